This is an optimization exercise on Yosys and OpenROAD, whose aim is small area and a short achievable clock period, not a production implementation. Where RTL was checked, it was by simulation tests only, not by an equivalence proof against the original. Runs are listed by start time; runs that overlapped did not see each other's results, and the first one shown may already differ from the original design. The series may have gaps, and a smaller design here may also do less where the tests do not look. Function not checked in run 2: the RTL went through the layout flow alone.

$ cat design/flow/design.v
`timescale 1ns / 1ps
module multiplier_comb_reg (
    input  logic        CLK_i,
    input  logic [31:0] DIN1_i,
    input  logic [31:0] DIN2_i,
    output logic [63:0] DOUT_o
);
    logic [31:0] din1_q;
    logic [31:0] din2_q;
    logic [63:0] prod;
    always_ff @(posedge CLK_i) begin
        din1_q <= DIN1_i;
        din2_q <= DIN2_i;
        DOUT_o <= prod;
    end
    multiplier_comb u_mult (
        .DIN1_i ( din1_q ),
        .DIN2_i ( din2_q ),
        .DOUT_o ( prod   )
    );
endmodule

`timescale 1ns / 1ps
module multiplier_comb (
    input  logic [31:0] DIN1_i,
    input  logic [31:0] DIN2_i,
    output logic [63:0] DOUT_o
);
    logic [0:31][32:0] rca_in1;
    logic [0:31][32:0] rca_in2;
    logic [0:31][32:0] rca_out;
    logic [0:31]       c_in;
    logic [0:31]       c_out;
    logic [63:0] data_out;
    genvar i;
    generate
        for (i = 0; i < 32; i++) begin : adders
            adder_RCA_33b adder (
                .C_i     ( c_in[i]    ),
                .A_33b_i ( rca_in1[i] ),
                .B_33b_i ( rca_in2[i] ),
                .S_33b_o ( rca_out[i] ),
                .C_o     ( c_out[i]   )           
            );
        end
    endgenerate
    generate
        for (i = 0; i < 31; i++) begin
            assign c_in[i] = 1'b0;
            assign rca_in1[i] = (DIN2_i[i]) ? {DIN1_i[31], DIN1_i} : 33'b0;
            assign rca_in2[i + 1] = {rca_out[i][32], rca_out[i][32:1]};
            assign data_out[i] = rca_out[i][0];
        end
    endgenerate
    assign rca_in2[0] = 33'b0;
    assign rca_in1[31] = (DIN2_i[31]) ? ~{DIN1_i[31], DIN1_i} : 33'b0;       
    assign c_in[31] = DIN2_i[31];                                            
    assign data_out[63:31] = rca_out[31];
    assign DOUT_o = data_out;
endmodule
module adder_RCA_33b(
        input  logic        C_i,
        input  logic [32:0] A_33b_i,
        input  logic [32:0] B_33b_i,
        output logic [32:0] S_33b_o,
        output logic        C_o
    );
    logic [32:0] carry_out;
    logic [32:0] carry_in;
    assign C_o = carry_out[32];
    assign carry_in = {carry_out[31:0], C_i};
    genvar k;
    generate
        for (k = 0; k <= 32; k++) begin : adders
            carry_adder fa (
                carry_in[k], 
                A_33b_i[k], 
                B_33b_i[k], 
                S_33b_o[k], 
                carry_out[k]
            );
        end
    endgenerate
endmodule
module carry_adder(
        input  logic C_i,
        input  logic A_i,
        input  logic B_i,
        output logic S_o,
        output logic C_o
    );
    logic and1;
    logic and2;
    logic xor1;
    logic xor2;
    assign and1 = A_i & B_i;
    assign xor1 = A_i ^ B_i;
    assign and2 = C_i & xor1;
    assign S_o  = C_i ^ xor1;
    assign C_o  = and1 | and2;
endmodule
$ cat design/flow/run.sh
#!/bin/bash
# synth_recipe.tcl (not shown) runs the flow's synth.tcl, then flattens the netlist and writes it again
# the make line also repeats each setting of config.mk as NAME=value (left out here)
make -C /OpenROAD-flow-scripts/flow DESIGN_CONFIG=/design/flow/config.mk WORK_HOME=/design/flow/orfs CLKGATE_MAP_FILE= SYNTH_SCRIPT=/design/flow/synth_recipe.tcl finish
$ cat design/flow/config.mk
export PLATFORM = sky130hd
export DESIGN_NAME = multiplier_comb_reg
export DESIGN_NICKNAME = multiplier_comb_reg
export VERILOG_FILES = /design/flow/design.v
export SDC_FILE = /design/flow/constraint.sdc
export NUM_CORES = 4
export LEC_CHECK = 0
export CAP_MARGIN = 20
export CORE_MARGIN = 2
export CORE_UTILIZATION = 40
export SLEW_MARGIN = 20
$ cat design/flow/constraint.sdc
create_clock -name core_clock -period 44.0 [get_ports {CLK_i}]
set_input_delay 8.8000 -clock core_clock [delete_from_list [all_inputs] [get_ports {CLK_i}]]
set_output_delay 8.8000 -clock core_clock [all_outputs]
set_load 0.01 [all_outputs]
==> results.cfg, run 1 <==
[run_status]
outcome = timing/DRC/antenna clean

[clock_tree]
tritoncts = built
post-cts-setup-buffer-count = 0
cts_htree_levels = 4
clkTransAtPathRegs_ns = 0.07
holdBufCountCts = 0
cts_max_path_buffers = 2
clk_root_buffer_cell = sky130_fd_sc_hd__clkbuf_16
cts-buffers-inserted = 17
cts.sink_count = 128
worstSkewPairLatency_ns = 0.50

[synth]
netlist_top_cells_area = sky130_fd_sc_hd__fa_1 (65%), sky130_fd_sc_hd__and2_1 (19%), sky130_fd_sc_hd__dfxtp_1 (8.6%)
ys_seq_elements = 128
yosysUniqueCellTypes = 13
ys_seq_area_share_pct = 8.61
warnings_from_yosys = 1
postSynthCellCount = 2436
edff_count_synth = 0
synthesis.area_um2 = 29800
synthMostInstantiatedCell = sky130_fd_sc_hd__fa_1
syn_avg_cell_area_um2 = 12.2
synth_top_flop_cell = sky130_fd_sc_hd__dfxtp_1
share_of_synthesized_flip_flops_with_an_asynchronous_set_or_reset_pct = 0
synth.net_count = 3494
commonest_cells_post_synth = sky130_fd_sc_hd__fa_1 (963), sky130_fd_sc_hd__and2_1 (910), sky130_fd_sc_hd__dfxtp_1 (128), sky130_fd_sc_hd__clkbuf_2 (114), sky130_fd_sc_hd__inv_1 (96)
synth_top_cell_by_area = sky130_fd_sc_hd__fa_1
synth_largest_type_area_fraction_pct = 64.7

[setup_path]
r2r_setup_slack_ns = 1.25
critical_path.n_buffers_inverters = 2
critPathLaunch = din1_q[1]
setup.worst_path.end_class = flop
critical_path_depth = 95
most_frequent_cell_on_the_critical_path = sky130_fd_sc_hd__fa_1
worst_reg_to_reg_path_cell_count = 95
arrival_ns = 43.10
crit_path_max_fanout = 2
crit_path_max_incr_delay_ns = 0.60
critical-path-slowest-cell = sky130_fd_sc_hd__fa_2
cpLargestDelayFamily = adder cells
crit_type = flop to flop
worst_r2r_startpoint = din1_q[1]
worst_setup_path_start_kind = flop
cp.required_ns = 44.36
r2r-end = DOUT_o[62]
cp-endpoint = DOUT_o[62]

[layout]
core_util_final_pct = 44.7
layout-drive-gt1-share_pct = 18.8
multi_input_comb_area_um2 = 26900
design.final.nets = 3466
layout.filler_cells = 6762
area.sequential_um2 = 2570
syn_to_final_growth_pct = 11.1

[global_route]
number_of_global_route_vias_before_repair = 19176
grt_max_degree = 35
grt_antenna_before_repair = 0
globalRouteTotalUtil_pct = 14.6
first_pass_grt_wire_length_um = 94600
grt.overflow.total = 0

[floorplan]
top_level_ports = 129
die_w_um = 277
fp-row-count = 100
die-height_um = 277
core_area_um2 = 74100
initial_utilization_pct = 40.2
die_area_um2 = 76600

[timing]
max_slew.worst_pin.slew_ns = 0.962
max-slew-margin-rel_pct = 35.8
timing_hold_violations_final = 0
finalSetupViolations = 0
final_min_period_over_clock_period_pct = 97.1
timing_max_transition_violations_final = 0
post-route-worst-setup-slack_ns = 1.25
final_critical_period_ns = 42.75
maximum_operating_frequency_ghz = 0.0234
maximum_clock_skew_at_final_layout_ns = 0.0249

[place]
dp_worst_setup_slack_ns = 0.0151
io_buffer_count = 128
globalplace.congestion = 0.729
detailed_place_hpwl_um = 41200

[detailed_routing]
post-route-drc-count = 0
drtPass1Iterations = 4
drtAntennaViolNets = 0
wl_per_cell_um = 13.9
route.detailed.vias_per_inst = 4.64
detail_route.iter0.violations = 341
total_via_count_after_detailed_routing = 15742
detail_route.wirelength_um = 47300

[job]
maxCapViolations = 0

[min_path]
hold_path_depth = 2
timing.hold.worst.class = flop to flop
worst min path at each step:
stage                     slack (ns)        end  startpoint
final                           0.67  DOUT_o[1]   din1_q[0]
after global routing            0.70  DOUT_o[1]   din1_q[0]
after CTS                       0.67  DOUT_o[1]   din1_q[0]
after detailed placement        0.65  DOUT_o[1]   din1_q[0]
after global placement          0.61  DOUT_o[1]   din1_q[0]
after floorplan                 0.50  DOUT_o[0]   din2_q[0]
area by class of cell:
| cell class | count | area share, % |
|---|---|---|
| repair buffers | 146 | 4.32 |
| well taps | 969 | 3.67 |
| flip-flops and latches | 128 | 7.76 |
| diodes | 1 | 0.00757 |
| inverters | 96 | 1.09 |
| clock buffers | 18 | 1.30 |
| multi-input cells | 2019 | 81.2 |
| clock inverters | 14 | 0.609 |
sequential cells by signal, indices dropped and copies added (netlist names):
name,cells
din2_q,32
din1_q,32
DOUT_o,64
per-stage QoR:
step | setup TNS, ns | cells | hold slack [ns] | cell area [um^2]
3_5_place_dp | 0 | 3358 | 0.652 | 31400
4_1_cts | 0 | 3390 | 0.669 | 32100
3_3_place_gp | 0 | 3358 | 0.609 | 31400
5_1_grt | -0.0709 | 3390 | 0.696 | 33100
2_1_floorplan | 0 | 2436 | 0.497 | 29800
6_report | 0 | 3391 | 0.666 | 33100
routing by layer:
metal  track usage [%]  share of wire, %
met5                 0                 0
met3              1.95               1.7
met4              3.55               1.6
met2              25.5                56
met1              19.4                41
kinds of logic (layout without fill, tap and decap cells):
family | after synthesis | in the layout | synth area share (%)
other | 0 | 1 | 0
adder cells (fa/ha/maj) | 993 | 993 | 66.0
AND/OR/NAND/NOR | 1026 | 1026 | 20.9
buffers and inverters | 289 | 274 | 4.52
flip-flops | 128 | 128 | 8.61
cell usage in the layout (no fill, tap or decap), drive strengths merged:
cell type,Yosys,layout
dfxtp,128,128
buf,79,18
clkinvlp,0,1
or2b,4,4
inv,96,102
and2,910,910
bufinv,0,4
nand2,83,83
clkbuf,114,18
fa,963,963
nor2b,1,1
diode,0,1
nand2b,28,28
ha,30,30
clkinv,0,3
clkdlybuf4s50,0,128
timing repair:
item,4_1_cts,5_1_grt
pin swaps,0,1
endpoints found under the setup margin,1,5
gates resized for setup,1,408
tightest hold or removal path: stages, from the launching register on:
cell and delay (ns):
sky130_fd_sc_hd__dfxtp_1 0.33, sky130_fd_sc_hd__and2_1 0.13, sky130_fd_sc_hd__ha_1 0.16
Power of run 1 is not shown: default switching activity piles up to over one toggle a cycle in this logic, so the estimate is an artifact.
==> run 2: too many edits to list; what changed since run 1 <==
design/flow/design.v: 101 -> 3041 lines; modules unchanged: 1
  multiplier_comb: edited, 37 -> 2920 lines, shown in part
  mc_bseln: new, 6 lines
  mc_bsel: new, 6 lines
  mc_xnor2: new, 6 lines
  mc_xor2: new, 6 lines
  mc_xor3: new, 6 lines
  mc_inv: new, 6 lines
  mc_fa: new, 7 lines
  mc_ha: new, 7 lines
  mc_nand2: new, 6 lines
  mc_nand2b: new, 6 lines
  mc_nor2b: new, 6 lines
  mc_nand3: new, 6 lines
  mc_or2: new, 6 lines
  mc_nor2: new, 6 lines
  mc_o21ai: new, 6 lines
  mc_a21oi: new, 6 lines
  removed: adder_RCA_33b, carry_adder
==> module multiplier_comb, changes in run 2, first 47 of 2950 lines <==
@@ -3,35 +3,2918 @@
     input  logic [31:0] DIN2_i,
     output logic [63:0] DOUT_o
 );
-    logic [0:31][32:0] rca_in1;
-    logic [0:31][32:0] rca_in2;
-    logic [0:31][32:0] rca_out;
-    logic [0:31]       c_in;
-    logic [0:31]       c_out;
-    logic [63:0] data_out;
-    genvar i;
-    generate
-        for (i = 0; i < 32; i++) begin : adders
-            adder_RCA_33b adder (
-                .C_i     ( c_in[i]    ),
-                .A_33b_i ( rca_in1[i] ),
-                .B_33b_i ( rca_in2[i] ),
-                .S_33b_o ( rca_out[i] ),
-                .C_o     ( c_out[i]   )           
-            );
-        end
-    endgenerate
-    generate
-        for (i = 0; i < 31; i++) begin
-            assign c_in[i] = 1'b0;
-            assign rca_in1[i] = (DIN2_i[i]) ? {DIN1_i[31], DIN1_i} : 33'b0;
-            assign rca_in2[i + 1] = {rca_out[i][32], rca_out[i][32:1]};
-            assign data_out[i] = rca_out[i][0];
-        end
-    endgenerate
-    assign rca_in2[0] = 33'b0;
-    assign rca_in1[31] = (DIN2_i[31]) ? ~{DIN1_i[31], DIN1_i} : 33'b0;       
-    assign c_in[31] = DIN2_i[31];                                            
-    assign data_out[63:31] = rca_out[31];
-    assign DOUT_o = data_out;
+    wire neg0, negn0, on0, tn0, cor0;
+    assign neg0 = DIN2_i[1];
+    assign cor0 = DIN2_i[1];
+    mc_inv u_1 (.a(DIN2_i[1]), .y(negn0));
+    mc_inv u_2 (.a(DIN2_i[0]), .y(on0));
+    mc_nand2b u_3 (.an(DIN2_i[0]), .b(DIN2_i[1]), .y(tn0));
+    wire [31:0] u0;
+    mc_xnor2 u_4 (.a(DIN1_i[0]), .b(neg0), .y(u0[0]));
+    mc_xnor2 u_5 (.a(DIN1_i[1]), .b(neg0), .y(u0[1]));
+    mc_xnor2 u_6 (.a(DIN1_i[2]), .b(neg0), .y(u0[2]));
+    mc_xnor2 u_7 (.a(DIN1_i[3]), .b(neg0), .y(u0[3]));
+    mc_xnor2 u_8 (.a(DIN1_i[4]), .b(neg0), .y(u0[4]));
==> module mc_bseln as of run 2 <==
module mc_bseln (
    input  logic u0, on, u1, tn,
    output logic ppn
);
    assign ppn = (u0 | on) & (u1 | tn);
endmodule
==> module mc_bsel as of run 2 <==
module mc_bsel (
    input  logic u0, on, u1, tn,
    output logic pp
);
    assign pp = ~((u0 | on) & (u1 | tn));
endmodule
==> module mc_xnor2 as of run 2 <==
module mc_xnor2 (
    input  logic a, b,
    output logic y
);
    assign y = ~(a ^ b);
endmodule
==> module mc_xor2 as of run 2 <==
module mc_xor2 (
    input  logic a, b,
    output logic y
);
    assign y = a ^ b;
endmodule
==> module mc_xor3 as of run 2 <==
module mc_xor3 (
    input  logic a, b, c,
    output logic y
);
    assign y = a ^ b ^ c;
endmodule
==> module mc_inv as of run 2 <==
module mc_inv (
    input  logic a,
    output logic y
);
    assign y = ~a;
endmodule
==> module mc_fa as of run 2 <==
module mc_fa (
    input  logic a, b, ci,
    output logic s, co
);
    assign s  = a ^ b ^ ci;
    assign co = (a & b) | (a & ci) | (b & ci);
endmodule
==> module mc_ha as of run 2 <==
module mc_ha (
    input  logic a, b,
    output logic s, co
);
    assign s  = a ^ b;
    assign co = a & b;
endmodule
==> module mc_nand2 as of run 2 <==
module mc_nand2 (
    input  logic a, b,
    output logic y
);
    assign y = ~(a & b);
endmodule
==> module mc_nand2b as of run 2 <==
module mc_nand2b (
    input  logic an, b,
    output logic y
);
    assign y = ~(~an & b);
endmodule
==> module mc_nor2b as of run 2 <==
module mc_nor2b (
    input  logic a, bn,
    output logic y
);
    assign y = ~(a | ~bn);
endmodule
==> module mc_nand3 as of run 2 <==
module mc_nand3 (
    input  logic a, b, c,
    output logic y
);
    assign y = ~(a & b & c);
endmodule
==> module mc_or2 as of run 2 <==
module mc_or2 (
    input  logic a, b,
    output logic y
);
    assign y = a | b;
endmodule
==> module mc_nor2 as of run 2 <==
module mc_nor2 (
    input  logic a, b,
    output logic y
);
    assign y = ~(a | b);
endmodule
==> module mc_o21ai as of run 2 <==
module mc_o21ai (
    input  logic a1, a2, b1,
    output logic y
);
    assign y = ~((a1 | a2) & b1);
endmodule
==> module mc_a21oi as of run 2 <==
module mc_a21oi (
    input  logic a1, a2, b1,
    output logic y
);
    assign y = ~((a1 & a2) | b1);
endmodule
removed: design/flow/run.sh
==> design/flow/flow/run.sh (new file) <==
#!/bin/bash
# Own layout flow: the standard ORFS flow (standard.sh, unchanged synthesis,
# floorplan, power grid, placement, CTS and routing), except that the port
# buffers that buffer_ports inserts are plain sky130_fd_sc_hd__buf_1 cells
# rather than the clock-delay cells it picks by default.
set -euo pipefail
bash standard.sh "BUFFER_PORTS_ARGS=-buffer_cell sky130_fd_sc_hd__buf_1" finish > standard_flow.log 2>&1
==> design/flow/standard.sh (new file) <==
#!/bin/bash
# synth_recipe.tcl (not shown) runs the flow's synth.tcl, then flattens the netlist and writes it again
# the make line also repeats each setting of config.mk as NAME=value (left out here)
make -C /OpenROAD-flow-scripts/flow DESIGN_CONFIG=/design/flow/config.mk WORK_HOME=/design/flow/orfs CLKGATE_MAP_FILE= SYNTH_SCRIPT=/design/flow/synth_recipe.tcl "${@:-finish}"
--- a/design/flow/config.mk
+++ b/design/flow/config.mk
@@ -9,3 +9,4 @@
 export CORE_MARGIN = 2
 export CORE_UTILIZATION = 40
 export SLEW_MARGIN = 20
+export SYNTH_HIERARCHICAL = 1
==> run 2 against run 1 <==
Sequential share of layout area grew 2.4 points. Highest routed layer unchanged. Clock skew down 0.0043 ns. Critical path depth decreased by 94. Synthesized cell count down 13%. Critical path type is now flop to output port. Cell area fell by 23%. Synthesized area decreased by 23%.
==> results.cfg, run 2 <==
[floorplan]
die_area_um2 = 59500
fp-row-count = 87
core_area_um2 = 56600
top_level_ports = 129
die-height_um = 244
initial_utilization_pct = 40.6
die_w_um = 244

[layout]
core_util_final_pct = 44.7
multi_input_comb_area_um2 = 20000
layout.cells.most_common_list = sky130_fd_sc_hd__o22ai_1 (513), sky130_fd_sc_hd__fa_1 (422), sky130_fd_sc_hd__xor2_1 (302)
layout-drive-gt1-share_pct = 9.06
layout.filler_cells = 5373
area.sequential_um2 = 2560
layout_commonest_cell = sky130_fd_sc_hd__o22ai_1
fin_area_um2 = 25300
syn_to_final_growth_pct = 10.0
n_antenna_cell = 0
largest_reg_flops = 64
registers.top_by_ff_count = DOUT_o
largest_registers = DOUT_o (64), din1_q (32), din2_q (32)
design.final.nets = 2889

[place]
placed_area_um2 = 24700
io_buffer_count = 128
globalplace.congestion = 0.935
detailed_place_hpwl_um = 55600

[synth]
synthesis.area_um2 = 23000
synthMostInstantiatedCell = sky130_fd_sc_hd__o22ai_1
warnings_from_yosys = 7
synth_top_cell_by_area = sky130_fd_sc_hd__fa_1
synth_largest_type_area_fraction_pct = 36.7
ys_seq_area_share_pct = 11.1
synth_top_flop_cell = sky130_fd_sc_hd__dfxtp_1
ys_seq_elements = 128
syn_avg_cell_area_um2 = 10.8
edff_count_synth = 0
share_of_synthesized_flip_flops_with_an_asynchronous_set_or_reset_pct = 0
yosysUniqueCellTypes = 16
commonest_cells_post_synth = sky130_fd_sc_hd__o22ai_1 (513), sky130_fd_sc_hd__fa_1 (422), sky130_fd_sc_hd__xnor2_1 (315), sky130_fd_sc_hd__xor2_1 (302), sky130_fd_sc_hd__dfxtp_1 (128)
postSynthCellCount = 2127
synth.net_count = 2721
netlist_top_cells_area = sky130_fd_sc_hd__fa_1 (37%), sky130_fd_sc_hd__o22ai_1 (14%), sky130_fd_sc_hd__xnor2_1 (12%)

[global_route]
grt_max_degree = 35
grt.overflow.total = 0
number_of_global_route_vias_before_repair = 20310
grt_antenna_before_repair = 0
globalRouteTotalUtil_pct = 25.0
first_pass_grt_wire_length_um = 114000

[clock_tree]
post-cts-setup-buffer-count = 0
cts_htree_levels = 4
cts-buffers-inserted = 17
worstSkewPairLatency_ns = 0.51
tritoncts = built
clk_root_buffer_cell = sky130_fd_sc_hd__clkbuf_16
holdBufCountCts = 0
cts_max_path_buffers = 2
cts-resized-gates = 0
cts.sink_count = 128
clkTransAtPathRegs_ns = 0.08

[timing]
finalSetupViolations = 0
final_min_period_over_clock_period_pct = 22.2
timing.setup.tns_ns = 0
maximum_operating_frequency_ghz = 0.102
timing_max_transition_violations_final = 0
timing_hold_violations_final = 0
max-slew-margin-rel_pct = 25.6
max_slew.worst_pin.slew_ns = 1.11
final_critical_period_ns = 9.78
maximum_clock_skew_at_final_layout_ns = 0.0206
rsz_0062_raised_after_global_routing = false

[detailed_routing]
drtPass1Iterations = 7
detail_route.wirelength_um = 72900
wl_per_cell_um = 23.8
total_via_count_after_detailed_routing = 18610
post-route-drc-count = 0
route.detailed.vias_per_inst = 6.07
drtAntennaViolNets = 0
detail_route.iter0.violations = 2173

[setup_path]
critical_path.n_buffers_inverters = 1
cpLargestDelayFamily = flip-flops
worst_setup_path_start_kind = flop
critical_path_depth = 1
crit_type = flop to output port
arrival_ns = 0.98
cp-endpoint = DOUT_o[26]
critPathLaunch = DOUT_o[26]
setup.worst_path.end_class = output port
r2r_setup_slack_ns = 35.28
worst_r2r_startpoint = din2_q[9]
r2r-end = DOUT_o[61]
worstPathCellList = buf_1
crit_path_max_fanout = 1
worst_reg_to_reg_path_cell_count = 38
critical-path-slowest-cell = sky130_fd_sc_hd__dfxtp_1
crit_path_max_incr_delay_ns = 0.31
cp.required_ns = 35.20

[min_path]
timing.hold.worst.class = flop to flop

[job]
maxCapViolations = 0

[run_status]
outcome = timing/DRC/antenna clean
run 2: stage by stage:
stage,setup slack (ns),instances,hold slack (ns)
6_report,34.22,3064,0.855
5_1_grt,34.16,3064,0.902
4_1_cts,34.17,3064,0.867
3_5_place_dp,34.74,3032,0.852
3_3_place_gp,34.76,3032,0.851
2_1_floorplan,34.87,2127,1.01
run 2: kinds of logic (layout without fill, tap and decap cells):
| group | count (synthesis) | after routing | synth area share, % |
|---|---|---|---|
| AOI/OAI and AO/OA | 619 | 619 | 17.7 |
| xor gates and xnor gates | 617 | 617 | 23.5 |
| adders and majority gates | 529 | 529 | 42.5 |
| buffers and inverters | 98 | 279 | 2.64 |
| DFF | 128 | 128 | 11.1 |
| and+or+nand+nor | 136 | 136 | 2.46 |
run 2: final cells by class:
class	instances	share of cell area, %
Multi-Input combinational cell	1901	78.9
Sequential cell	128	10.1
Timing Repair Buffer	213	4.42
Tap cell	756	3.74
Clock buffer	17	1.68
Clock inverter	15	0.647
Inverter	34	0.504
run 2: metal layers:
layer	wire length, um	global-route usage, %	vias up
li1	-	-	7988
met4	3630	12.9	0
met2	34900	41.3	1140
met5	0	0	-
met1	27700	30.1	9225
met3	6730	6.31	257
run 2: how the worst min path moves through the flow:
stage | startpoint | to | slack (ns) | cells after the start
after floorplan | din2_q[2] | DOUT_o[2] | 1.01 | 5
after global placement | din2_q[1] | DOUT_o[0] | 0.85 | 2
after detailed placement | din2_q[1] | DOUT_o[0] | 0.85 | 2
after CTS | din2_q[1] | DOUT_o[0] | 0.87 | 2
after global routing | din2_q[1] | DOUT_o[0] | 0.90 | 2
final | din2_q[1] | DOUT_o[0] | 0.85 | 2
run 2: per-module statistics from Yosys, one instance, submodules excluded, excerpt:
module / cells inside / flops+latches
mc_nand2: 1 / 0
mc_nand3: 1 / 0
mc_bsel: 1 / 0
mc_fa: 1 / 0
mc_ha: 1 / 0
mc_nand2b: 1 / 0
multiplier_comb: 64 / 0
mc_xnor2: 1 / 0
Power of run 2 is left out for the same reason.
==> run 3, diff against run 2 <==
--- a/design/flow/design.v
+++ b/design/flow/design.v
@@ -2233,12 +2233,10 @@
     mc_xnor2 u_2605 (.a(pp15[31]), .b(c2601), .y(s2603));
     mc_or2 u_2606 (.a(pp15[31]), .b(c2601), .y(c2604));
     wire [63:0] sm;
-    wire s2607, c2608;
-    mc_ha u_2609 (.a(cor0), .b(pp0[0]), .s(s2607), .co(c2608));
-    assign sm[0] = s2607;
-    wire s2610, c2611;
-    mc_ha u_2612 (.a(pp0[1]), .b(c2608), .s(s2610), .co(c2611));
-    assign sm[1] = s2610;
+    wire c2608;
+    mc_ha u_2609 (.a(cor0), .b(pp0[0]), .s(sm[0]), .co(c2608));
+    wire c2611;
+    mc_ha u_2612 (.a(pp0[1]), .b(c2608), .s(sm[1]), .co(c2611));
     wire p2613, g2614;
     mc_ha u_2615 (.a(pp1[0]), .b(s1150), .s(p2613), .co(g2614));
     wire p2616, g2617;
@@ -2247,28 +2245,20 @@
     mc_ha u_2621 (.a(s1156), .b(s1159), .s(p2619), .co(g2620));
     wire p2622, g2623;
     mc_ha u_2624 (.a(c1160), .b(s1165), .s(p2622), .co(g2623));
-    wire n2625;
-    mc_xor2 u_2626 (.a(p2613), .b(c2611), .y(n2625));
-    assign sm[2] = n2625;
+    mc_xor2 u_2626 (.a(p2613), .b(c2611), .y(sm[2]));
     wire n2627;
     mc_a21oi u_2628 (.a1(p2613), .a2(c2611), .b1(g2614), .y(n2627));
-    wire n2629;
-    mc_xnor2 u_2630 (.a(p2616), .b(n2627), .y(n2629));
-    assign sm[3] = n2629;
+    mc_xnor2 u_2630 (.a(p2616), .b(n2627), .y(sm[3]));
     wire n2631;
     mc_a21oi u_2632 (.a1(p2616), .a2(g2614), .b1(g2617), .y(n2631));
     wire n2633;
     mc_nand3 u_2634 (.a(p2616), .b(p2613), .c(c2611), .y(n2633));
     wire n2635;
     mc_nand2 u_2636 (.a(n2631), .b(n2633), .y(n2635));
-    wire n2637;
-    mc_xor2 u_2638 (.a(p2619), .b(n2635), .y(n2637));
-    assign sm[4] = n2637;
+    mc_xor2 u_2638 (.a(p2619), .b(n2635), .y(sm[4]));
     wire n2639;
     mc_a21oi u_2640 (.a1(p2619), .a2(n2635), .b1(g2620), .y(n2639));
-    wire n2641;
-    mc_xnor2 u_2642 (.a(p2622), .b(n2639), .y(n2641));
-    assign sm[5] = n2641;
+    mc_xnor2 u_2642 (.a(p2622), .b(n2639), .y(sm[5]));
     wire n2643;
     mc_a21oi u_2644 (.a1(p2622), .a2(g2620), .b1(g2623), .y(n2643));
     wire n2645;
@@ -2293,28 +2283,20 @@
     mc_ha u_2667 (.a(c1184), .b(s1195), .s(p2665), .co(g2666));
     wire p2668, g2669;
     mc_ha u_2670 (.a(s1204), .b(s1207), .s(p2668), .co(g2669));
-    wire n2671;
-    mc_xor2 u_2672 (.a(p2659), .b(n2657), .y(n2671));
-    assign sm[6] = n2671;
+    mc_xor2 u_2672 (.a(p2659), .b(n2657), .y(sm[6]));
     wire n2673;
     mc_a21oi u_2674 (.a1(p2659), .a2(n2657), .b1(g2660), .y(n2673));
-    wire n2675;
-    mc_xnor2 u_2676 (.a(p2662), .b(n2673), .y(n2675));
-    assign sm[7] = n2675;
+    mc_xnor2 u_2676 (.a(p2662), .b(n2673), .y(sm[7]));
     wire n2677;
     mc_a21oi u_2678 (.a1(p2662), .a2(g2660), .b1(g2663), .y(n2677));
     wire n2679;
     mc_nand3 u_2680 (.a(p2662), .b(p2659), .c(n2657), .y(n2679));
     wire n2681;
     mc_nand2 u_2682 (.a(n2677), .b(n2679), .y(n2681));
-    wire n2683;
-    mc_xor2 u_2684 (.a(p2665), .b(n2681), .y(n2683));
-    assign sm[8] = n2683;
+    mc_xor2 u_2684 (.a(p2665), .b(n2681), .y(sm[8]));
     wire n2685;
     mc_a21oi u_2686 (.a1(p2665), .a2(n2681), .b1(g2666), .y(n2685));
-    wire n2687;
-    mc_xnor2 u_2688 (.a(p2668), .b(n2685), .y(n2687));
-    assign sm[9] = n2687;
+    mc_xnor2 u_2688 (.a(p2668), .b(n2685), .y(sm[9]));
     wire n2689;
     mc_a21oi u_2690 (.a1(p2668), .a2(g2666), .b1(g2669), .y(n2689));
     wire n2691;
@@ -2339,28 +2321,20 @@
     mc_ha u_2713 (.a(c1238), .b(s1255), .s(p2711), .co(g2712));
     wire p2714, g2715;
     mc_ha u_2716 (.a(s1270), .b(s1273), .s(p2714), .co(g2715));
-    wire n2717;
-    mc_xor2 u_2718 (.a(p2705), .b(n2703), .y(n2717));
-    assign sm[10] = n2717;
+    mc_xor2 u_2718 (.a(p2705), .b(n2703), .y(sm[10]));
     wire n2719;
     mc_a21oi u_2720 (.a1(p2705), .a2(n2703), .b1(g2706), .y(n2719));
-    wire n2721;
-    mc_xnor2 u_2722 (.a(p2708), .b(n2719), .y(n2721));
-    assign sm[11] = n2721;
+    mc_xnor2 u_2722 (.a(p2708), .b(n2719), .y(sm[11]));
     wire n2723;
     mc_a21oi u_2724 (.a1(p2708), .a2(g2706), .b1(g2709), .y(n2723));
     wire n2725;
     mc_nand3 u_2726 (.a(p2708), .b(p2705), .c(n2703), .y(n2725));
     wire n2727;
     mc_nand2 u_2728 (.a(n2723), .b(n2725), .y(n2727));
-    wire n2729;
-    mc_xor2 u_2730 (.a(p2711), .b(n2727), .y(n2729));
-    assign sm[12] = n2729;
+    mc_xor2 u_2730 (.a(p2711), .b(n2727), .y(sm[12]));
     wire n2731;
     mc_a21oi u_2732 (.a1(p2711), .a2(n2727), .b1(g2712), .y(n2731));
-    wire n2733;
-    mc_xnor2 u_2734 (.a(p2714), .b(n2731), .y(n2733));
-    assign sm[13] = n2733;
+    mc_xnor2 u_2734 (.a(p2714), .b(n2731), .y(sm[13]));
     wire n2735;
     mc_a21oi u_2736 (.a1(p2714), .a2(g2712), .b1(g2715), .y(n2735));
     wire n2737;
@@ -2385,28 +2359,20 @@
     mc_ha u_2759 (.a(c1316), .b(s1339), .s(p2757), .co(g2758));
     wire p2760, g2761;
     mc_ha u_2762 (.a(c1340), .b(s1363), .s(p2760), .co(g2761));
-    wire n2763;
-    mc_xor2 u_2764 (.a(p2751), .b(n2749), .y(n2763));
-    assign sm[14] = n2763;
+    mc_xor2 u_2764 (.a(p2751), .b(n2749), .y(sm[14]));
     wire n2765;
     mc_a21oi u_2766 (.a1(p2751), .a2(n2749), .b1(g2752), .y(n2765));
-    wire n2767;
-    mc_xnor2 u_2768 (.a(p2754), .b(n2765), .y(n2767));
-    assign sm[15] = n2767;
+    mc_xnor2 u_2768 (.a(p2754), .b(n2765), .y(sm[15]));
     wire n2769;
     mc_a21oi u_2770 (.a1(p2754), .a2(g2752), .b1(g2755), .y(n2769));
     wire n2771;
     mc_nand3 u_2772 (.a(p2754), .b(p2751), .c(n2749), .y(n2771));
     wire n2773;
     mc_nand2 u_2774 (.a(n2769), .b(n2771), .y(n2773));
-    wire n2775;
-    mc_xor2 u_2776 (.a(p2757), .b(n2773), .y(n2775));
-    assign sm[16] = n2775;
+    mc_xor2 u_2776 (.a(p2757), .b(n2773), .y(sm[16]));
     wire n2777;
     mc_a21oi u_2778 (.a1(p2757), .a2(n2773), .b1(g2758), .y(n2777));
-    wire n2779;
-    mc_xnor2 u_2780 (.a(p2760), .b(n2777), .y(n2779));
-    assign sm[17] = n2779;
+    mc_xnor2 u_2780 (.a(p2760), .b(n2777), .y(sm[17]));
     wire n2781;
     mc_a21oi u_2782 (.a1(p2760), .a2(g2758), .b1(g2761), .y(n2781));
     wire n2783;
@@ -2431,28 +2397,20 @@
     mc_ha u_2805 (.a(c1418), .b(s1447), .s(p2803), .co(g2804));
     wire p2806, g2807;
     mc_ha u_2808 (.a(c1448), .b(s1477), .s(p2806), .co(g2807));
-    wire n2809;
-    mc_xor2 u_2810 (.a(p2797), .b(n2795), .y(n2809));
-    assign sm[18] = n2809;
+    mc_xor2 u_2810 (.a(p2797), .b(n2795), .y(sm[18]));
     wire n2811;
     mc_a21oi u_2812 (.a1(p2797), .a2(n2795), .b1(g2798), .y(n2811));
-    wire n2813;
-    mc_xnor2 u_2814 (.a(p2800), .b(n2811), .y(n2813));
-    assign sm[19] = n2813;
+    mc_xnor2 u_2814 (.a(p2800), .b(n2811), .y(sm[19]));
     wire n2815;
     mc_a21oi u_2816 (.a1(p2800), .a2(g2798), .b1(g2801), .y(n2815));
     wire n2817;
     mc_nand3 u_2818 (.a(p2800), .b(p2797), .c(n2795), .y(n2817));
     wire n2819;
     mc_nand2 u_2820 (.a(n2815), .b(n2817), .y(n2819));
-    wire n2821;
-    mc_xor2 u_2822 (.a(p2803), .b(n2819), .y(n2821));
-    assign sm[20] = n2821;
+    mc_xor2 u_2822 (.a(p2803), .b(n2819), .y(sm[20]));
     wire n2823;
     mc_a21oi u_2824 (.a1(p2803), .a2(n2819), .b1(g2804), .y(n2823));
-    wire n2825;
-    mc_xnor2 u_2826 (.a(p2806), .b(n2823), .y(n2825));
-    assign sm[21] = n2825;
+    mc_xnor2 u_2826 (.a(p2806), .b(n2823), .y(sm[21]));
     wire n2827;
     mc_a21oi u_2828 (.a1(p2806), .a2(g2804), .b1(g2807), .y(n2827));
     wire n2829;
@@ -2477,28 +2435,20 @@
     mc_ha u_2851 (.a(c1544), .b(s1579), .s(p2849), .co(g2850));
     wire p2852, g2853;
     mc_ha u_2854 (.a(c1580), .b(s1615), .s(p2852), .co(g2853));
-    wire n2855;
-    mc_xor2 u_2856 (.a(p2843), .b(n2841), .y(n2855));
-    assign sm[22] = n2855;
+    mc_xor2 u_2856 (.a(p2843), .b(n2841), .y(sm[22]));
     wire n2857;
     mc_a21oi u_2858 (.a1(p2843), .a2(n2841), .b1(g2844), .y(n2857));
-    wire n2859;
-    mc_xnor2 u_2860 (.a(p2846), .b(n2857), .y(n2859));
-    assign sm[23] = n2859;
+    mc_xnor2 u_2860 (.a(p2846), .b(n2857), .y(sm[23]));
     wire n2861;
     mc_a21oi u_2862 (.a1(p2846), .a2(g2844), .b1(g2847), .y(n2861));
     wire n2863;
     mc_nand3 u_2864 (.a(p2846), .b(p2843), .c(n2841), .y(n2863));
     wire n2865;
     mc_nand2 u_2866 (.a(n2861), .b(n2863), .y(n2865));
-    wire n2867;
-    mc_xor2 u_2868 (.a(p2849), .b(n2865), .y(n2867));
-    assign sm[24] = n2867;
+    mc_xor2 u_2868 (.a(p2849), .b(n2865), .y(sm[24]));
     wire n2869;
     mc_a21oi u_2870 (.a1(p2849), .a2(n2865), .b1(g2850), .y(n2869));
-    wire n2871;
-    mc_xnor2 u_2872 (.a(p2852), .b(n2869), .y(n2871));
-    assign sm[25] = n2871;
+    mc_xnor2 u_2872 (.a(p2852), .b(n2869), .y(sm[25]));
     wire n2873;
     mc_a21oi u_2874 (.a1(p2852), .a2(g2850), .b1(g2853), .y(n2873));
     wire n2875;
@@ -2523,28 +2473,20 @@
     mc_ha u_2897 (.a(s1732), .b(s1735), .s(p2895), .co(g2896));
     wire p2898, g2899;
     mc_ha u_2900 (.a(c1736), .b(s1777), .s(p2898), .co(g2899));
-    wire n2901;
-    mc_xor2 u_2902 (.a(p2889), .b(n2887), .y(n2901));
-    assign sm[26] = n2901;
+    mc_xor2 u_2902 (.a(p2889), .b(n2887), .y(sm[26]));
     wire n2903;
     mc_a21oi u_2904 (.a1(p2889), .a2(n2887), .b1(g2890), .y(n2903));
-    wire n2905;
-    mc_xnor2 u_2906 (.a(p2892), .b(n2903), .y(n2905));
-    assign sm[27] = n2905;
+    mc_xnor2 u_2906 (.a(p2892), .b(n2903), .y(sm[27]));
     wire n2907;
     mc_a21oi u_2908 (.a1(p2892), .a2(g2890), .b1(g2893), .y(n2907));
     wire n2909;
     mc_nand3 u_2910 (.a(p2892), .b(p2889), .c(n2887), .y(n2909));
     wire n2911;
     mc_nand2 u_2912 (.a(n2907), .b(n2909), .y(n2911));
-    wire n2913;
-    mc_xor2 u_2914 (.a(p2895), .b(n2911), .y(n2913));
-    assign sm[28] = n2913;
+    mc_xor2 u_2914 (.a(p2895), .b(n2911), .y(sm[28]));
     wire n2915;
     mc_a21oi u_2916 (.a1(p2895), .a2(n2911), .b1(g2896), .y(n2915));
-    wire n2917;
-    mc_xnor2 u_2918 (.a(p2898), .b(n2915), .y(n2917));
-    assign sm[29] = n2917;
+    mc_xnor2 u_2918 (.a(p2898), .b(n2915), .y(sm[29]));
     wire n2919;
     mc_a21oi u_2920 (.a1(p2898), .a2(g2896), .b1(g2899), .y(n2919));
     wire n2921;
@@ -2569,28 +2511,20 @@
     mc_ha u_2943 (.a(c1868), .b(s1912), .s(p2941), .co(g2942));
     wire p2944, g2945;
     mc_ha u_2946 (.a(c1913), .b(s1957), .s(p2944), .co(g2945));
-    wire n2947;
-    mc_xor2 u_2948 (.a(p2935), .b(n2933), .y(n2947));
-    assign sm[30] = n2947;
+    mc_xor2 u_2948 (.a(p2935), .b(n2933), .y(sm[30]));
     wire n2949;
     mc_a21oi u_2950 (.a1(p2935), .a2(n2933), .b1(g2936), .y(n2949));
-    wire n2951;
-    mc_xnor2 u_2952 (.a(p2938), .b(n2949), .y(n2951));
-    assign sm[31] = n2951;
+    mc_xnor2 u_2952 (.a(p2938), .b(n2949), .y(sm[31]));
     wire n2953;
     mc_a21oi u_2954 (.a1(p2938), .a2(g2936), .b1(g2939), .y(n2953));
     wire n2955;
     mc_nand3 u_2956 (.a(p2938), .b(p2935), .c(n2933), .y(n2955));
     wire n2957;
     mc_nand2 u_2958 (.a(n2953), .b(n2955), .y(n2957));
-    wire n2959;
-    mc_xor2 u_2960 (.a(p2941), .b(n2957), .y(n2959));
-    assign sm[32] = n2959;
+    mc_xor2 u_2960 (.a(p2941), .b(n2957), .y(sm[32]));
     wire n2961;
     mc_a21oi u_2962 (.a1(p2941), .a2(n2957), .b1(g2942), .y(n2961));
-    wire n2963;
-    mc_xnor2 u_2964 (.a(p2944), .b(n2961), .y(n2963));
-    assign sm[33] = n2963;
+    mc_xnor2 u_2964 (.a(p2944), .b(n2961), .y(sm[33]));
     wire n2965;
     mc_a21oi u_2966 (.a1(p2944), .a2(g2942), .b1(g2945), .y(n2965));
     wire n2967;
@@ -2615,28 +2549,20 @@
     mc_ha u_2989 (.a(s2084), .b(c2046), .s(p2987), .co(g2988));
     wire p2990, g2991;
     mc_ha u_2992 (.a(s2124), .b(c2085), .s(p2990), .co(g2991));
-    wire n2993;
-    mc_xor2 u_2994 (.a(p2981), .b(n2979), .y(n2993));
-    assign sm[34] = n2993;
+    mc_xor2 u_2994 (.a(p2981), .b(n2979), .y(sm[34]));
     wire n2995;
     mc_a21oi u_2996 (.a1(p2981), .a2(n2979), .b1(g2982), .y(n2995));
-    wire n2997;
-    mc_xnor2 u_2998 (.a(p2984), .b(n2995), .y(n2997));
-    assign sm[35] = n2997;
+    mc_xnor2 u_2998 (.a(p2984), .b(n2995), .y(sm[35]));
     wire n2999;
     mc_a21oi u_3000 (.a1(p2984), .a2(g2982), .b1(g2985), .y(n2999));
     wire n3001;
     mc_nand3 u_3002 (.a(p2984), .b(p2981), .c(n2979), .y(n3001));
     wire n3003;
     mc_nand2 u_3004 (.a(n2999), .b(n3001), .y(n3003));
-    wire n3005;
-    mc_xor2 u_3006 (.a(p2987), .b(n3003), .y(n3005));
-    assign sm[36] = n3005;
+    mc_xor2 u_3006 (.a(p2987), .b(n3003), .y(sm[36]));
     wire n3007;
     mc_a21oi u_3008 (.a1(p2987), .a2(n3003), .b1(g2988), .y(n3007));
-    wire n3009;
-    mc_xnor2 u_3010 (.a(p2990), .b(n3007), .y(n3009));
-    assign sm[37] = n3009;
+    mc_xnor2 u_3010 (.a(p2990), .b(n3007), .y(sm[37]));
     wire n3011;
     mc_a21oi u_3012 (.a1(p2990), .a2(g2988), .b1(g2991), .y(n3011));
     wire n3013;
@@ -2661,28 +2587,20 @@
     mc_ha u_3035 (.a(c2198), .b(s2230), .s(p3033), .co(g3034));
     wire p3036, g3037;
     mc_ha u_3038 (.a(s2264), .b(c2231), .s(p3036), .co(g3037));
-    wire n3039;
-    mc_xor2 u_3040 (.a(p3027), .b(n3025), .y(n3039));
-    assign sm[38] = n3039;
+    mc_xor2 u_3040 (.a(p3027), .b(n3025), .y(sm[38]));
     wire n3041;
     mc_a21oi u_3042 (.a1(p3027), .a2(n3025), .b1(g3028), .y(n3041));
-    wire n3043;
-    mc_xnor2 u_3044 (.a(p3030), .b(n3041), .y(n3043));
-    assign sm[39] = n3043;
+    mc_xnor2 u_3044 (.a(p3030), .b(n3041), .y(sm[39]));
     wire n3045;
     mc_a21oi u_3046 (.a1(p3030), .a2(g3028), .b1(g3031), .y(n3045));
     wire n3047;
     mc_nand3 u_3048 (.a(p3030), .b(p3027), .c(n3025), .y(n3047));
     wire n3049;
     mc_nand2 u_3050 (.a(n3045), .b(n3047), .y(n3049));
-    wire n3051;
-    mc_xor2 u_3052 (.a(p3033), .b(n3049), .y(n3051));
-    assign sm[40] = n3051;
+    mc_xor2 u_3052 (.a(p3033), .b(n3049), .y(sm[40]));
     wire n3053;
     mc_a21oi u_3054 (.a1(p3033), .a2(n3049), .b1(g3034), .y(n3053));
-    wire n3055;
-    mc_xnor2 u_3056 (.a(p3036), .b(n3053), .y(n3055));
-    assign sm[41] = n3055;
+    mc_xnor2 u_3056 (.a(p3036), .b(n3053), .y(sm[41]));
     wire n3057;
     mc_a21oi u_3058 (.a1(p3036), .a2(g3034), .b1(g3037), .y(n3057));
     wire n3059;
@@ -2707,28 +2625,20 @@
     mc_ha u_3081 (.a(c2326), .b(s2352), .s(p3079), .co(g3080));
     wire p3082, g3083;
     mc_ha u_3084 (.a(s2380), .b(c2353), .s(p3082), .co(g3083));
-    wire n3085;
-    mc_xor2 u_3086 (.a(p3073), .b(n3071), .y(n3085));
-    assign sm[42] = n3085;
+    mc_xor2 u_3086 (.a(p3073), .b(n3071), .y(sm[42]));
     wire n3087;
     mc_a21oi u_3088 (.a1(p3073), .a2(n3071), .b1(g3074), .y(n3087));
-    wire n3089;
-    mc_xnor2 u_3090 (.a(p3076), .b(n3087), .y(n3089));
-    assign sm[43] = n3089;
+    mc_xnor2 u_3090 (.a(p3076), .b(n3087), .y(sm[43]));
     wire n3091;
     mc_a21oi u_3092 (.a1(p3076), .a2(g3074), .b1(g3077), .y(n3091));
     wire n3093;
     mc_nand3 u_3094 (.a(p3076), .b(p3073), .c(n3071), .y(n3093));
     wire n3095;
     mc_nand2 u_3096 (.a(n3091), .b(n3093), .y(n3095));
-    wire n3097;
-    mc_xor2 u_3098 (.a(p3079), .b(n3095), .y(n3097));
-    assign sm[44] = n3097;
+    mc_xor2 u_3098 (.a(p3079), .b(n3095), .y(sm[44]));
     wire n3099;
     mc_a21oi u_3100 (.a1(p3079), .a2(n3095), .b1(g3080), .y(n3099));
-    wire n3101;
-    mc_xnor2 u_3102 (.a(p3082), .b(n3099), .y(n3101));
-    assign sm[45] = n3101;
+    mc_xnor2 u_3102 (.a(p3082), .b(n3099), .y(sm[45]));
     wire n3103;
     mc_a21oi u_3104 (.a1(p3082), .a2(g3080), .b1(g3083), .y(n3103));
     wire n3105;
@@ -2753,28 +2663,20 @@
     mc_ha u_3127 (.a(c2430), .b(s2450), .s(p3125), .co(g3126));
     wire p3128, g3129;
     mc_ha u_3130 (.a(s2472), .b(c2451), .s(p3128), .co(g3129));
-    wire n3131;
-    mc_xor2 u_3132 (.a(p3119), .b(n3117), .y(n3131));
-    assign sm[46] = n3131;
+    mc_xor2 u_3132 (.a(p3119), .b(n3117), .y(sm[46]));
     wire n3133;
     mc_a21oi u_3134 (.a1(p3119), .a2(n3117), .b1(g3120), .y(n3133));
-    wire n3135;
-    mc_xnor2 u_3136 (.a(p3122), .b(n3133), .y(n3135));
-    assign sm[47] = n3135;
+    mc_xnor2 u_3136 (.a(p3122), .b(n3133), .y(sm[47]));
     wire n3137;
     mc_a21oi u_3138 (.a1(p3122), .a2(g3120), .b1(g3123), .y(n3137));
     wire n3139;
     mc_nand3 u_3140 (.a(p3122), .b(p3119), .c(n3117), .y(n3139));
     wire n3141;
     mc_nand2 u_3142 (.a(n3137), .b(n3139), .y(n3141));
-    wire n3143;
-    mc_xor2 u_3144 (.a(p3125), .b(n3141), .y(n3143));
-    assign sm[48] = n3143;
+    mc_xor2 u_3144 (.a(p3125), .b(n3141), .y(sm[48]));
     wire n3145;
     mc_a21oi u_3146 (.a1(p3125), .a2(n3141), .b1(g3126), .y(n3145));
-    wire n3147;
-    mc_xnor2 u_3148 (.a(p3128), .b(n3145), .y(n3147));
-    assign sm[49] = n3147;
+    mc_xnor2 u_3148 (.a(p3128), .b(n3145), .y(sm[49]));
     wire n3149;
     mc_a21oi u_3150 (.a1(p3128), .a2(g3126), .b1(g3129), .y(n3149));
     wire n3151;
@@ -2799,28 +2701,20 @@
     mc_ha u_3173 (.a(c2510), .b(s2524), .s(p3171), .co(g3172));
     wire p3174, g3175;
     mc_ha u_3176 (.a(s2540), .b(c2525), .s(p3174), .co(g3175));
-    wire n3177;
-    mc_xor2 u_3178 (.a(p3165), .b(n3163), .y(n3177));
-    assign sm[50] = n3177;
+    mc_xor2 u_3178 (.a(p3165), .b(n3163), .y(sm[50]));
     wire n3179;
     mc_a21oi u_3180 (.a1(p3165), .a2(n3163), .b1(g3166), .y(n3179));
-    wire n3181;
-    mc_xnor2 u_3182 (.a(p3168), .b(n3179), .y(n3181));
-    assign sm[51] = n3181;
+    mc_xnor2 u_3182 (.a(p3168), .b(n3179), .y(sm[51]));
     wire n3183;
     mc_a21oi u_3184 (.a1(p3168), .a2(g3166), .b1(g3169), .y(n3183));
     wire n3185;
     mc_nand3 u_3186 (.a(p3168), .b(p3165), .c(n3163), .y(n3185));
     wire n3187;
     mc_nand2 u_3188 (.a(n3183), .b(n3185), .y(n3187));
-    wire n3189;
-    mc_xor2 u_3190 (.a(p3171), .b(n3187), .y(n3189));
-    assign sm[52] = n3189;
+    mc_xor2 u_3190 (.a(p3171), .b(n3187), .y(sm[52]));
     wire n3191;
     mc_a21oi u_3192 (.a1(p3171), .a2(n3187), .b1(g3172), .y(n3191));
-    wire n3193;
-    mc_xnor2 u_3194 (.a(p3174), .b(n3191), .y(n3193));
-    assign sm[53] = n3193;
+    mc_xnor2 u_3194 (.a(p3174), .b(n3191), .y(sm[53]));
     wire n3195;
     mc_a21oi u_3196 (.a1(p3174), .a2(g3172), .b1(g3175), .y(n3195));
     wire n3197;
@@ -2845,28 +2739,20 @@
     mc_ha u_3219 (.a(c2566), .b(s2574), .s(p3217), .co(g3218));
     wire p3220, g3221;
     mc_ha u_3222 (.a(s2584), .b(c2575), .s(p3220), .co(g3221));
-    wire n3223;
-    mc_xor2 u_3224 (.a(p3211), .b(n3209), .y(n3223));
-    assign sm[54] = n3223;
+    mc_xor2 u_3224 (.a(p3211), .b(n3209), .y(sm[54]));
     wire n3225;
     mc_a21oi u_3226 (.a1(p3211), .a2(n3209), .b1(g3212), .y(n3225));
-    wire n3227;
-    mc_xnor2 u_3228 (.a(p3214), .b(n3225), .y(n3227));
-    assign sm[55] = n3227;
+    mc_xnor2 u_3228 (.a(p3214), .b(n3225), .y(sm[55]));
     wire n3229;
     mc_a21oi u_3230 (.a1(p3214), .a2(g3212), .b1(g3215), .y(n3229));
     wire n3231;
     mc_nand3 u_3232 (.a(p3214), .b(p3211), .c(n3209), .y(n3231));
     wire n3233;
     mc_nand2 u_3234 (.a(n3229), .b(n3231), .y(n3233));
-    wire n3235;
-    mc_xor2 u_3236 (.a(p3217), .b(n3233), .y(n3235));
-    assign sm[56] = n3235;
+    mc_xor2 u_3236 (.a(p3217), .b(n3233), .y(sm[56]));
     wire n3237;
     mc_a21oi u_3238 (.a1(p3217), .a2(n3233), .b1(g3218), .y(n3237));
-    wire n3239;
-    mc_xnor2 u_3240 (.a(p3220), .b(n3237), .y(n3239));
-    assign sm[57] = n3239;
+    mc_xnor2 u_3240 (.a(p3220), .b(n3237), .y(sm[57]));
     wire n3241;
     mc_a21oi u_3242 (.a1(p3220), .a2(g3218), .b1(g3221), .y(n3241));
     wire n3243;
@@ -2889,28 +2775,20 @@
     mc_ha u_3262 (.a(s2597), .b(c2591), .s(p3260), .co(g3261));
     wire p3263, g3264;
     mc_ha u_3265 (.a(s2600), .b(c2598), .s(p3263), .co(g3264));
-    wire n3266;
-    mc_xor2 u_3267 (.a(p3257), .b(n3255), .y(n3266));
-    assign sm[58] = n3266;
+    mc_xor2 u_3267 (.a(p3257), .b(n3255), .y(sm[58]));
     wire n3268;
     mc_a21oi u_3269 (.a1(p3257), .a2(n3255), .b1(g3258), .y(n3268));
-    wire n3270;
-    mc_xnor2 u_3271 (.a(p3260), .b(n3268), .y(n3270));
-    assign sm[59] = n3270;
+    mc_xnor2 u_3271 (.a(p3260), .b(n3268), .y(sm[59]));
     wire n3272;
     mc_a21oi u_3273 (.a1(p3260), .a2(g3258), .b1(g3261), .y(n3272));
     wire n3274;
     mc_nand3 u_3275 (.a(p3260), .b(p3257), .c(n3255), .y(n3274));
     wire n3276;
     mc_nand2 u_3277 (.a(n3272), .b(n3274), .y(n3276));
-    wire n3278;
-    mc_xor2 u_3279 (.a(p3263), .b(n3276), .y(n3278));
-    assign sm[60] = n3278;
+    mc_xor2 u_3279 (.a(p3263), .b(n3276), .y(sm[60]));
     wire n3280;
     mc_a21oi u_3281 (.a1(p3263), .a2(n3276), .b1(g3264), .y(n3280));
-    wire n3282;
-    mc_xnor2 u_3283 (.a(s2603), .b(n3280), .y(n3282));
-    assign sm[61] = n3282;
+    mc_xnor2 u_3283 (.a(s2603), .b(n3280), .y(sm[61]));
     wire n3284;
     mc_nand2 u_3285 (.a(s2603), .b(g3264), .y(n3284));
     wire n3286;
@@ -2929,16 +2807,12 @@
     mc_nand2 u_3299 (.a(n3290), .b(n3296), .y(n3298));
     wire p3300, g3301;
     mc_ha u_3302 (.a(sn15), .b(c2604), .s(p3300), .co(g3301));
-    wire n3303;
-    mc_xor2 u_3304 (.a(p3300), .b(n3298), .y(n3303));
-    assign sm[62] = n3303;
+    mc_xor2 u_3304 (.a(p3300), .b(n3298), .y(sm[62]));
     wire n3305;
     mc_a21oi u_3306 (.a1(p3300), .a2(n3298), .b1(g3301), .y(n3305));
     wire n3307;
     mc_inv u_3308 (.a(n3305), .y(n3307));
-    wire n3309;
-    mc_inv u_3310 (.a(n3307), .y(n3309));
-    assign sm[63] = n3309;
+    mc_inv u_3310 (.a(n3307), .y(sm[63]));
     assign DOUT_o = sm;
 endmodule
 module mc_bseln (
==> design/flow/flow/run.sh (replaced) <==
#!/bin/bash
# Own layout flow: the standard ORFS flow (standard.sh: the standard
# synthesis, floorplan, power grid, placement, CTS and routing) with two changes:
#  1. after synthesis, combinational cells that ABC's speed script up-sized
#     (the design has no timing pressure at the design's period) go back to
#     their smallest drive strength; repair_design re-sizes any that need it.
#     Flip-flops are left exactly as synthesis made them.
#  2. the port buffers that buffer_ports inserts are plain buf_1 cells rather
#     than the clock-delay cells it picks by default.
set -euo pipefail
R=orfs/results/sky130hd/multiplier_comb_reg/base
bash standard.sh synth > synth.log 2>&1
cp $R/1_2_yosys.v synth_netlist_orig.v
sed -E -i \
  -e 's/\bsky130_fd_sc_hd__(a21oi|a21boi|a22oi|a211oi|o211ai|o21ai|nor2b|nand2b|nor2|nand2|nor3|nand3|inv|xor2|xnor2|o22ai|a21o|o21a|or2|and2)_(2|4|8)\b/sky130_fd_sc_hd__\1_1/g' \
  $R/1_2_yosys.v
diff synth_netlist_orig.v $R/1_2_yosys.v > downsize.diff || true
touch $R/1_2_yosys.v
bash standard.sh "BUFFER_PORTS_ARGS=-buffer_cell sky130_fd_sc_hd__buf_1" finish > layout.log 2>&1
--- a/design/flow/config.mk
+++ b/design/flow/config.mk
@@ -8,5 +8,7 @@
 export CAP_MARGIN = 20
 export CORE_MARGIN = 2
 export CORE_UTILIZATION = 40
+export CTS_BUF_LIST = sky130_fd_sc_hd__clkbuf_8
+export CTS_CLUSTER_SIZE = 16
 export SLEW_MARGIN = 20
 export SYNTH_HIERARCHICAL = 1
==> run 3 against run 2 <==
Still clean on timing, DRC and antenna. Sequential share of layout area increased by 0.19 points. Hold slack improved by 0.016 ns. Non-clock buffer count is 1 higher. Final cell count down 0.23%. Clock-buffer cell count stayed put. Cell area shrank 1.9%. Clock skew increased by 0.0038 ns. Critical path type unchanged. Critical endpoint is now DOUT_o[7]. Largest cell class unchanged.
==> results.cfg, run 3 <==
[layout]
core_util_final_pct = 45.1
layout.filler_cells = 5305
layout-drive-gt1-share_pct = 5.76
n_antenna_cell = 0
largest_reg_flops = 64
area.sequential_um2 = 2560
registers.top_by_ff_count = DOUT_o
layout.cells.most_common_list = sky130_fd_sc_hd__o22ai_1 (513), sky130_fd_sc_hd__fa_1 (422), sky130_fd_sc_hd__xor2_1 (302)
syn_to_final_growth_pct = 11.6
layout_commonest_cell = sky130_fd_sc_hd__o22ai_1
largest_registers = DOUT_o (64), din1_q (32), din2_q (32)
multi_input_comb_area_um2 = 19700
design.final.nets = 2890

[setup_path]
arrival_ns = 1.07
crit_type = flop to output port
critical-path-slowest-cell = sky130_fd_sc_hd__dfxtp_1
worstPathCellList = buf_1
crit_path_max_incr_delay_ns = 0.33
cpLargestDelayFamily = flip-flops
critical_path.n_buffers_inverters = 1
worst_setup_path_start_kind = flop
setup.worst_path.end_class = output port
cp.required_ns = 35.20
crit_path_max_fanout = 1

[clock_tree]
cts.sink_count = 128
tritoncts = built
cts_htree_levels = 4
clk_root_buffer_cell = sky130_fd_sc_hd__clkbuf_8
cts_max_path_buffers = 2
post-cts-setup-buffer-count = 0
holdBufCountCts = 0
worstSkewPairLatency_ns = 0.58
cts-buffers-inserted = 17
clkTransAtPathRegs_ns = 0.09
cts-resized-gates = 0

[floorplan]
initial_utilization_pct = 40.4
die_area_um2 = 57500
die-height_um = 240
die_w_um = 240
top_level_ports = 129
fp-row-count = 86
core_area_um2 = 55100

[detailed_routing]
route.detailed.vias_per_inst = 6.11
post-route-drc-count = 0
drtAntennaViolNets = 0
total_via_count_after_detailed_routing = 18686
detail_route.iter0.violations = 2014
drtPass1Iterations = 7
wl_per_cell_um = 23.8
detail_route.wirelength_um = 72600

[min_path]
timing.hold.worst.class = flop to flop

[global_route]
number_of_global_route_vias_before_repair = 20136
grt.overflow.total = 0
first_pass_grt_wire_length_um = 113000
globalRouteTotalUtil_pct = 26.0
grt_antenna_before_repair = 0
grt_max_degree = 35

[timing]
rsz_0062_raised_after_global_routing = false
finalSetupViolations = 0
timing.setup.tns_ns = 0
max_slew.worst_pin.slew_ns = 1.07
final_min_period_over_clock_period_pct = 22.4
maximum_operating_frequency_ghz = 0.101
max-slew-margin-rel_pct = 28.5
timing_max_transition_violations_final = 0
maximum_clock_skew_at_final_layout_ns = 0.0244
timing_hold_violations_final = 0
final_critical_period_ns = 9.87

[synth]
synthesis.area_um2 = 22200
syn_avg_cell_area_um2 = 10.8
warnings_from_yosys = 7
postSynthCellCount = 2063
synth.net_count = 2657

[place]
io_buffer_count = 128
detailed_place_hpwl_um = 55000
globalplace.congestion = 0.947

[run_status]
outcome = timing/DRC/antenna clean

[job]
maxCapViolations = 0
-- run 3: final cells by class --
class | count | share of cell area [%]
Sequential cell | 128 | 10.3
Timing Repair Buffer | 214 | 4.53
Multi-Input combinational cell | 1901 | 79.3
Tap cell | 748 | 3.77
Clock inverter | 15 | 0.670
Clock buffer | 17 | 0.942
Inverter | 34 | 0.514
-- run 3: final timing paths --
check	start	endpoint	slack [ns]	cells past startpoint
max	DOUT_o[7]	DOUT_o[7]	34.13	1
min	din2_q[1]	DOUT_o[0]	0.87	2
max reg2reg	din2_q[5]	DOUT_o[61]	35.55	36
min reg2reg	din2_q[1]	DOUT_o[0]	0.87	2
-- run 3: metrics by stage --
step	hold slack [ns]	instance area (um^2)	worst slack [ns]	std cells
after floorplan	0.888	22200	34.87	2063
after global placement	0.877	24400	34.76	3025
after detailed placement	0.849	24400	34.74	3025
after CTS	0.874	24800	34.06	3057
after global routing	0.920	24800	34.06	3057
final	0.871	24800	34.13	3057
-- run 3: layer usage --
layer	share of wire [%]	wire length (um)	GRT usage [%]
met4	4.3	3140	12.0
met2	49	35300	43.5
met1	38	27500	32.2
met5	0	0	0
met3	9.3	6760	5.52
Power of run 3 is left out for the same reason.
==> run 4, diff against run 3 <==
--- a/design/flow/config.mk
+++ b/design/flow/config.mk
@@ -8,7 +8,8 @@
 export CAP_MARGIN = 20
 export CORE_MARGIN = 2
 export CORE_UTILIZATION = 40
-export CTS_BUF_LIST = sky130_fd_sc_hd__clkbuf_8
-export CTS_CLUSTER_SIZE = 16
+export CTS_BUF_LIST = sky130_fd_sc_hd__clkbuf_4 sky130_fd_sc_hd__clkbuf_8
+export CTS_CLUSTER_DIAMETER = 200
+export CTS_CLUSTER_SIZE = 32
 export SLEW_MARGIN = 20
 export SYNTH_HIERARCHICAL = 1
==> run 4 against run 3 <==
Highest routed layer unchanged. Via count stayed put. Fmax unchanged. Still clean. Worst setup slack did not move. Clock-buffer cell count is the same.
==> results.cfg, run 4 <==
[run_status]
outcome = timing/DRC/antenna clean

[layout]
syn_to_final_growth_pct = 11.6
layout-drive-gt1-share_pct = 5.76
layout.cells.most_common_list = sky130_fd_sc_hd__o22ai_1 (513), sky130_fd_sc_hd__fa_1 (422), sky130_fd_sc_hd__xor2_1 (302)
registers.top_by_ff_count = DOUT_o
layout_commonest_cell = sky130_fd_sc_hd__o22ai_1
largest_reg_flops = 64
design.final.nets = 2890
n_antenna_cell = 0
largest_registers = DOUT_o (64), din1_q (32), din2_q (32)

[floorplan]
fp-row-count = 86
die_area_um2 = 57500
initial_utilization_pct = 40.4
die_w_um = 240
core_area_um2 = 55100
top_level_ports = 129
die-height_um = 240

[timing]
max_slew.worst_pin.slew_ns = 1.07
final_min_period_over_clock_period_pct = 22.4
maximum_clock_skew_at_final_layout_ns = 0.0244
max-slew-margin-rel_pct = 28.5
timing_max_transition_violations_final = 0
timing_hold_violations_final = 0
maximum_operating_frequency_ghz = 0.101
rsz_0062_raised_after_global_routing = false
final_critical_period_ns = 9.87
timing.setup.tns_ns = 0
finalSetupViolations = 0

[setup_path]
setup.worst_path.end_class = output port
crit_path_max_incr_delay_ns = 0.33
cpLargestDelayFamily = flip-flops
critical-path-slowest-cell = sky130_fd_sc_hd__dfxtp_1
arrival_ns = 1.07
critical_path.n_buffers_inverters = 1
crit_type = flop to output port
worst_setup_path_start_kind = flop
worstPathCellList = buf_1
crit_path_max_fanout = 1
cp.required_ns = 35.20

[clock_tree]
clkTransAtPathRegs_ns = 0.09
cts-buffers-inserted = 17
worstSkewPairLatency_ns = 0.58
clk_root_buffer_cell = sky130_fd_sc_hd__clkbuf_8
cts_htree_levels = 4
tritoncts = built
post-cts-setup-buffer-count = 0
cts-resized-gates = 0
cts.sink_count = 128
cts_max_path_buffers = 2
holdBufCountCts = 0

[detailed_routing]
post-route-drc-count = 0
detail_route.iter0.violations = 2014
drtAntennaViolNets = 0
detail_route.wirelength_um = 72600
drtPass1Iterations = 7
route.detailed.vias_per_inst = 6.11
total_via_count_after_detailed_routing = 18686
wl_per_cell_um = 23.8

[min_path]
timing.hold.worst.class = flop to flop

[synth]
synthesis.area_um2 = 22200
synth.net_count = 2657
warnings_from_yosys = 7
postSynthCellCount = 2063
syn_avg_cell_area_um2 = 10.8

[place]
io_buffer_count = 128
globalplace.congestion = 0.947
detailed_place_hpwl_um = 55000

[job]
maxCapViolations = 0

[global_route]
grt_max_degree = 35
number_of_global_route_vias_before_repair = 20136
grt_antenna_before_repair = 0
first_pass_grt_wire_length_um = 113000
grt.overflow.total = 0
globalRouteTotalUtil_pct = 26.0
run 4: cell type report:
type	instances	area, um^2
fill	5305	30300
multi-input combinational	1901	19700
sequential	128	2560
timing repair buffer	214	1130
tap	748	936
clock buffer	17	234
clock inverter	15	166
inverter	34	128
run 4: layer usage:
layer | global-route usage, % | wire length, um | part of all wire [%] | vias to the layer above
li1 | - | - | - | 8015
met4 | 12.0 | 3140 | 4.3 | 0
met1 | 32.2 | 27500 | 38 | 9289
met5 | 0 | 0 | 0 | -
met2 | 43.5 | 35300 | 49 | 1141
met3 | 5.52 | 6760 | 9.3 | 241
run 4: final timing paths:
kind	from	endpoint	slack, ns	cells past startpoint
worst max register to register	din2_q[5]	DOUT_o[61]	35.55	36
worst min register to register	din2_q[1]	DOUT_o[0]	0.87	2
worst min-delay path	din2_q[1]	DOUT_o[0]	0.87	2
worst max-delay path	DOUT_o[7]	DOUT_o[7]	34.13	1
run 4: metrics by stage:
step	utilization (%)	cell area (um^2)	hold slack [ns]	cells	setup WS, ns
2_1_floorplan	-	22200	0.888	2063	34.87
3_3_place_gp	44.3	24400	0.877	3025	34.76
3_5_place_dp	44.3	24400	0.849	3025	34.74
4_1_cts	45.1	24800	0.874	3057	34.06
5_1_grt	45.1	24800	0.920	3057	34.06
6_report	45.1	24800	0.871	3057	34.13
Power of run 4 is left out for the same reason.
==> run 5, diff against run 4 <==
--- a/design/flow/config.mk
+++ b/design/flow/config.mk
@@ -8,8 +8,5 @@
 export CAP_MARGIN = 20
 export CORE_MARGIN = 2
 export CORE_UTILIZATION = 40
-export CTS_BUF_LIST = sky130_fd_sc_hd__clkbuf_4 sky130_fd_sc_hd__clkbuf_8
-export CTS_CLUSTER_DIAMETER = 200
-export CTS_CLUSTER_SIZE = 32
 export SLEW_MARGIN = 20
 export SYNTH_HIERARCHICAL = 1
==> run 5 against run 4 <==
First-iteration DRC count up 4.7%. Largest cell class unchanged. Highest routed layer unchanged. Cell area up 0.77%. Critical path depth unchanged.
==> results.cfg, run 5 <==
[detailed_routing]
route.detailed.vias_per_inst = 6.07
drtAntennaViolNets = 0
total_via_count_after_detailed_routing = 18563
drtPass1Iterations = 6
post-route-drc-count = 0
wl_per_cell_um = 23.8
detail_route.wirelength_um = 72800
detail_route.iter0.violations = 2108

[floorplan]
die-height_um = 240
initial_utilization_pct = 40.4
fp-row-count = 86
top_level_ports = 129
die_w_um = 240
die_area_um2 = 57500
core_area_um2 = 55100

[layout]
area.sequential_um2 = 2560
largest_registers = DOUT_o (64), din1_q (32), din2_q (32)
largest_reg_flops = 64
layout.cells.most_common_list = sky130_fd_sc_hd__o22ai_1 (513), sky130_fd_sc_hd__fa_1 (422), sky130_fd_sc_hd__xor2_1 (302)
n_antenna_cell = 0
fin_area_um2 = 25000
design.final.nets = 2890
layout_commonest_cell = sky130_fd_sc_hd__o22ai_1
final_cell_count_no_fill = 3057
multi_input_comb_area_um2 = 19700
layout-drive-gt1-share_pct = 5.76
layout.filler_cells = 5282
registers.top_by_ff_count = DOUT_o
syn_to_final_growth_pct = 12.5

[clock_tree]
cts_max_path_buffers = 2
clkTransAtPathRegs_ns = 0.07
tritoncts = built
holdBufCountCts = 0
cts-resized-gates = 0
cts-buffers-inserted = 17
clk_root_buffer_cell = sky130_fd_sc_hd__clkbuf_16
post-cts-setup-buffer-count = 0
cts.sink_count = 128
worstSkewPairLatency_ns = 0.49
cts_htree_levels = 4

[timing]
timing.setup.tns_ns = 0
timing_max_transition_violations_final = 0
final_critical_period_ns = 9.77
max-slew-margin-rel_pct = 28.5
timing_hold_violations_final = 0
final_min_period_over_clock_period_pct = 22.2
maximum_clock_skew_at_final_layout_ns = 0.0263
rsz_0062_raised_after_global_routing = false
max_slew.worst_pin.slew_ns = 1.07
finalSetupViolations = 0
maximum_operating_frequency_ghz = 0.102

[setup_path]
r2r-end = DOUT_o[61]
critical-path-slowest-cell = sky130_fd_sc_hd__dfxtp_1
crit_path_max_incr_delay_ns = 0.32
crit_path_max_fanout = 1
critPathLaunch = DOUT_o[7]
crit_type = flop to output port
setup.worst_path.end_class = output port
cpLargestDelayFamily = flip-flops
critical_path.n_buffers_inverters = 1
critical_path_depth = 1
worst_setup_path_start_kind = flop
r2r_setup_slack_ns = 35.57
worstPathCellList = buf_1
worst_reg_to_reg_path_cell_count = 36
arrival_ns = 0.97
cp.required_ns = 35.20
cp-endpoint = DOUT_o[7]
worst_r2r_startpoint = din2_q[5]

[synth]
warnings_from_yosys = 7
synth.net_count = 2657
synthesis.area_um2 = 22200
syn_avg_cell_area_um2 = 10.8
postSynthCellCount = 2063

[global_route]
grt_max_degree = 35
grt.overflow.total = 0
globalRouteTotalUtil_pct = 26.0
number_of_global_route_vias_before_repair = 20154
first_pass_grt_wire_length_um = 113000
grt_antenna_before_repair = 0

[min_path]
timing.hold.worst.class = flop to flop

[job]
maxCapViolations = 0

[run_status]
outcome = timing/DRC/antenna clean

[place]
placed_area_um2 = 24400
io_buffer_count = 128
post-place-cells = 3025
detailed_place_hpwl_um = 55000
globalplace.congestion = 0.947
[run 5: worst min-delay path by stage]
stage	start	end	slack, ns	cells past startpoint
after floorplan	din2_q[2]	DOUT_o[2]	0.89	4
after global placement	din2_q[1]	DOUT_o[0]	0.88	2
after detailed placement	din2_q[1]	DOUT_o[0]	0.85	2
after CTS	din2_q[1]	DOUT_o[0]	0.87	2
after global routing	din2_q[1]	DOUT_o[0]	0.91	2
final	din2_q[1]	DOUT_o[0]	0.86	2
[run 5: cell type report]
cell class,count,share of cell area (%)
flip-flops and latches,128,10.2
clock buffers,17,1.70
multi-input cells,1901,78.6
inverters,34,0.510
well taps,748,3.74
repair buffers,214,4.50
clock inverters,15,0.665
[run 5: stage by stage]
stage | util (%) | hold WS (ns) | worst slack [ns]
2_1_floorplan | - | 0.888 | 34.87
3_3_place_gp | 44.3 | 0.877 | 34.76
3_5_place_dp | 44.3 | 0.849 | 34.74
4_1_cts | 45.4 | 0.868 | 34.17
5_1_grt | 45.4 | 0.913 | 34.18
6_report | 45.4 | 0.862 | 34.23
[run 5: metal layers]
layer / vias up / track usage, % / share of wire [%]
li1: 8006 / - / -
met1: 9262 / 32.1 / 39
met2: 1065 / 43.5 / 49
met3: 230 / 5.09 / 8.4
met4: 0 / 12.4 / 4.3
met5: - / 0 / 0
Power of run 5 is left out for the same reason.

==> afterwards: timing with drivers on the ports <==
The results above use ideal ports. As a check the final layouts listed here were re-extracted and re-timed, cells and wires unchanged. Step 1: set_driving_cell puts a clkbuf_16 on CLK_i and a buf_2 on each other input, an assumption about the parent block. Step 2 times the ports against the registers' clock, not the clock port: input delays grow and output delays shrink by t, the midpoint of the rising clock arrivals with the driver on. a / b / c = ideal ports / drivers / drivers and shift; a / b = the first two.
run | t (ns) | setup slack, ns | latest minus earliest clock arrival (ns)
run 1 | 0.546 | 1.254 / 1.254 / 1.254 | 0.025 / 0.025
run 2 | 0.553 | 34.223 / 34.166 / 34.719 | 0.021 / 0.021
run 3 | 0.624 | 34.131 / 34.078 / 34.702 | 0.024 / 0.024
run 4 | 0.624 | 34.131 / 34.078 / 34.702 | 0.024 / 0.024
run 5 | 0.540 | 34.226 / 34.167 / 34.707 | 0.026 / 0.027
After both steps setup and hold are still met in every run listed.
